This is an optimization exercise on Yosys and OpenROAD, whose aim is small area and a short achievable clock period, not a production implementation.
The RTL was checked by simulation tests, not by an equivalence proof against the original design.
Order is by start time. A run may have started before the one above it ended, and the first run may already hold edits.
Some runs may be left out. An edit can pass the tests and still lose a function that they never use.
Power is estimated from default activity; no workload was simulated.

File: design/flow/config.mk
export PLATFORM = sky130hd
export DESIGN_NAME = cpu1
export DESIGN_NICKNAME = cpu1
export VERILOG_FILES = /design/flow/design.v
export SDC_FILE = /design/flow/constraint.sdc
export NUM_CORES = 8
export LEC_CHECK = 0
export CAP_MARGIN = 20
export CORE_MARGIN = 2
export CORE_UTILIZATION = 55
export PLACE_DENSITY = 0.7
export SLEW_MARGIN = 20
File: design/flow/constraint.sdc
create_clock -name core_clock -period 20.0 [get_ports {clk}]
set_input_delay 4.0000 -clock core_clock [delete_from_list [all_inputs] [get_ports {clk}]]
set_output_delay 4.0000 -clock core_clock [all_outputs]
set_load 0.01 [all_outputs]
File: design/flow/design.v
module cpu1 (
    input wire clk,
    input wire reset,
    output wire [7:0] mem_addr,
    output wire mem_we,
    output wire [31:0] mem_wdata,
    input wire [31:0] mem_rdata
);
    localparam [4:0] C_RST   = 5'd0,  C_ADDI  = 5'd1,  C_ADDIU = 5'd2,  C_BR    = 5'd3,
                     C_SLLM  = 5'd4,  C_LOAD  = 5'd5,  C_LUI   = 5'd6,  C_SBH   = 5'd7,
                     C_SLTI  = 5'd8,  C_SW    = 5'd9,  C_J     = 5'd10, C_JAL   = 5'd11,
                     C_ADD   = 5'd12, C_AND   = 5'd13, C_DIV   = 5'd14, C_MULT  = 5'd15,
                     C_JR    = 5'd16, C_MFHI  = 5'd17, C_MFLO  = 5'd18, C_SHIFT = 5'd19,
                     C_SLT   = 5'd20, C_SUB   = 5'd21, C_BREAK = 5'd22, C_RTE   = 5'd23,
                     C_ADDM  = 5'd24, C_UNDEF = 5'd25, C_OVF   = 5'd26;
    reg        fetch;       
    reg [5:0]  cnt;
    reg [4:0]  cls;
    reg [1:0]  ph;
    reg        rst_r;       
    reg        clr;         
    reg [31:0] IR, A, B, PC, EPC, HI, LO;
    reg        q1;
    reg [31:8] MDR;         
    reg [7:0]  addr_r;
    reg        we_r;
    wire [5:0]  op    = IR[31:26];
    wire [4:0]  rs    = IR[25:21];
    wire [4:0]  rt    = IR[20:16];
    wire [4:0]  rd    = IR[15:11];
    wire [4:0]  shamt = IR[10:6];
    wire [5:0]  funct = IR[5:0];
    wire [31:0] seimm = {{16{IR[15]}}, IR[15:0]};
    assign mem_addr  = addr_r;
    assign mem_we    = we_r;
    assign mem_wdata = B;
    reg [4:0] dec;
    always @(*) begin
        case (op)
            6'h00: case (funct)
                6'h20: dec = C_ADD;
                6'h24: dec = C_AND;
                6'h1A: dec = C_DIV;
                6'h18: dec = C_MULT;
                6'h08: dec = C_JR;
                6'h10: dec = C_MFHI;
                6'h12: dec = C_MFLO;
                6'h00, 6'h04, 6'h03, 6'h07, 6'h02: dec = C_SHIFT;
                6'h2A: dec = C_SLT;
                6'h22: dec = C_SUB;
                6'h0D: dec = C_BREAK;
                6'h13: dec = C_RTE;
                6'h05: dec = C_ADDM;
                default: dec = C_UNDEF;
            endcase
            6'h01: dec = C_SLLM;
            6'h02: dec = C_J;
            6'h03: dec = C_JAL;
            6'h04, 6'h05, 6'h06, 6'h07: dec = C_BR;
            6'h08: dec = C_ADDI;
            6'h09: dec = C_ADDIU;
            6'h0A: dec = C_SLTI;
            6'h0F: dec = C_LUI;
            6'h20, 6'h21, 6'h23: dec = C_LOAD;
            6'h28, 6'h29: dec = C_SBH;
            6'h2B: dec = C_SW;
            6'h2D: dec = C_RST;
            default: dec = C_UNDEF;
        endcase
    end
    function has_wb(input [4:0] k);
        case (k)
            C_ADDI, C_ADDIU, C_SLLM, C_LOAD, C_LUI, C_SLTI, C_JAL,
            C_ADD, C_AND, C_SHIFT, C_SLT, C_SUB, C_ADDM: has_wb = 1'b1;
            default: has_wb = 1'b0;
        endcase
    endfunction
    localparam NC = 30;
    localparam X_PC = 0, X_HI = 1, Y_B = 2, Y_IMM = 3, Y_IMM4 = 4, Y_4 = 5, INV = 6,
               MSTEP = 7, MINIT = 8, A_LD = 9, A_RD = 10, B_LD = 11, B_RD = 12, B_PC = 13,
               B_UP = 14, IR_LD = 15, MDR_LD = 16, PC_SUM = 17, PC_JT = 18, PC_A = 19,
               PC_EPC = 20, PC_RD = 21, EPC_SUM = 22, EPC_PC = 23, AD_SUM = 24, AD_A = 25,
               AD_B = 26, AD_VEC = 27, AD_HOLD = 28, OVF_CHK = 29;
    function [NC-1:0] ctrl_of(input f, input [5:0] c, input [4:0] k);
        reg [NC-1:0] v;
        begin
            v = {NC{1'b0}};
            case (k)
                C_ADDI, C_ADDIU, C_SLLM, C_LOAD, C_SBH, C_SW: v[Y_IMM] = 1'b1;
                C_SLTI: begin v[Y_IMM] = 1'b1; v[INV] = 1'b1; end
                C_ADD, C_ADDM: v[Y_B] = 1'b1;
                C_SUB, C_SLT: begin v[Y_B] = 1'b1; v[INV] = 1'b1; end
                default: ;
            endcase
            if (f) begin
                if (c == 6'd5) begin
                    v[X_PC] = 1'b1; v[Y_4] = 1'b1; v[Y_IMM] = 1'b0; v[Y_B] = 1'b0; v[INV] = 1'b0;
                    v[PC_SUM] = 1'b1;
                end
                if (c == 6'd0 && k == C_BREAK) begin
                    v[X_PC] = 1'b1; v[Y_4] = 1'b1; v[INV] = 1'b1; v[PC_SUM] = 1'b1;
                end
                if (c == 6'd0) begin
                    v[PC_JT]  = (k == C_J) || (k == C_JAL);
                    v[PC_A]   = (k == C_JR);
                    v[PC_EPC] = (k == C_RTE);
                end
                v[IR_LD] = (c == 6'd3);
                v[A_LD]  = (c[5:2] == 4'd1);
                v[B_LD]  = (c >= 6'd8);
            end else begin
                v[B_LD] = (c == 6'd0) && (k != C_OVF);
                case (k)
                    C_ADDI: v[OVF_CHK] = (c == 6'd0);
                    C_ADD, C_SUB: v[OVF_CHK] = (c == 6'd1);
                    C_BR: begin
                        v[Y_B] = ~c[2]; v[INV] = ~c[2];
                        v[X_PC] = c[2]; v[Y_IMM4] = c[2]; v[PC_SUM] = c[2];
                    end
                    C_UNDEF: begin
                        v[X_PC] = 1'b1; v[Y_IMM4] = 1'b1;
                        v[EPC_SUM] = (c == 6'd1);
                        v[PC_RD] = (c == 6'd6);
                        v[AD_VEC] = (c >= 6'd2);
                    end
                    C_OVF: begin
                        v[EPC_PC] = (c == 6'd2);
                        v[PC_RD] = (c == 6'd7);
                        v[AD_VEC] = (c >= 6'd2);
                    end
                    C_MULT: begin
                        v[X_HI] = 1'b1;
                        v[MINIT] = (c == 6'd1);
                        v[MSTEP] = (c >= 6'd2) && (c <= 6'd33);
                    end
                    C_J: v[PC_JT] = (c == 6'd1);
                    C_JAL: begin
                        v[PC_JT] = (c == 6'd1) || (c == 6'd2);
                        v[B_PC] = (c == 6'd1);
                    end
                    C_SLLM: begin
                        v[AD_SUM] = (c == 6'd1);
                        v[AD_HOLD] = (c == 6'd2) || (c == 6'd3);
                        v[AD_B] = (c == 6'd4);
                        v[MDR_LD] = (c == 6'd4);
                    end
                    C_LOAD: begin
                        v[AD_SUM] = (c == 6'd3);
                        v[AD_HOLD] = (c >= 6'd4);
                        v[B_RD] = (c == 6'd6);
                        v[MDR_LD] = (c == 6'd6);
                    end
                    C_SBH: begin
                        v[AD_SUM] = (c == 6'd3);
                        v[AD_HOLD] = (c == 6'd4) || (c == 6'd5);
                        v[B_UP] = (c == 6'd7);
                    end
                    C_SW: begin
                        v[AD_SUM] = (c == 6'd3) || (c == 6'd7);
                        v[AD_HOLD] = (c == 6'd4) || (c == 6'd5) || (c == 6'd8) || (c == 6'd9);
                        v[B_UP] = (c == 6'd7);
                    end
                    C_ADDM: begin
                        v[AD_A] = (c == 6'd1);
                        v[AD_HOLD] = ((c >= 6'd2) && (c <= 6'd4)) || ((c >= 6'd6) && (c <= 6'd8));
                        v[AD_B] = (c == 6'd5);
                        v[A_RD] = (c == 6'd4);
                        v[B_RD] = (c == 6'd8);
                        v[MDR_LD] = (c == 6'd8);
                        v[OVF_CHK] = (c == 6'd9);
                    end
                    default: ;
                endcase
            end
            ctrl_of = v;
        end
    endfunction
    reg [NC-1:0] ct;        
    reg mb_q, mi_q;         
    wire inv = ct[INV] | mi_q;
    wire [31:0] xv = ct[X_PC] ? PC : (ct[X_HI] ? HI : A);
    wire [31:0] yv0 = ({32{ct[Y_B] | mb_q}} & B)
                    | ({32{ct[Y_IMM]}} & seimm)
                    | ({32{ct[Y_IMM4]}} & {seimm[29:0], 2'b00})
                    | {29'd0, ct[Y_4], 2'b00};
    wire [31:0] yv = inv ? ~yv0 : yv0;
    wire [31:0] sum = xv + yv + {31'd0, inv};
    wire ovf = (xv[31] == yv[31]) && (sum[31] != xv[31]);
    wire lt  = sum[31] ^ ovf;            
    wire eq  = (A == B);
    wire maior = ~lt & ~eq;
    wire taken = op[1] ? (op[0] ? maior : ~maior) : (op[0] ? ~eq : eq);
    wire ex_br2 = ~fetch & (cls == C_BR) & (cnt == 6'd2);
    reg nf, p_f;
    reg [5:0] nc, p_c;
    reg [4:0] nk, p_k;
    reg done;
    always @(*) begin
        done = 1'b0;
        p_k = cls;
        p_c = cnt + 6'd1;
        p_f = fetch;
        if (fetch) begin
            if (cnt == 6'd10) begin
                p_f = 1'b0;
                p_c = 6'd0;
                p_k = dec;
            end
        end else begin
            case (cls)
                C_RST, C_JR, C_BREAK, C_RTE: done = 1'b1;
                C_LUI, C_SLTI, C_J, C_SLT, C_ADD, C_SUB: done = (cnt == 6'd1);
                C_ADDI, C_ADDIU, C_JAL, C_SHIFT: done = (cnt == 6'd2);
                C_AND: done = (cnt == 6'd3);
                C_BR: done = (cnt == 6'd4);
                C_SLLM: done = (cnt == 6'd7);
                C_LOAD: done = (cnt == 6'd8);
                C_SBH, C_SW: done = (cnt == 6'd9);
                C_MULT: done = (cnt == 6'd35);
                C_ADDM: done = (cnt == 6'd10);
                C_UNDEF: done = (cnt == 6'd6);
                C_OVF: done = (cnt == 6'd7);
                C_DIV, C_MFHI, C_MFLO: p_c = 6'd1;
                default: ;
            endcase
            if (done) begin
                p_f = 1'b1;
                p_c = 6'd0;
            end
        end
        nf = p_f; nc = p_c; nk = p_k;
        if (ovf_q) begin
            nf = 1'b0; nc = {5'd0, fetch}; nk = C_OVF;
        end
        if (ex_br2 && !taken_q) begin
            nf = 1'b1; nc = 6'd0;
        end
    end
    wire [NC-1:0] ct_n = ctrl_of(p_f, p_c, p_k);
    always @(posedge clk) begin
        if (reset) begin
            fetch <= 1'b0;
            cnt <= 6'd0;
            cls <= C_RST;
            ct <= {NC{1'b0}};
        end else begin
            fetch <= nf;
            cnt <= nc;
            cls <= nk;
            ct <= ct_n;
        end
    end
    wire nb0 = ct[MINIT] ? A[0] : LO[1];
    wire nb1 = ct[MINIT] ? 1'b0 : LO[0];
    always @(posedge clk) begin
        mb_q <= ct_n[MSTEP] & (nb0 ^ nb1);
        mi_q <= ct_n[MSTEP] & nb0 & ~nb1;
    end
    always @(posedge clk) rst_r <= reset;
    reg ovf_q, taken_q;
    always @(posedge clk) begin
        if (reset) ovf_q <= 1'b0;
        else ovf_q <= ct[OVF_CHK] & ovf;
        taken_q <= taken;
    end
    always @(posedge clk) begin
        if (reset) ph <= 2'd0;
        else ph <= ph + 2'd1;
    end
    wire [1:0]  ph1 = ph + 2'd1;
    wire [31:0] sh_src = funct[2] ? A : B;
    wire [4:0]  sh_amt = funct[2] ? B[4:0] : shamt;
    wire        sh_right = funct[1];
    wire        sh_fill = funct[0] & sh_src[31];
    wire        sh_nz = (sh_amt[2:0] != 3'd0);
    wire [3:0]  sh_m0 = sh_right ? {2'b00, ph1} + {2'b00, sh_amt[4:3]}
                                 : {2'b00, ph1} - {2'b00, sh_amt[4:3]} - {3'b000, sh_nz};
    wire [3:0]  sh_m1 = sh_m0 + 4'd1;
    wire [2:0]  sh_s = sh_right ? sh_amt[2:0] : (3'd0 - sh_amt[2:0]);
    function [7:0] sh_chunk(input [3:0] x, input [31:0] src, input fill);
        begin
            if (x[3]) sh_chunk = 8'd0;
            else if (x[2]) sh_chunk = {8{fill}};
            else case (x[1:0])
                2'd0: sh_chunk = src[7:0];
                2'd1: sh_chunk = src[15:8];
                2'd2: sh_chunk = src[23:16];
                default: sh_chunk = src[31:24];
            endcase
        end
    endfunction
    wire [15:0] sh_win = {sh_chunk(sh_m1, sh_src, sh_fill), sh_chunk(sh_m0, sh_src, sh_fill)};
    wire [15:0] sh_w1 = sh_s[2] ? {4'd0, sh_win[15:4]} : sh_win;
    wire [15:0] sh_w2 = sh_s[1] ? {2'd0, sh_w1[15:2]} : sh_w1;
    wire [7:0]  sh_out = sh_s[0] ? sh_w2[8:1] : sh_w2[7:0];
    reg [31:0] wdata;
    always @(*) begin
        case (cls)
            C_SLLM: wdata = A;
            C_LOAD: wdata = op[1] ? B : (op[0] ? {16'd0, B[15:0]} : {24'd0, B[7:0]});
            C_LUI: wdata = {IR[15:0], 16'd0};
            C_SLTI, C_SLT: wdata = {31'd0, lt};
            C_JAL: wdata = B;
            C_AND: wdata = A & B;
            C_MFHI: wdata = HI;
            C_MFLO: wdata = LO;
            default: wdata = sum;
        endcase
    end
    reg [7:0] wchunk_n;
    always @(*) begin
        if (cls == C_SHIFT) wchunk_n = sh_out;
        else case (ph1)
            2'd0: wchunk_n = wdata[7:0];
            2'd1: wchunk_n = wdata[15:8];
            2'd2: wchunk_n = wdata[23:16];
            default: wchunk_n = wdata[31:24];
        endcase
    end
    wire wen_n = ((p_f & (p_c[5:2] == 4'd0) & has_wb(p_k)) |
                  (~p_f & (p_k == C_MFHI || p_k == C_MFLO) & (p_c == 6'd1)))
                 & ~ovf_q;
    reg       wen_q;
    reg [7:0] wchunk_q;
    always @(posedge clk) begin
        if (reset) wen_q <= 1'b0;
        else wen_q <= wen_n;
        wchunk_q <= wchunk_n;
    end
    reg [4:0] wsel;
    always @(*) begin
        case (cls)
            C_ADDI, C_ADDIU, C_SLLM, C_LOAD, C_LUI, C_SLTI: wsel = rt;
            C_JAL: wsel = 5'd31;
            C_ADDM: wsel = rs;
            default: wsel = rd;
        endcase
    end
    wire [7:0] wchunk = clr ? 8'd0 : wchunk_q;
    wire wen = wen_q & ~ovf_q;       
    wire [7:0] head [0:31];
    genvar r;
    generate
        for (r = 0; r < 32; r = r + 1) begin : RF
            reg [31:0] ring;
            always @(posedge clk)
                ring <= {(clr || (wen && wsel == r)) ? wchunk : ring[7:0], ring[31:8]};
            assign head[r] = ring[7:0];
        end
    endgenerate
    wire [4:0] rsel = ct[A_LD] ? rs : rt;
    wire [7:0] rchunk = head[rsel];
    always @(posedge clk) begin
        if (reset) clr <= 1'b1;
        else if (fetch && cnt == 6'd3) clr <= 1'b0;
    end
    always @(posedge clk) begin
        if (ct[A_RD])
            A <= mem_rdata;
        else if (ct[A_LD]) begin
            case (ph)
                2'd0: A[7:0]   <= rchunk;
                2'd1: A[15:8]  <= rchunk;
                2'd2: A[23:16] <= rchunk;
                default: A[31:24] <= rchunk;
            endcase
        end
    end
    always @(posedge clk) begin
        if (ct[B_RD])
            B <= mem_rdata;
        else if (ct[B_LD]) begin
            case (ph)
                2'd0: B[7:0]   <= rchunk;
                2'd1: B[15:8]  <= rchunk;
                2'd2: B[23:16] <= rchunk;
                default: B[31:24] <= rchunk;
            endcase
        end else if (ct[B_PC])
            B <= PC;
        else if (ct[B_UP])
            B[31:8] <= (cls == C_SW) ? MDR : 24'd0;
    end
    always @(posedge clk) begin
        if (ct[IR_LD]) IR <= mem_rdata;
    end
    always @(posedge clk) begin
        if (rst_r) MDR <= 24'd0;
        else if (ct[MDR_LD]) MDR <= mem_rdata[31:8];
    end
    wire [31:0] jt = {3'b000, PC[31:28], IR[22:0], 2'b00};
    reg [31:0] pc_next;
    always @(*) begin
        if (ct[PC_RD]) pc_next = {24'd0, mem_rdata[7:0]};
        else if (rst_r) pc_next = 32'd0;
        else if (ct[PC_SUM]) pc_next = sum;
        else if (ct[PC_JT]) pc_next = jt;
        else if (ct[PC_A]) pc_next = A;
        else if (ct[PC_EPC]) pc_next = EPC;
        else pc_next = PC;
    end
    always @(posedge clk) PC <= pc_next;
    reg [7:0] pc_next_addr;
    always @(*) begin
        if (rst_r) pc_next_addr = 8'd0;
        else if (ct[PC_SUM]) pc_next_addr = sum[7:0];
        else if (ct[PC_JT]) pc_next_addr = jt[7:0];
        else if (ct[PC_A]) pc_next_addr = A[7:0];
        else if (ct[PC_EPC]) pc_next_addr = EPC[7:0];
        else pc_next_addr = PC[7:0];
    end
    always @(posedge clk) begin
        if (rst_r) EPC <= 32'd0;
        else if (ct[EPC_SUM]) EPC <= sum;
        else if (ct[EPC_PC]) EPC <= PC;
    end
    always @(posedge clk) begin
        if (rst_r) begin
            HI <= 32'd0;
            LO <= 32'd0;
            q1 <= 1'b0;
        end else if (ct[MINIT]) begin
            HI <= 32'd0;
            LO <= A;
            q1 <= 1'b0;
        end else if (ct[MSTEP]) begin
            HI <= {1'b0, sum[31:1]};
            LO <= {sum[0], LO[31:1]};
            q1 <= LO[0];
        end
    end
    reg [7:0] addr_n;
    always @(*) begin
        if (ct[AD_SUM]) addr_n = sum[7:0];
        else if (ct[AD_A]) addr_n = A[7:0];
        else if (ct[AD_B]) addr_n = B[7:0];
        else if (ct[AD_VEC]) addr_n = (cls == C_OVF) ? 8'd254 : 8'd253;
        else if (ct[AD_HOLD]) addr_n = addr_r;
        else addr_n = pc_next_addr;
    end
    wire we_n = ~fetch & (cls == C_SBH || cls == C_SW) & (cnt == 6'd7);
    always @(posedge clk or posedge reset) begin
        if (reset) begin
            addr_r <= 8'd0;
            we_r <= 1'b0;
        end else begin
            addr_r <= addr_n;
            we_r <= we_n;
        end
    end
endmodule
File: design/flow/flow/run.sh
#!/bin/bash
# The standard layout (standard.sh, the standard synthesis unchanged),
# with two changes to how the layout is made: timing repair aims at 15 ns of
# setup slack (a 5 ns cycle; the constraint stays the design's own), and the
# port buffers are buf_2 cells. The whole make output goes to standard.log;
# ORFS keeps each step's own log under orfs/logs.
set -euo pipefail
bash standard.sh SETUP_SLACK_MARGIN=15 "BUFFER_PORTS_ARGS=-buffer_cell sky130_fd_sc_hd__buf_2" finish > standard.log 2>&1
File: design/flow/standard.sh
#!/bin/bash
# synth_recipe.tcl (not shown) runs the flow's synth.tcl, then flattens the netlist and writes it again
# the make line also repeats each setting of config.mk as NAME=value (left out here)
make -C /OpenROAD-flow-scripts/flow DESIGN_CONFIG=/design/flow/config.mk WORK_HOME=/design/flow/orfs CLKGATE_MAP_FILE= SYNTH_SCRIPT=/design/flow/synth_recipe.tcl "${@:-finish}"
==> reports/qor.csv, run 1 <==
stage;metric;value;unit
timing;fin crit share;0.2762;
timing;RSZ-0062 raised after global routing;true;
global_routing;pin count of the biggest net entering global routing;191;
timing;Max Transition Viols Final;0;
yosys;top cell type by total area after synthesis;dfxtp_1;
clocking;Max clock buf depth;3;
floorplanning;die width;303.8;µm
drt;1st-iter DRT viols;4880;
clocking;Hold Buf Count CTS;0;
timing;Tmin final;5523;ps
critical_path;Worst setup SP type;flip-flop;
yosys;Post-synth EDFFs;104;
timing;Least-Margin Pin Slew;1278;ps
clocking;htree depth;4;
place;GP Congestion;1.066;
timing;Relative slew margins;0.1481;
run_status;status;no timing/DRC/antenna violations;
final_layout;share of cells above drive strength 1;0.1377;
final_layout;most frequent cells in the layout;dfxtp_1 (1211), nor2_1 (536), mux2i_1 (421), nand2_1 (357), a21oi_1 (250);
critical_path;worst-path fanout max;2;
power_and_ir_drop;Peak VDD IR;0.09851;mV
clocking;CTS buffer count;134;
clocking;Clock Root Buffer;clkbuf_16;
floorplanning;starting density of the core;0.5575;
critical_path;crit path cell chain;buf_2;
final_layout;synthesis-to-layout area growth;14.80;%
clocking;clock-pin slew on the worst setup and hold paths;60;ps
floorplanning;Ports;75;
yosys;Syn Area/Cell;10.52;µm²
global_routing;first-pass GRT wire length;260900;µm
clocking;CTS tree;yes;
yosys;#FFs+latches synth;1344;
yosys;Syn Inst Count;4697;
final_layout;NumNets Final;4908;
drt;first-pass iteration count of the detailed router;8;
yosys;Yosys cell types;110;
critical_path;Buf/Inv on CP;1;
critical_path;Worst EP arrival;1520;ps
final_layout;final cell count without fillers;6064;
global_routing;Total Routing Usage GR;0.3861;
floorplanning;Die Span Y;303.8;µm
critical_path;crit-path max cell delay;560;ps
global_routing;total gr overflow;0;
final_layout;most common cell after layout, fill and taps aside;dfxtp_1;
global_routing;initial antenna violation count;11;
drt;routed len/inst;30.26;µm
timing;Setup Skew;42.55;ps
critical_path;critical path's slowest cell;edfxtp_1;
critical_path;WS Path Type;flip-flop to output port;
power_and_ir_drop;Leakage;21.68;nW
clocking;clock latency on the worst-skew pair;750;ps
final_layout;Util after Layout;0.6400;
timing;Final setup violation count;0;
power_and_ir_drop;PwrDens;98.64;nW/µm²
timing;fmax;181.0;MHz
yosys;ys flop type;dfxtp_1;
critical_path;Top Family by Delay on Critical Path;flip-flops;
drt;DR vias;39080;
drt;Residual DRC;0;
yosys;asr flop ratio synth;0.006696;
timing;number of hold violations in the final report;0;
critical_path;CP Capture Type;output port;
timing;Setup TNS;0;ps
yosys;Net Count, Synth;4820;
place;HPWL after DPL;121100;µm
drt;DRT Wirelength;183500;µm
run;Max-cap violations;0;
yosys;top post-synthesis cells by area;dfxtp_1 (50%), mux2i_1 (8.6%), edfxtp_1 (6.3%), nor2_1 (4.1%), nand2_1 (2.7%);
yosys;Ys Warns;1;
drt;via/cell ratio;6.444;
critical_path;worst endpoint required time;16000;ps
drt;Final ANT Viol Nets;0;
place;IO Port Bufs;74;
floorplanning;die area;92270;µm²
yosys;Mapped Area;49420;µm²
floorplanning;core area;88650;µm²
floorplanning;Row Count;109;
place;placed insts;5722;
yosys;sequential share of the synthesized area;0.5664;
global_routing;vias in the first global route;36700;
yosys;Yosys top cell area share;0.4987;
hold_path;worst min-delay path category;flip-flop to flip-flop;
clocking;Sink Count;1344;
-- worst paths after layout --
kind / startpoint / cells past startpoint / slack [ps] / end
worst max-delay path: B[19] / 1 / 14480 / mem_wdata[19]
worst min-delay path: RF[31].ring[28] / 0 / 310 / RF[31].ring[20]
worst max register to register: ct[1] / 14 / 15090 / PC[28]
worst min register to register: RF[31].ring[28] / 0 / 310 / RF[31].ring[20]
max in group asynchronous: reset / 3 / 16260 / addr_r[4]
min in group asynchronous: reset / 3 / 3530 / we_r
-- layout make-up --
class                      instances  area, µm²
fill                            7017      31910
sequential                      1344      28030
multi-input combinational       2984      20260
clock buffer                     186       3904
timing repair buffer             254       1921
tap                             1165       1458
clock inverter                    59      888.4
inverter                          67      259.0
antenna                            5      12.51
-- what timing repair did --
action | 4_1_cts | 5_1_grt
gates cloned | 1 | 3
hold endpoints to repair | 0 | 0
setup buffers | 55 | 33
endpoints found under the setup margin | 60 | 55
pin swaps | 1 | 25
gates resized for setup | 33 | 37
-- synthesized netlist by cell type (all sizes together) (30+ instances only) --
library cell and instances:
xnor2 30, edfxtp 104, a21o 33, dfxtp 1231, a32oi 30, a21oi 255
buf 81, a22o 47, ha 85, a221oi 55, mux2i 426, a22oi 60
a211oi 74, xor2 42, nand2 373, a222oi 47, clkbuf 224, inv 64
nor2 555, nor2b 36, nor3 60, nand3 109, o21ai 197
-- routing by layer --
metal,wire length (µm),share of wire,vias up,track usage
li1,-,-,17060,-
met1,70790,0.39,18870,0.4973
met2,78350,0.43,2501,0.5750
met3,21100,0.11,637,0.1089
met4,13200,0.072,12,0.2395
met5,70,0.00038,-,0
-- cell families after synthesis --
kind of cell,count (synthesis),share of synthesized area
flip-flops,1344,0.5664
adder cells (fa/ha/maj),90,0.02334
buffers and inverters,372,0.02985
AND/OR/NAND/NOR,1320,0.1211
AO/OA/AOI/OAI,1025,0.1442
multiplexers,474,0.1023
XOR/XNOR,72,0.01276
-- through the flow --
stage	cell area [µm²]	hold WS (ps)	setup slack (ps)	power, mW
floorplan	49470	309.6	14950	2.881
global placement	50850	309.6	14090	2.957
detailed placement	50860	312.1	14010	2.957
CTS	56270	305.2	14470	5.596
global route	56720	309.6	14440	5.718
finish	56730	307.4	14480	5.596
-- flip-flops by register name, indices dropped and copies added (netlist names), 2 cells and up, named ones only --
signal	count
RF.ring	1024
A	32
B	32
EPC	32
IR	32
LO	32
PC	32
HI	31
ct	30
MDR	24
addr_r	8
wchunk_q	8
cnt	6
cls	5
ph	2
-- where the power goes --
part	leakage (nW)	internal, mW	switching, mW	total [mW]
Clock	2.33	1.57	1.11	2.68
Combinational	8.35	0.0575	0.111	0.169
Sequential	11.0	2.71	0.0384	2.75
==> inputs of run 2 (changes only) <==
--- a/design/flow/design.v
+++ b/design/flow/design.v
@@ -21,3 +21,3 @@
     reg        clr;         
-    reg [31:0] IR, A, B, PC, EPC, HI, LO;
+    reg [31:0] IR, A, B, PC, HI, LO;
     reg        q1;
@@ -35,43 +35,40 @@
     assign mem_we    = we_r;
-    assign mem_wdata = B;
+    reg [31:0] wd_r;        
+    assign mem_wdata = wd_r;
     reg [4:0] dec;
     always @(*) begin
-        case (op)
-            6'h00: case (funct)
-                6'h20: dec = C_ADD;
-                6'h24: dec = C_AND;
-                6'h1A: dec = C_DIV;
-                6'h18: dec = C_MULT;
-                6'h08: dec = C_JR;
-                6'h10: dec = C_MFHI;
-                6'h12: dec = C_MFLO;
-                6'h00, 6'h04, 6'h03, 6'h07, 6'h02: dec = C_SHIFT;
-                6'h2A: dec = C_SLT;
-                6'h22: dec = C_SUB;
-                6'h0D: dec = C_BREAK;
-                6'h13: dec = C_RTE;
-                6'h05: dec = C_ADDM;
-                default: dec = C_UNDEF;
-            endcase
-            6'h01: dec = C_SLLM;
-            6'h02: dec = C_J;
-            6'h03: dec = C_JAL;
-            6'h04, 6'h05, 6'h06, 6'h07: dec = C_BR;
-            6'h08: dec = C_ADDI;
-            6'h09: dec = C_ADDIU;
-            6'h0A: dec = C_SLTI;
-            6'h0F: dec = C_LUI;
-            6'h20, 6'h21, 6'h23: dec = C_LOAD;
-            6'h28, 6'h29: dec = C_SBH;
-            6'h2B: dec = C_SW;
-            6'h2D: dec = C_RST;
-            default: dec = C_UNDEF;
-        endcase
+        dec = C_UNDEF;
+        if (op == 6'h00) begin
+            if (funct == 6'h20) dec = C_ADD;
+            else if (funct == 6'h24) dec = C_AND;
+            else if (funct == 6'h1A) dec = C_DIV;
+            else if (funct == 6'h18) dec = C_MULT;
+            else if (funct == 6'h08) dec = C_JR;
+            else if (funct == 6'h10) dec = C_MFHI;
+            else if (funct == 6'h12) dec = C_MFLO;
+            else if (funct == 6'h00 || funct == 6'h04 || funct == 6'h03 || funct == 6'h07 || funct == 6'h02)
+                dec = C_SHIFT;
+            else if (funct == 6'h2A) dec = C_SLT;
+            else if (funct == 6'h22) dec = C_SUB;
+            else if (funct == 6'h0D) dec = C_BREAK;
+            else if (funct == 6'h13) dec = C_RTE;
+            else if (funct == 6'h05) dec = C_ADDM;
+        end
+        else if (op == 6'h01) dec = C_SLLM;
+        else if (op == 6'h02) dec = C_J;
+        else if (op == 6'h03) dec = C_JAL;
+        else if (op[5:2] == 4'b0001) dec = C_BR;
+        else if (op == 6'h08) dec = C_ADDI;
+        else if (op == 6'h09) dec = C_ADDIU;
+        else if (op == 6'h0A) dec = C_SLTI;
+        else if (op == 6'h0F) dec = C_LUI;
+        else if (op == 6'h20 || op == 6'h21 || op == 6'h23) dec = C_LOAD;
+        else if (op == 6'h28 || op == 6'h29) dec = C_SBH;
+        else if (op == 6'h2B) dec = C_SW;
+        else if (op == 6'h2D) dec = C_RST;
     end
     function has_wb(input [4:0] k);
-        case (k)
-            C_ADDI, C_ADDIU, C_SLLM, C_LOAD, C_LUI, C_SLTI, C_JAL,
-            C_ADD, C_AND, C_SHIFT, C_SLT, C_SUB, C_ADDM: has_wb = 1'b1;
-            default: has_wb = 1'b0;
-        endcase
+        has_wb = (k == C_ADDI) || (k == C_ADDIU) || (k == C_SLLM) || (k == C_LOAD) ||
+                 (k == C_LUI) || (k == C_SLTI) || (k == C_ADD) || (k == C_AND) ||
+                 (k == C_SHIFT) || (k == C_SLT) || (k == C_SUB) || (k == C_ADDM);
     endfunction
@@ -88,3 +85,5 @@
             case (k)
-                C_ADDI, C_ADDIU, C_SLLM, C_LOAD, C_SBH, C_SW: v[Y_IMM] = 1'b1;
+                C_ADDI, C_ADDIU, C_LOAD, C_SBH, C_SW: v[Y_IMM] = 1'b1;
+                C_SLLM: v[Y_IMM] = ~f && (c == 6'd1);   
+                C_MFHI: v[X_HI] = 1'b1;       
                 C_SLTI: begin v[Y_IMM] = 1'b1; v[INV] = 1'b1; end
@@ -121,3 +120,2 @@
                         v[X_PC] = 1'b1; v[Y_IMM4] = 1'b1;
-                        v[EPC_SUM] = (c == 6'd1);
                         v[PC_RD] = (c == 6'd6);
@@ -126,3 +124,3 @@
                     C_OVF: begin
-                        v[EPC_PC] = (c == 6'd2);
+                        v[X_PC] = 1'b1;             
                         v[PC_RD] = (c == 6'd7);
@@ -136,6 +134,3 @@
                     C_J: v[PC_JT] = (c == 6'd1);
-                    C_JAL: begin
-                        v[PC_JT] = (c == 6'd1) || (c == 6'd2);
-                        v[B_PC] = (c == 6'd1);
-                    end
+                    C_JAL: v[PC_JT] = (c == 6'd1) || (c == 6'd2);
                     C_SLLM: begin
@@ -177,3 +172,3 @@
     endfunction
-    reg [NC-1:0] ct;        
+    wire [NC-1:0] ct = ctrl_of(fetch, cnt, cls);    
     reg mb_q, mi_q;         
@@ -190,4 +185,2 @@
     wire eq  = (A == B);
-    wire maior = ~lt & ~eq;
-    wire taken = op[1] ? (op[0] ? maior : ~maior) : (op[0] ? ~eq : eq);
     wire ex_br2 = ~fetch & (cls == C_BR) & (cnt == 6'd2);
@@ -238,3 +231,3 @@
     end
-    wire [NC-1:0] ct_n = ctrl_of(p_f, p_c, p_k);
+    wire [NC-1:0] ct_n = ctrl_of(p_f, p_c, p_k);    
     always @(posedge clk) begin
@@ -244,3 +237,2 @@
             cls <= C_RST;
-            ct <= {NC{1'b0}};
         end else begin
@@ -249,3 +241,2 @@
             cls <= nk;
-            ct <= ct_n;
         end
@@ -259,8 +250,16 @@
     always @(posedge clk) rst_r <= reset;
-    reg ovf_q, taken_q;
+    reg chk_q, s31_q, x31_q, y31_q, eq_q;
     always @(posedge clk) begin
-        if (reset) ovf_q <= 1'b0;
-        else ovf_q <= ct[OVF_CHK] & ovf;
-        taken_q <= taken;
-    end
+        if (reset) chk_q <= 1'b0;
+        else chk_q <= ct[OVF_CHK];
+        s31_q <= sum[31];
+        x31_q <= xv[31];
+        y31_q <= yv[31];
+        eq_q <= eq;
+    end
+    wire ovf_r = (x31_q == y31_q) && (s31_q != x31_q);
+    wire ovf_q = chk_q & ovf_r;
+    wire lt_r = s31_q ^ ovf_r;
+    wire maior_r = ~lt_r & ~eq_q;
+    wire taken_q = op[1] ? (op[0] ? maior_r : ~maior_r) : (op[0] ? ~eq_q : eq_q);
     always @(posedge clk) begin
@@ -270,11 +269,15 @@
     wire [1:0]  ph1 = ph + 2'd1;
-    wire [31:0] sh_src = funct[2] ? A : B;
-    wire [4:0]  sh_amt = funct[2] ? B[4:0] : shamt;
-    wire        sh_right = funct[1];
-    wire        sh_fill = funct[0] & sh_src[31];
+    wire [31:0] sh_src = B;
+    wire [4:0]  sh_amt = funct[2] ? A[4:0] : shamt;
     wire        sh_nz = (sh_amt[2:0] != 3'd0);
-    wire [3:0]  sh_m0 = sh_right ? {2'b00, ph1} + {2'b00, sh_amt[4:3]}
-                                 : {2'b00, ph1} - {2'b00, sh_amt[4:3]} - {3'b000, sh_nz};
+    reg  [3:0]  sh_off;
+    reg  [2:0]  sh_s;
+    reg         sh_fill;
+    always @(posedge clk) begin
+        sh_off <= funct[1] ? {2'b00, sh_amt[4:3]} : 4'd0 - {2'b00, sh_amt[4:3]} - {3'b000, sh_nz};
+        sh_s <= funct[1] ? sh_amt[2:0] : (3'd0 - sh_amt[2:0]);
+        sh_fill <= funct[0] & B[31];
+    end
+    wire [3:0]  sh_m0 = {2'b00, ph1} + sh_off;
     wire [3:0]  sh_m1 = sh_m0 + 4'd1;
-    wire [2:0]  sh_s = sh_right ? sh_amt[2:0] : (3'd0 - sh_amt[2:0]);
     function [7:0] sh_chunk(input [3:0] x, input [31:0] src, input fill);
@@ -295,27 +298,35 @@
     wire [7:0]  sh_out = sh_s[0] ? sh_w2[8:1] : sh_w2[7:0];
-    reg [31:0] wdata;
+    wire jal_early = fetch & (cnt >= 6'd7) & (cnt <= 6'd10);
+    wire jal_w = fetch && cnt >= 6'd6 && cnt <= 6'd9;
+    reg [31:0] wdata;           
+    reg        w_sum, w_lt;
     always @(*) begin
-        case (cls)
-            C_SLLM: wdata = A;
+        w_sum = 1'b0; w_lt = 1'b0;
+        wdata = 32'd0;
+        if (jal_w) wdata = PC;
+        else case (cls)
             C_LOAD: wdata = op[1] ? B : (op[0] ? {16'd0, B[15:0]} : {24'd0, B[7:0]});
             C_LUI: wdata = {IR[15:0], 16'd0};
-            C_SLTI, C_SLT: wdata = {31'd0, lt};
-            C_JAL: wdata = B;
+            C_SLTI, C_SLT: w_lt = 1'b1;
             C_AND: wdata = A & B;
-            C_MFHI: wdata = HI;
             C_MFLO: wdata = LO;
-            default: wdata = sum;
+            C_SHIFT: ;
+            default: w_sum = 1'b1;
         endcase
     end
-    reg [7:0] wchunk_n;
-    always @(*) begin
-        if (cls == C_SHIFT) wchunk_n = sh_out;
-        else case (ph1)
-            2'd0: wchunk_n = wdata[7:0];
-            2'd1: wchunk_n = wdata[15:8];
-            2'd2: wchunk_n = wdata[23:16];
-            default: wchunk_n = wdata[31:24];
+    function [7:0] chunk_of(input [31:0] w, input [1:0] k);
+        case (k)
+            2'd0: chunk_of = w[7:0];
+            2'd1: chunk_of = w[15:8];
+            2'd2: chunk_of = w[23:16];
+            default: chunk_of = w[31:24];
         endcase
-    end
+    endfunction
+    wire [7:0] wchunk_n = (cls == C_SHIFT && !jal_w) ? sh_out :
+                          w_sum ? chunk_of(sum, ph1) :
+                          w_lt ? {7'd0, lt & (ph1 == 2'd0)} :
+                          chunk_of(wdata, ph1);
     wire wen_n = ((p_f & (p_c[5:2] == 4'd0) & has_wb(p_k)) |
+                  (p_f & (p_c >= 6'd7) & (p_c <= 6'd10) & (op == 6'h03)) |
+                  (~p_f & (p_k == C_UNDEF || p_k == C_OVF) & (p_c >= 6'd3) & (p_c <= 6'd6)) |
                   (~p_f & (p_k == C_MFHI || p_k == C_MFLO) & (p_c == 6'd1)))
@@ -329,9 +340,10 @@
     end
-    reg [4:0] wsel;
+    reg [5:0] wsel;
     always @(*) begin
-        case (cls)
-            C_ADDI, C_ADDIU, C_SLLM, C_LOAD, C_LUI, C_SLTI: wsel = rt;
-            C_JAL: wsel = 5'd31;
-            C_ADDM: wsel = rs;
-            default: wsel = rd;
+        if (jal_early) wsel = 6'd31;
+        else case (cls)
+            C_ADDI, C_ADDIU, C_SLLM, C_LOAD, C_LUI, C_SLTI: wsel = {1'b0, rt};
+            C_ADDM: wsel = {1'b0, rs};
+            C_UNDEF, C_OVF: wsel = 6'd32;
+            default: wsel = {1'b0, rd};
         endcase
@@ -340,6 +352,6 @@
     wire wen = wen_q & ~ovf_q;       
-    wire [7:0] head [0:31];
+    wire [7:0] head [0:32];
     genvar r;
     generate
-        for (r = 0; r < 32; r = r + 1) begin : RF
+        for (r = 0; r < 33; r = r + 1) begin : RF
             reg [31:0] ring;
@@ -350,3 +362,5 @@
     endgenerate
-    wire [4:0] rsel = ct[A_LD] ? rs : rt;
+    wire swap = (op == 6'h00) && (funct == 6'h04 || funct == 6'h07);
+    wire rte = (op == 6'h00) && (funct == 6'h13);
+    wire [5:0] rsel = (ct[A_LD] ^ swap) ? {1'b0, rs} : (rte ? 6'd32 : {1'b0, rt});
     wire [7:0] rchunk = head[rsel];
@@ -378,7 +392,5 @@
             endcase
-        end else if (ct[B_PC])
-            B <= PC;
-        else if (ct[B_UP])
-            B[31:8] <= (cls == C_SW) ? MDR : 24'd0;
+        end
     end
+    always @(posedge clk) wd_r <= {(cls == C_SW) ? MDR : 24'd0, B[7:0]};
     always @(posedge clk) begin
@@ -393,8 +405,8 @@
     always @(*) begin
-        if (ct[PC_RD]) pc_next = {24'd0, mem_rdata[7:0]};
+        if (ct[PC_SUM]) pc_next = sum;
+        else if (ct[PC_RD]) pc_next = {24'd0, mem_rdata[7:0]};
         else if (rst_r) pc_next = 32'd0;
-        else if (ct[PC_SUM]) pc_next = sum;
         else if (ct[PC_JT]) pc_next = jt;
         else if (ct[PC_A]) pc_next = A;
-        else if (ct[PC_EPC]) pc_next = EPC;
+        else if (ct[PC_EPC]) pc_next = B;
         else pc_next = PC;
@@ -404,7 +416,7 @@
     always @(*) begin
-        if (rst_r) pc_next_addr = 8'd0;
-        else if (ct[PC_SUM]) pc_next_addr = sum[7:0];
+        if (ct[PC_SUM]) pc_next_addr = sum[7:0];
+        else if (rst_r) pc_next_addr = 8'd0;
         else if (ct[PC_JT]) pc_next_addr = jt[7:0];
         else if (ct[PC_A]) pc_next_addr = A[7:0];
-        else if (ct[PC_EPC]) pc_next_addr = EPC[7:0];
+        else if (ct[PC_EPC]) pc_next_addr = B[7:0];
         else pc_next_addr = PC[7:0];
@@ -412,7 +424,2 @@
     always @(posedge clk) begin
-        if (rst_r) EPC <= 32'd0;
-        else if (ct[EPC_SUM]) EPC <= sum;
-        else if (ct[EPC_PC]) EPC <= PC;
-    end
-    always @(posedge clk) begin
         if (rst_r) begin
@@ -441,3 +448,3 @@
     wire we_n = ~fetch & (cls == C_SBH || cls == C_SW) & (cnt == 6'd7);
-    always @(posedge clk or posedge reset) begin
+    always @(posedge clk) begin
         if (reset) begin
==> reports/qor.csv, run 2 <==
stage;metric;value;unit;change
run_status;status;no timing/DRC/antenna violations;;unchanged
yosys;Post-synth EDFFs;128;;was 104
yosys;#FFs+latches synth;1352;;was 1344
critical_path;crit-path max cell delay;350;ps;was 560 ps
final_layout;share of cells above drive strength 1;0.1415;;was 0.1377
power_and_ir_drop;clock share of power;0.466;;was 0.478
floorplanning;Row Count;108;;was 109
clocking;htree depth;4;;unchanged
final_layout;fillers;6879;;was 7017
drt;via/cell ratio;6.414;;was 6.444
drt;routed len/inst;30.06;µm;was 30.26 µm
final_layout;most frequent cells in the layout;dfxtp_1 (1188), nor2_1 (498), mux2i_1 (359), nand2_1 (321), a21oi_1 (201);;was dfxtp_1 (1211), nor2_1 (536), mux2i_1 (421), nand2_1 (357), a21oi_1 (250)
place;HPWL after DPL;119600;µm;was 121100 µm
yosys;Yosys top cell area share;0.5080;;was 0.4987
power_and_ir_drop;Peak VDD IR;0.1003;mV;was 0.09851 mV
critical_path;Worst setup SP type;flip-flop;;unchanged
critical_path;CP Capture Type;output port;;unchanged
power_and_ir_drop;Logic pwr share;0.033;;was 0.030
clocking;CTS tree;yes;;unchanged
yosys;Ys Warns;1;;unchanged
power_and_ir_drop;Leakage;21.80;nW;was 21.68 nW
yosys;Mapped Area;48240;µm²;was 49420 µm²
power_and_ir_drop;Sw Share;0.2229;;was 0.2245
power_and_ir_drop;Int Pwr;4.289;mW;was 4.340 mW
power_and_ir_drop;PwrDens;99.09;nW/µm²;was 98.64 nW/µm²
drt;first-pass iteration count of the detailed router;10;;was 8
run;Max-cap violations;0;;unchanged
floorplanning;die width;300.2;µm;was 303.8 µm
floorplanning;Ports;75;;unchanged
final_layout;Biggest register;RF.ring;;unchanged
global_routing;initial antenna violation count;8;;was 11
yosys;sequential share of the synthesized area;0.5876;;was 0.5664
timing;Max Transition Viols Final;0;;unchanged
clocking;Max clock buf depth;3;;unchanged
yosys;Yosys cell types;109;;was 110
drt;DRT Wirelength;175200;µm;was 183500 µm
clocking;clock latency on the worst-skew pair;750;ps;about the same
final_layout;register area;28400;µm²;was 28030 µm²
floorplanning;core area;86890;µm²;was 88650 µm²
yosys;Synth top cells by count;dfxtp_1 (1224), nor2_1 (510), mux2i_1 (359);;was dfxtp_1 (1231), nor2_1 (539), mux2i_1 (425)
global_routing;Total Routing Usage GR;0.3805;;was 0.3861
timing;fin crit share;0.2600;;was 0.2762
floorplanning;Die Span Y;300.2;µm;was 303.8 µm
timing;Least-Margin Pin Slew;1281;ps;was 1278 ps
drt;Residual DRC;0;;unchanged
drt;Final ANT Viol Nets;0;;unchanged
timing;number of hold violations in the final report;0;;unchanged
yosys;asr flop ratio synth;0;;was 0.006696
place;DP Worst Slack;13960;ps;was 14010 ps
timing;Setup TNS;0;ps;unchanged
timing;RSZ-0062 raised after global routing;true;;unchanged
place;GP Congestion;1.050;;was 1.066
power_and_ir_drop;NetSw;1.230;mW;was 1.257 mW
clocking;CTS buffer count;132;;was 134
power_and_ir_drop;Flop pwr share;0.501;;was 0.492
final_layout;Util after Layout;0.6409;;was 0.6400
timing;Final setup violation count;0;;unchanged
critical_path;Worst EP arrival;1200;ps;was 1520 ps
critical_path;worst-path fanout max;2;;unchanged
yosys;Syn Area/Cell;10.74;µm²;was 10.52 µm²
global_routing;total gr overflow;0;;unchanged
yosys;top cell type by total area after synthesis;dfxtp_1;;unchanged
yosys;dominant cell by count in the synthesized netlist;dfxtp_1;;unchanged
hold_path;worst min-delay path category;flip-flop to flip-flop;;unchanged
drt;DR vias;37390;;was 39080
timing;final worst slack;14800;ps;was 14480 ps
final_layout;NumNets Final;4685;;was 4908
timing;Setup Skew;25.48;ps;was 42.55 ps
timing;Final Hold Slack;315.1;ps;was 307.4 ps
final_layout;most common cell after layout, fill and taps aside;dfxtp_1;;unchanged
global_routing;vias in the first global route;35580;;was 36700
yosys;Syn Inst Count;4491;;was 4697
timing;Relative slew margins;0.1393;;was 0.1481
timing;fmax;192.3;MHz;was 181.0 MHz
floorplanning;die area;90090;µm²;was 92270 µm²
critical_path;Top Family by Delay on Critical Path;flip-flops;;unchanged
final_layout;synthesis-to-layout area growth;15.45;%;was 14.80%
place;IO Port Bufs;74;;unchanged
final_layout;footprint of the multi-input gates;19240;µm²;was 20260 µm²
global_routing;pin count of the biggest net entering global routing;81;;was 191
critical_path;worst endpoint required time;16000;ps;about the same
critical_path;Buf/Inv on CP;1;;unchanged
yosys;top post-synthesis cells by area;dfxtp_1 (51%), edfxtp_1 (8.0%), mux2i_1 (7.4%), nor2_1 (4.0%), nand2_1 (2.5%);;was dfxtp_1 (50%), mux2i_1 (8.6%), edfxtp_1 (6.3%), nor2_1 (4.1%), nand2_1 (2.7%)
critical_path;critical path's slowest cell;dfxtp_2;;was edfxtp_1
clocking;Sink Count;1352;;was 1344
global_routing;first-pass GRT wire length;249000;µm;was 260900 µm
final_layout;max reg flops;1056;;was 1024
timing;Tmin final;5200;ps;was 5523 ps
yosys;ys flop type;dfxtp_1;;unchanged
floorplanning;starting density of the core;0.5552;;was 0.5575
clocking;Clock Root Buffer;clkbuf_16;;unchanged
yosys;Net Count, Synth;4607;;was 4820
critical_path;crit path cell chain;buf_6;;was buf_2
clocking;clock-pin slew on the worst setup and hold paths;70;ps;was 60 ps
critical_path;WS Path Type;flip-flop to output port;;unchanged
drt;1st-iter DRT viols;5018;;was 4880
-- run 2: cell types whose count changed after synthesis, sizes merged, moves of 33 or more --
| cell | before | now |
|---|---|---|
| mux2i | 426 | 359 |
| o21ai | 197 | 159 |
| a21oi | 255 | 213 |
| a221oi | 55 | 21 |
| nand2 | 373 | 323 |
| nor2 | 555 | 522 |
| a211oi | 74 | 37 |
-- run 2: power by group through the flow --
stage          combinational, mW  clock (mW)  sequential (mW)
2_1_floorplan             0.0956           0             2.81
5_1_grt                    0.182        2.70             2.77
4_1_cts                    0.171        2.58             2.77
3_5_place_dp               0.167           0             2.83
6_report                   0.180        2.57             2.77
3_3_place_gp               0.168           0             2.83
-- run 2: final timing paths --
check                                      from             end  slack [ps]  depth (start not counted)
worst max-delay path                  addr_r[7]     mem_addr[7]       14800                          1
worst min-delay path            RF[22].ring[13]  RF[22].ring[5]         320                          0
worst max register to register           cls[3]  RF[3].ring[30]       15030                         12
worst min register to register  RF[22].ring[13]  RF[22].ring[5]         320                          0
-- run 2: what timing repair did --
action / 4_1_cts / 5_1_grt
setup endpoints to repair: 177 / 176
gates cloned: 3 / 2
setup buffers: 20 / 25
hold buffers: 0 / 0
pin swaps: 16 / 40
gates resized for setup: 96 / 106
hold endpoints to repair: 0 / 0
-- run 2: kinds of logic (layout without fill, tap and decap cells) --
logic type	after synthesis	after routing	share of synthesized area
DFF	1352	1352	0.5876
xor gates and xnor gates	77	77	0.01398
muxes	382	382	0.08150
AOI/OAI and AO/OA	934	934	0.1372
adders and majority gates	84	84	0.02200
other	0	3	0
and+or+nand+nor	1315	1316	0.1288
buffers and inverters	347	526	0.02892
-- run 2: through the flow --
step | instances | total power [mW] | cell area, µm²
after floorplan | 4491 | 2.905 | 48250
after detailed placement | 5539 | 2.993 | 49840
after CTS | 5798 | 5.518 | 54960
after global routing | 5826 | 5.644 | 55680
final | 5829 | 5.519 | 55690
after global placement | 5539 | 2.993 | 49840
-- run 2: final cells by class --
type / instances / share of cell area
Clock inverter: 50 / 0.01049
Clock buffer: 186 / 0.07037
Tap cell: 1155 / 0.02595
Sequential cell: 1352 / 0.5100
Timing Repair Buffer: 227 / 0.03318
Multi-Input combinational cell: 2793 / 0.3455
Antenna cell: 3 / 0.0001348
Inverter: 63 / 0.004336
-- run 2: routing by layer --
metal | wire [µm] | part of all wire | vias to the layer above | GRT usage
met2 | 77880 | 0.44 | 2352 | 0.5929
met5 | 31 | 0.00018 | - | 0
li1 | - | - | 16330 | -
met4 | 15960 | 0.091 | 6 | 0.2942
met3 | 16530 | 0.094 | 699 | 0.08505
met1 | 64840 | 0.37 | 18000 | 0.4592
==> inputs of run 3 (changes only) <==
--- a/design/flow/design.v
+++ b/design/flow/design.v
@@ -362,5 +362,12 @@
     endgenerate
-    wire swap = (op == 6'h00) && (funct == 6'h04 || funct == 6'h07);
-    wire rte = (op == 6'h00) && (funct == 6'h13);
-    wire [5:0] rsel = (ct[A_LD] ^ swap) ? {1'b0, rs} : (rte ? 6'd32 : {1'b0, rt});
+    wire [31:0] irn = ct[IR_LD] ? mem_rdata : IR;
+    wire swap_n = (irn[31:26] == 6'h00) && (irn[5:2] == 4'b0001) && (irn[1] == irn[0]);
+    wire rte_n = (irn[31:26] == 6'h00) && (irn[5:0] == 6'h13);
+    wire a_ld_n = p_f & (p_c[5:2] == 4'd1);
+    reg  sel_rs, sel_epc;
+    always @(posedge clk) begin
+        sel_rs <= a_ld_n ^ swap_n;
+        sel_epc <= rte_n;
+    end
+    wire [5:0] rsel = sel_rs ? {1'b0, rs} : (sel_epc ? 6'd32 : {1'b0, rt});
     wire [7:0] rchunk = head[rsel];
--- a/design/flow/config.mk
+++ b/design/flow/config.mk
@@ -10,2 +10,4 @@
 export CORE_UTILIZATION = 55
+export CTS_CLUSTER_DIAMETER = 60
+export CTS_CLUSTER_SIZE = 30
 export PLACE_DENSITY = 0.7
==> reports/qor.csv, run 3 <==
stage;metric;value;unit;change
timing;final worst slack;14840;ps;was 14800 ps
yosys;Syn Inst Count;4479;;was 4491
critical_path;r2r setup slk;15060;ps;was 15030 ps
final_layout;NumNets Final;4602;;was 4685
final_layout;Biggest register;RF.ring;;unchanged
run;Max-cap violations;0;;unchanged
floorplanning;Ports;75;;unchanged
timing;Final Hold Slack;299.2;ps;was 315.1 ps
timing;Max Transition Viols Final;0;;unchanged
timing;Setup TNS;0;ps;unchanged
yosys;Synth top cells by count;dfxtp_1 (1238), nand2_1 (435), nor2_1 (411);;was dfxtp_1 (1224), nor2_1 (510), mux2i_1 (359)
place;placed insts;5490;;was 5539
global_routing;vias in the first global route;33620;;was 35580
critical_path;Worst EP arrival;1160;ps;was 1200 ps
critical_path;crit path cell chain;buf_2;;was buf_6
place;IO Port Bufs;74;;unchanged
place;DP Worst Slack;13370;ps;was 13960 ps
drt;routed len/inst;27.75;µm;was 30.06 µm
global_routing;first-pass GRT wire length;227900;µm;was 249000 µm
critical_path;cell depth of the worst flop-to-flop path;21;;was 12
drt;DRT Wirelength;157800;µm;was 175200 µm
critical_path;worst-path fanout max;1;;was 2
global_routing;total gr overflow;0;;unchanged
drt;Final ANT Viol Nets;0;;unchanged
floorplanning;Row Count;107;;was 108
yosys;Yosys top cell area share;0.5256;;was 0.5080
timing;Least-Margin Pin Slew;1232;ps;was 1281 ps
floorplanning;die width;296.8;µm;was 300.2 µm
place;HPWL after DPL;105800;µm;was 119600 µm
place;GP Congestion;1.032;;was 1.050
clocking;Clock Root Buffer;clkbuf_16;;unchanged
run_status;status;no timing/DRC/antenna violations;;unchanged
critical_path;Buf/Inv on CP;1;;unchanged
critical_path;Worst setup SP type;flip-flop;;unchanged
timing;RSZ-0062 raised after global routing;true;;unchanged
floorplanning;starting density of the core;0.5546;;was 0.5552
yosys;#FFs+latches synth;1354;;was 1352
yosys;Ys Warns;1;;unchanged
yosys;Mapped Area;47150;µm²;was 48240 µm²
yosys;Syn Area/Cell;10.53;µm²;was 10.74 µm²
global_routing;Total Routing Usage GR;0.3471;;was 0.3805
timing;Relative slew margins;0.1785;;was 0.1393
timing;fmax;193.9;MHz;was 192.3 MHz
hold_path;hold depth;0;;unchanged
hold_path;worst min-delay path category;flip-flop to flip-flop;;unchanged
drt;first-pass iteration count of the detailed router;12;;was 10
yosys;dominant cell by count in the synthesized netlist;dfxtp_1;;unchanged
timing;fin crit share;0.2579;;was 0.2600
timing;Final setup violation count;0;;unchanged
global_routing;initial antenna violation count;3;;was 8
drt;Residual DRC;0;;unchanged
critical_path;WS Path Type;flip-flop to output port;;unchanged
floorplanning;core area;85010;µm²;was 86890 µm²
floorplanning;Die Span Y;296.8;µm;was 300.2 µm
power_and_ir_drop;PwrDens;94.33;nW/µm²;was 99.09 nW/µm²
power_and_ir_drop;Peak VDD IR;0.09217;mV;was 0.1003 mV
timing;Setup Skew;49.50;ps;was 25.48 ps
critical_path;worst endpoint required time;16000;ps;about the same
hold_path;Min-Delay Endpoint;RF[6].ring[11];;was RF[22].ring[5]
final_layout;final cell count without fillers;5686;;was 5829
clocking;clock latency on the worst-skew pair;720;ps;was 750 ps
clocking;Sink Count;1354;;was 1352
clocking;CTS buffer count;81;;was 132
drt;DR vias;35710;;was 37390
clocking;CTS tree;yes;;unchanged
floorplanning;die area;88080;µm²;was 90090 µm²
clocking;clock-pin slew on the worst setup and hold paths;110;ps;was 70 ps
yosys;ys flop type;dfxtp_1;;unchanged
drt;1st-iter DRT viols;4744;;was 5018
final_layout;synthesis-to-layout area growth;12.16;%;was 15.45%
yosys;asr flop ratio synth;0;;unchanged
yosys;Post-synth EDFFs;116;;was 128
global_routing;pin count of the biggest net entering global routing;197;;was 81
critical_path;critical path's slowest cell;dfxtp_1;;was dfxtp_2
timing;number of hold violations in the final report;0;;unchanged
drt;via/cell ratio;6.280;;was 6.414
final_layout;n_diodes;0;;was 3
yosys;top post-synthesis cells by area;dfxtp_1 (53%), edfxtp_1 (7.4%), mux2i_1 (5.7%), nand2_1 (3.5%), nor2_1 (3.3%);;was dfxtp_1 (51%), edfxtp_1 (8.0%), mux2i_1 (7.4%), nor2_1 (4.0%), nand2_1 (2.5%)
critical_path;reg-to-reg startpoint;cnt[1];;was cls[3]
clocking;Max clock buf depth;3;;unchanged
yosys;sequential share of the synthesized area;0.5995;;was 0.5876
critical_path;CP Capture Type;output port;;unchanged
yosys;top cell type by total area after synthesis;dfxtp_1;;unchanged
power_and_ir_drop;Leakage;20.59;nW;was 21.80 nW
critical_path;Worst R2R End;wchunk_q[6];;was RF[3].ring[30]
critical_path;crit-path max cell delay;330;ps;was 350 ps
hold_path;HP Start;RF[6].ring[19];;was RF[22].ring[13]
final_layout;max reg flops;1056;;unchanged
final_layout;share of cells above drive strength 1;0.1182;;was 0.1415
final_layout;most common cell after layout, fill and taps aside;dfxtp_1;;unchanged
yosys;Net Count, Synth;4596;;was 4607
place;cell area after placement;48670;µm²;was 49840 µm²
critical_path;Top Family by Delay on Critical Path;flip-flops;;unchanged
final_layout;most frequent cells in the layout;dfxtp_1 (1194), nand2_1 (433), nor2_1 (400), a21oi_1 (296), mux2i_1 (270);;was dfxtp_1 (1188), nor2_1 (498), mux2i_1 (359), nand2_1 (321), a21oi_1 (201)
clocking;htree depth;3;;was 4
timing;Tmin final;5157;ps;was 5200 ps
yosys;Yosys cell types;83;;was 109
final_layout;cell area after layout;52880;µm²;was 55690 µm²
-- run 3: cell type report --
type | count | area [µm²]
Sequential cell | 1354 | 28330
Multi-Input combinational cell | 2779 | 18150
Tap cell | 1144 | 1431
Clock buffer | 85 | 2095
Fill cell | 6825 | 32130
Timing Repair Buffer | 217 | 1833
Inverter | 52 | 197.7
Clock inverter | 55 | 840.8
-- run 3: where the power goes --
part / switching [mW] / internal, mW / total [mW] / leakage [nW]
combinational: 0.186 / 0.103 / 0.289 / 8.13
clock: 1.05 / 0.853 / 1.90 / 1.42
sequential: 0.0488 / 2.75 / 2.80 / 11.0
-- run 3: how the worst max path moves through the flow --
stage	cells after the start	end	slack (ps)	from
after floorplan	5	sel_rs	14980	mem_rdata[29]
after global placement	18	wchunk_q[6]	13570	cnt[1]
after detailed placement	18	wchunk_q[6]	13370	cnt[1]
after CTS	1	mem_wdata[17]	14830	wd_r[17]
after global routing	1	mem_wdata[11]	14820	wd_r[11]
final	1	mem_wdata[17]	14840	wd_r[17]
-- run 3: layer usage --
metal | wire, µm | vias up | track usage
li1 | - | 15960 | -
met1 | 60020 | 17130 | 0.4389
met2 | 69300 | 2048 | 0.5359
met3 | 15550 | 570 | 0.07344
met4 | 12900 | 2 | 0.2340
met5 | 13 | - | 0
-- run 3: kinds of logic (layout without fill, tap and decap cells) --
logic type	after synthesis	in the layout	share of synthesized area
DFF	1354	1354	0.5995
adders and majority gates	85	85	0.02277
AOI/OAI and AO/OA	1052	1052	0.1478
xor gates and xnor gates	77	77	0.01430
and+or+nand+nor	1272	1273	0.1234
buffers and inverters	347	409	0.02776
muxes	292	292	0.06448
-- run 3: what timing repair did --
action | 4_1_cts | 5_1_grt
hold buffers | 0 | 0
endpoints found under the setup margin | 137 | 94
cloned | 2 | 3
buffers inserted | 14 | 36
pin swaps | 11 | 39
resized for setup | 95 | 90
hold endpoints to repair | 0 | 0
-- run 3: metrics by stage --
stage | total power [mW] | util
CTS | 4.984 | 0.6134
detailed placement | 3.128 | 0.5725
finish | 4.989 | 0.6221
global placement | 3.128 | 0.5725
global route | 5.114 | 0.6221
floorplan | 3.020 | -
==> inputs of run 4 (changes only) <==
--- a/design/flow/config.mk
+++ b/design/flow/config.mk
@@ -11,3 +11,3 @@
 export CTS_CLUSTER_DIAMETER = 60
-export CTS_CLUSTER_SIZE = 30
+export CTS_CLUSTER_SIZE = 25
 export PLACE_DENSITY = 0.7
==> reports/qor.csv, run 4 <==
stage;metric;value;unit;change
yosys;top post-synthesis cells by area;dfxtp_1 (53%), edfxtp_1 (7.4%), mux2i_1 (5.7%), nand2_1 (3.5%), nor2_1 (3.3%);;unchanged
critical_path;CP Capture Type;output port;;unchanged
yosys;sequential share of the synthesized area;0.5995;;unchanged
drt;first-pass iteration count of the detailed router;10;;was 12
global_routing;initial antenna violation count;2;;was 3
timing;Relative slew margins;0.1665;;was 0.1785
yosys;asr flop ratio synth;0;;unchanged
timing;Setup Skew;35.36;ps;was 49.50 ps
yosys;dominant cell by count in the synthesized netlist;dfxtp_1;;unchanged
yosys;Mapped Area;47150;µm²;unchanged
yosys;Yosys top cell area share;0.5256;;unchanged
drt;DRT Wirelength;157000;µm;was 157800 µm
clocking;CTS tree;yes;;unchanged
floorplanning;die area;88080;µm²;unchanged
timing;Tmin final;5154;ps;was 5157 ps
yosys;Ys Warns;1;;unchanged
clocking;Clock Root Buffer;clkbuf_16;;unchanged
floorplanning;die width;296.8;µm;unchanged
critical_path;critical path's slowest cell;dfxtp_2;;was dfxtp_1
floorplanning;Ports;75;;unchanged
floorplanning;Die Span Y;296.8;µm;unchanged
place;HPWL after DPL;105800;µm;unchanged
clocking;Max clock buf depth;3;;unchanged
yosys;Post-synth EDFFs;116;;unchanged
global_routing;total gr overflow;0;;unchanged
run;Max-cap violations;0;;unchanged
timing;RSZ-0062 raised after global routing;true;;unchanged
clocking;Hold Buf Count CTS;0;;unchanged
clocking;clock-pin slew on the worst setup and hold paths;90;ps;was 110 ps
drt;routed len/inst;27.73;µm;was 27.75 µm
final_layout;footprint of the multi-input gates;18110;µm²;was 18150 µm²
timing;fin crit share;0.2577;;was 0.2579
clocking;htree depth;3;;unchanged
final_layout;fillers;6853;;was 6825
yosys;top cell type by total area after synthesis;dfxtp_1;;unchanged
timing;number of hold violations in the final report;0;;unchanged
critical_path;crit-path max cell delay;360;ps;was 330 ps
yosys;ys flop type;dfxtp_1;;unchanged
global_routing;vias in the first global route;33550;;was 33620
hold_path;worst min-delay path category;flip-flop to flip-flop;;unchanged
drt;DR vias;35530;;was 35710
yosys;Yosys cell types;83;;unchanged
critical_path;Worst EP arrival;1150;ps;was 1160 ps
critical_path;Top Family by Delay on Critical Path;flip-flops;;unchanged
final_layout;Util after Layout;0.6167;;was 0.6221
final_layout;Biggest register;RF.ring;;unchanged
timing;Final setup violation count;0;;unchanged
floorplanning;Row Count;107;;unchanged
critical_path;Buf/Inv on CP;1;;unchanged
drt;via/cell ratio;6.277;;was 6.280
final_layout;most frequent cells in the layout;dfxtp_1 (1196), nand2_1 (434), nor2_1 (399), a21oi_1 (297), mux2i_1 (270);;was dfxtp_1 (1194), nand2_1 (433), nor2_1 (400), a21oi_1 (296), mux2i_1 (270)
place;IO Port Bufs;74;;unchanged
yosys;#FFs+latches synth;1354;;unchanged
global_routing;pin count of the biggest net entering global routing;197;;unchanged
drt;Residual DRC;0;;unchanged
yosys;Net Count, Synth;4596;;unchanged
critical_path;worst-path fanout max;2;;was 1
drt;Final ANT Viol Nets;0;;unchanged
global_routing;first-pass GRT wire length;227200;µm;was 227900 µm
power_and_ir_drop;Peak VDD IR;0.09434;mV;was 0.09217 mV
final_layout;max reg flops;1056;;unchanged
timing;Least-Margin Pin Slew;1250;ps;was 1232 ps
final_layout;register area;28330;µm²;about the same
yosys;Synth top cells by count;dfxtp_1 (1238), nand2_1 (435), nor2_1 (411);;unchanged
power_and_ir_drop;PwrDens;93.81;nW/µm²;was 94.33 nW/µm²
drt;1st-iter DRT viols;4337;;was 4744
critical_path;crit path cell chain;buf_6;;was buf_2
run_status;status;no timing/DRC/antenna violations;;unchanged
clocking;CTS buffer count;82;;was 81
timing;fmax;194.0;MHz;was 193.9 MHz
clocking;clock latency on the worst-skew pair;700;ps;was 720 ps
clocking;Sink Count;1354;;unchanged
final_layout;NumNets Final;4584;;was 4602
yosys;Syn Inst Count;4479;;unchanged
place;cell area after placement;48670;µm²;unchanged
place;GP Congestion;1.032;;unchanged
critical_path;Worst setup SP type;flip-flop;;unchanged
final_layout;share of cells above drive strength 1;0.1112;;was 0.1182
timing;Max Transition Viols Final;0;;unchanged
timing;Setup TNS;0;ps;unchanged
final_layout;most common cell after layout, fill and taps aside;dfxtp_1;;unchanged
critical_path;worst endpoint required time;16000;ps;about the same
final_layout;cell area after layout;52430;µm²;was 52880 µm²
power_and_ir_drop;Leakage;20.37;nW;was 20.59 nW
floorplanning;starting density of the core;0.5546;;unchanged
critical_path;WS Path Type;flip-flop to output port;;unchanged
yosys;Syn Area/Cell;10.53;µm²;unchanged
final_layout;synthesis-to-layout area growth;11.20;%;was 12.16%
global_routing;Total Routing Usage GR;0.3457;;was 0.3471
floorplanning;core area;85010;µm²;unchanged
[run 4: cell counts after synthesis]
No cell type changed its count.
[run 4: worst paths after layout]
kind | from | cells after the start | slack, ps | to
max | addr_r[6] | 1 | 14850 | mem_addr[6]
min | RF[6].ring[19] | 0 | 310 | RF[6].ring[11]
max reg2reg | cnt[1] | 18 | 15070 | wchunk_q[6]
min reg2reg | RF[6].ring[19] | 0 | 310 | RF[6].ring[11]
[run 4: metrics by stage]
step / hold WS, ps / power (mW) / setup WS [ps] / cells
floorplan: 309.6 / 3.020 / 14980 / 4479
global placement: 309.5 / 3.128 / 13570 / 5490
detailed placement: 312.1 / 3.128 / 13370 / 5490
CTS: 312.9 / 4.916 / 14830 / 5639
global route: 319.5 / 5.050 / 14830 / 5660
finish: 314.6 / 4.919 / 14850 / 5661
[run 4: power by group]
part / internal [mW] / switching, mW / total, mW
Combinational: 0.103 / 0.186 / 0.290
Clock: 0.856 / 0.978 / 1.83
Sequential: 2.75 / 0.0486 / 2.80
[run 4: timing repair]
item,in CTS,in global routing
setup buffers,14,20
setup endpoints to repair,137,91
cloned,2,1
resized for setup,92,81
pin swaps,11,31
[run 4: cell type report]
cell class / count / area share
flip-flops and latches: 1354 / 0.5403
clock inverters: 41 / 0.01119
diodes: 1 / 0.00004773
multi-input cells: 2779 / 0.3454
clock buffers: 92 / 0.04105
repair buffers: 198 / 0.03095
well taps: 1144 / 0.02730
inverters: 52 / 0.003770
[run 4: cell families after synthesis]
family	count (synthesis)	synth area share
adders and majority gates	85	0.02277
muxes	292	0.06448
DFF	1354	0.5995
buffers and inverters	347	0.02776
and+or+nand+nor	1272	0.1234
AOI/OAI and AO/OA	1052	0.1478
xor gates and xnor gates	77	0.01430
[run 4: routing by layer]
metal	routed length [µm]	track usage
met1	60300	0.4374
met2	69180	0.5324
met3	15040	0.07585
met4	12440	0.2311
met5	12	0
==> inputs of run 5 (changes only) <==
--- a/design/flow/config.mk
+++ b/design/flow/config.mk
@@ -9,6 +9,6 @@
 export CORE_MARGIN = 2
-export CORE_UTILIZATION = 55
+export CORE_UTILIZATION = 60
 export CTS_CLUSTER_DIAMETER = 60
 export CTS_CLUSTER_SIZE = 25
-export PLACE_DENSITY = 0.7
+export PLACE_DENSITY = 0.72
 export SLEW_MARGIN = 20
==> reports/qor.csv, run 5 <==
stage;metric;value;unit;change
clocking;clock latency on the worst-skew pair;690;ps;was 700 ps
floorplanning;Die Span Y;284.3;µm;was 296.8 µm
floorplanning;Row Count;102;;was 107
clocking;clock-pin slew on the worst setup and hold paths;90;ps;about the same
drt;routed length on met2;69540;µm;was 69180 µm
global_routing;vias in the first global route;33860;;was 33550
floorplanning;starting density of the core;0.6076;;was 0.5546
run_status;status;no timing/DRC/antenna violations;;unchanged
timing;fin crit share;0.2574;;was 0.2577
yosys;Syn Area/Cell;10.53;µm²;unchanged
timing;Least-Margin Pin Slew;1275;ps;was 1250 ps
place;GP Congestion;1.029;;was 1.032
place;IO Port Bufs;74;;unchanged
clocking;CTS tree;yes;;unchanged
critical_path;Buf/Inv on CP;1;;unchanged
global_routing;total gr overflow;0;;unchanged
final_layout;most common cell after layout, fill and taps aside;dfxtp_1;;unchanged
global_routing;initial antenna violation count;3;;was 2
drt;Met3 Routed Length;15810;µm;was 15040 µm
yosys;Ys Warns;1;;unchanged
power_and_ir_drop;Peak VDD IR;0.1092;mV;was 0.09434 mV
yosys;dominant cell by count in the synthesized netlist;dfxtp_1;;unchanged
timing;RSZ-0062 raised after global routing;true;;unchanged
critical_path;worst-path fanout max;1;;was 2
floorplanning;Ports;75;;unchanged
timing;Relative slew margins;0.1499;;was 0.1665
critical_path;critical path's slowest cell;dfxtp_2;;unchanged
clocking;Max clock buf depth;3;;unchanged
yosys;ys flop type;dfxtp_1;;unchanged
final_layout;share of cells above drive strength 1;0.1088;;was 0.1112
place;DP Worst Slack;13470;ps;was 13370 ps
drt;Post-Route M1 WL;59650;µm;was 60300 µm
timing;Setup Skew;61.71;ps;was 35.36 ps
timing;final worst slack;14850;ps;about the same
drt;DR vias;35810;;was 35530
run;Max-cap violations;0;;unchanged
final_layout;fillers;6098;;was 6853
global_routing;Total Routing Usage GR;0.3810;;was 0.3457
yosys;Syn Inst Count;4479;;unchanged
critical_path;Worst setup SP type;flip-flop;;unchanged
hold_path;worst min-delay path category;flip-flop to flip-flop;;unchanged
clocking;CTS buffer count;82;;unchanged
global_routing;pin count of the biggest net entering global routing;85;;was 197
drt;via/cell ratio;6.459;;was 6.277
yosys;sequential share of the synthesized area;0.5995;;unchanged
final_layout;Util after Layout;0.6731;;was 0.6167
final_layout;most frequent cells in the layout;dfxtp_1 (1196), nand2_1 (434), nor2_1 (400), a21oi_1 (298), mux2i_1 (270);;was dfxtp_1 (1196), nand2_1 (434), nor2_1 (399), a21oi_1 (297), mux2i_1 (270)
power_and_ir_drop;Pwr Total;4.907;mW;was 4.919 mW
critical_path;worst endpoint required time;16000;ps;about the same
final_layout;Biggest register;RF.ring;;unchanged
power_and_ir_drop;PwrDens;93.96;nW/µm²;was 93.81 nW/µm²
yosys;Mapped Area;47150;µm²;unchanged
clocking;Clock Root Buffer;clkbuf_16;;unchanged
timing;Final setup violation count;0;;unchanged
yosys;Synth top cells by count;dfxtp_1 (1238), nand2_1 (435), nor2_1 (411);;unchanged
floorplanning;die area;80840;µm²;was 88080 µm²
yosys;top cell type by total area after synthesis;dfxtp_1;;unchanged
timing;Max Transition Viols Final;0;;unchanged
drt;DRT Wirelength;158000;µm;was 157000 µm
drt;1st-iter DRT viols;4692;;was 4337
final_layout;cell area after layout;52230;µm²;was 52430 µm²
yosys;#FFs+latches synth;1354;;unchanged
timing;fmax;194.3;MHz;was 194.0 MHz
final_layout;n_diodes;0;;was 1
timing;Setup TNS;0;ps;unchanged
clocking;htree depth;3;;unchanged
drt;Final ANT Viol Nets;0;;unchanged
final_layout;synthesis-to-layout area growth;10.76;%;was 11.20%
final_layout;NumNets Final;4572;;was 4584
yosys;top post-synthesis cells by area;dfxtp_1 (53%), edfxtp_1 (7.4%), mux2i_1 (5.7%), nand2_1 (3.5%), nor2_1 (3.3%);;unchanged
clocking;Sink Count;1354;;unchanged
critical_path;CP Capture Type;output port;;unchanged
timing;Tmin final;5147;ps;was 5154 ps
global_routing;first-pass GRT wire length;228100;µm;was 227200 µm
place;cell area after placement;48510;µm²;was 48670 µm²
yosys;asr flop ratio synth;0;;unchanged
drt;Top Layer Used;met5;;unchanged
final_layout;max reg flops;1056;;unchanged
critical_path;Worst EP arrival;1150;ps;about the same
drt;Residual DRC;0;;unchanged
yosys;Net Count, Synth;4596;;unchanged
floorplanning;core area;77590;µm²;was 85010 µm²
critical_path;Top Family by Delay on Critical Path;flip-flops;;unchanged
critical_path;WS Path Type;flip-flop to output port;;unchanged
yosys;Post-synth EDFFs;116;;unchanged
floorplanning;die width;284.3;µm;was 296.8 µm
critical_path;crit-path max cell delay;360;ps;about the same
yosys;Yosys cell types;83;;unchanged
drt;routed len/inst;28.49;µm;was 27.73 µm
yosys;Yosys top cell area share;0.5256;;unchanged
timing;number of hold violations in the final report;0;;unchanged
power_and_ir_drop;Leakage;20.35;nW;was 20.37 nW
drt;first-pass iteration count of the detailed router;19;;was 10
place;HPWL after DPL;106800;µm;was 105800 µm
clocking;Hold Buf Count CTS;0;;unchanged
critical_path;crit path cell chain;buf_6;;unchanged
[run 5: changes by cell type in the layout (fill, tap and decap cells not counted), sizes merged]
cell and change:
buf -14, clkinv +8, inv -4, clkbuf -3
bufbuf +1, diode -1
[run 5: power by group]
group / switching [mW] / internal [mW]
clock: 0.984 / 0.847
sequential: 0.0589 / 2.75
combinational: 0.169 / 0.101
total: 1.21 / 3.69
[run 5: timing repair]
item | in CTS | in global routing
buffers inserted | 15 | 14
setup endpoints to repair | 114 | 116
resized for setup | 100 | 62
gates cloned | 3 | 1
pin swaps | 14 | 19
[run 5: kinds of logic (layout without fill, tap and decap cells)]
| family | count (synthesis) | in the layout | share of synthesized area |
|---|---|---|---|
| mux | 292 | 292 | 0.06448 |
| buf+inv | 347 | 371 | 0.02776 |
| compound gates | 1052 | 1052 | 0.1478 |
| fa+ha+maj | 85 | 85 | 0.02277 |
| flops | 1354 | 1354 | 0.5995 |
| xor+xnor | 77 | 77 | 0.01430 |
| simple gates | 1272 | 1273 | 0.1234 |
[run 5: path summary, 6_finish.rpt]
check | start | end | slack, ps | cells after the start
max | wd_r[23] | mem_wdata[23] | 14850 | 1
min | RF[21].ring[16] | RF[21].ring[8] | 320 | 0
max reg2reg | cnt[5] | wchunk_q[4] | 15090 | 18
min reg2reg | RF[21].ring[16] | RF[21].ring[8] | 320 | 0
[run 5: layout make-up]
type                            count  area, µm²  share of cell area
Multi-Input combinational cell   2779      18120              0.3470
Clock buffer                       88       2116             0.04051
Sequential cell                  1354      28330              0.5425
Clock inverter                     45      620.6             0.01188
Tap cell                         1040       1301             0.02492
Inverter                           52      197.7            0.003785
Timing Repair Buffer              186       1536             0.02942
[run 5: stage by stage]
step,std cells,hold slack [ps]
6_report,5544,317.0
5_1_grt,5544,320.3
4_1_cts,5528,319.7
3_5_place_dp,5377,312.1
3_3_place_gp,5376,309.5
2_1_floorplan,4479,309.6
[run 5: metal layers]
| layer | global-route usage | up-vias |
|---|---|---|
| met5 | 0 | - |
| met4 | 0.2575 | 2 |
| met3 | 0.07368 | 605 |
| met2 | 0.5896 | 2230 |
| met1 | 0.4858 | 17120 |
| li1 | - | 15860 |
==> inputs of run 6 (changes only) <==
--- a/design/flow/config.mk
+++ b/design/flow/config.mk
@@ -7,2 +7,3 @@
 export LEC_CHECK = 0
+export ABC_AREA = 1
 export CAP_MARGIN = 20
==> reports/qor.csv, run 6 <==
stage;metric;value;unit;change
yosys;post-synthesis simple-gate area fraction;0.1433;;was 0.1234
timing;final worst slack;14860;ps;was 14850 ps
global_routing;pin count of the biggest net entering global routing;57;;was 85
floorplanning;die area;79010;µm²;was 80840 µm²
drt;routed len/inst;25.46;µm;was 28.49 µm
floorplanning;Die Span Y;281.1;µm;was 284.3 µm
yosys;Yosys top cell area share;0.5380;;was 0.5256
yosys;#FFs+latches synth;1354;;unchanged
yosys;Yosys cell types;64;;was 83
critical_path;Top Family by Delay on Critical Path;flip-flops;;unchanged
power_and_ir_drop;clock share of power;0.376;;was 0.373
hold_path;Min-Delay Endpoint;RF[10].ring[13];;was RF[21].ring[8]
critical_path;Worst setup SP type;flip-flop;;unchanged
hold_path;worst min-delay path category;flip-flop to flip-flop;;unchanged
place;GP Congestion;1.044;;was 1.029
timing;Relative slew margins;0.2151;;was 0.1499
global_routing;vias in the first global route;33860;;about the same
timing;Tmin final;5145;ps;was 5147 ps
final_layout;share of cells above drive strength 1;0.07825;;was 0.1088
final_layout;max reg flops;1056;;unchanged
yosys;Net Count, Synth;5075;;was 4596
critical_path;worst endpoint required time;16000;ps;about the same
yosys;largest family of logic cells by synthesized area;compound AO/OA/AOI/OAI gates;;unchanged
clocking;clock-pin slew on the worst setup and hold paths;90;ps;about the same
drt;1st-iter DRT viols;5094;;was 4692
yosys;sequential share of the synthesized area;0.6136;;was 0.5995
drt;Final ANT Viol Nets;0;;unchanged
critical_path;cell depth of the worst flop-to-flop path;22;;was 18
place;HPWL after DPL;111000;µm;was 106800 µm
global_routing;total gr overflow;0;;unchanged
critical_path;crit-path max cell delay;340;ps;was 360 ps
yosys;top post-synthesis cells by area;dfxtp_1 (54%), edfxtp_1 (7.6%), nand2_1 (7.5%), o21ai_0 (5.9%), inv_1 (4.2%);;was dfxtp_1 (53%), edfxtp_1 (7.4%), mux2i_1 (5.7%), nand2_1 (3.5%), nor2_1 (3.3%)
final_layout;cell area after layout;50680;µm²;was 52230 µm²
clocking;Sink Count;1354;;unchanged
final_layout;most frequent cells in the layout;dfxtp_1 (1209), nand2_1 (916), o21ai_0 (536), inv_1 (509), nor2_1 (287);;was dfxtp_1 (1196), nand2_1 (434), nor2_1 (400), a21oi_1 (298), mux2i_1 (270)
power_and_ir_drop;Flop pwr share;0.565;;was 0.572
yosys;asr flop ratio synth;0;;unchanged
final_layout;Util after Layout;0.6673;;was 0.6731
final_layout;Biggest register;RF.ring;;unchanged
drt;via/cell ratio;6.031;;was 6.459
critical_path;Worst R2R End;wchunk_q[4];;unchanged
power_and_ir_drop;Leakage;20.55;nW;was 20.35 nW
global_routing;Total Routing Usage GR;0.3862;;was 0.3810
clocking;CTS buffer count;81;;was 82
critical_path;critical path's slowest cell;dfxtp_1;;was dfxtp_2
place;DP Worst Slack;14030;ps;was 13470 ps
power_and_ir_drop;NetSw;1.250;mW;was 1.212 mW
floorplanning;Row Count;101;;was 102
floorplanning;die width;281.1;µm;was 284.3 µm
drt;DR vias;36670;;was 35810
timing;number of hold violations in the final report;0;;unchanged
floorplanning;Ports;75;;unchanged
power_and_ir_drop;Logic pwr share;0.060;;was 0.055
timing;Setup Skew;46.57;ps;was 61.71 ps
power_and_ir_drop;Pwr Total;4.936;mW;was 4.907 mW
yosys;Mapped Area;46060;µm²;was 47150 µm²
yosys;Ys Warns;1;;unchanged
yosys;ys flop type;dfxtp_1;;unchanged
drt;DRT Wirelength;154800;µm;was 158000 µm
final_layout;NumNets Final;5121;;was 4572
clocking;clock latency on the worst-skew pair;690;ps;about the same
final_layout;synthesis-to-layout area growth;10.02;%;was 10.76%
drt;Residual DRC;0;;unchanged
final_layout;most common cell after layout, fill and taps aside;dfxtp_1;;unchanged
yosys;Syn Inst Count;4958;;was 4479
yosys;top cell type by total area after synthesis;dfxtp_1;;unchanged
critical_path;crit path cell chain;buf_2;;was buf_6
clocking;Clock Root Buffer;clkbuf_16;;unchanged
critical_path;r2r setup slk;15240;ps;was 15090 ps
timing;Setup TNS;0;ps;unchanged
global_routing;first-pass GRT wire length;223100;µm;was 228100 µm
power_and_ir_drop;Peak VDD IR;0.1113;mV;was 0.1092 mV
global_routing;initial antenna violation count;5;;was 3
hold_path;hold depth;0;;unchanged
hold_path;HP Start;RF[10].ring[21];;was RF[21].ring[16]
yosys;mux cell area share after synthesis;0.001304;;was 0.06448
critical_path;reg-to-reg startpoint;cnt[1];;was cnt[5]
yosys;Post-synth EDFFs;116;;unchanged
run;Max-cap violations;0;;unchanged
critical_path;Worst EP arrival;1140;ps;was 1150 ps
clocking;CTS tree;yes;;unchanged
run_status;status;no timing/DRC/antenna violations;;unchanged
timing;fmax;194.4;MHz;was 194.3 MHz
power_and_ir_drop;Int Pwr;3.687;mW;was 3.695 mW
timing;Final setup violation count;0;;unchanged
critical_path;worst-path fanout max;1;;unchanged
yosys;Compound-Gate Fraction of Synth Area;0.1478;;about the same
floorplanning;starting density of the core;0.6065;;was 0.6076
drt;first-pass iteration count of the detailed router;7;;was 19
yosys;Syn Area/Cell;9.291;µm²;was 10.53 µm²
yosys;post-synthesis adder-cell area fraction;0.02287;;was 0.02277
yosys;Post-Synth XOR/XNOR Area;0.01046;;was 0.01430
timing;Max Transition Viols Final;0;;unchanged
timing;RSZ-0062 raised after global routing;true;;unchanged
place;cell area after placement;47350;µm²;was 48510 µm²
yosys;dominant cell by count in the synthesized netlist;dfxtp_1;;unchanged
critical_path;WS Path Type;flip-flop to output port;;unchanged
yosys;Synth top cells by count;dfxtp_1 (1238), nand2_1 (918), o21ai_0 (543);;was dfxtp_1 (1238), nand2_1 (435), nor2_1 (411)
clocking;Max clock buf depth;3;;unchanged
clocking;htree depth;3;;unchanged
timing;fin crit share;0.2572;;was 0.2574
power_and_ir_drop;PwrDens;97.40;nW/µm²;was 93.96 nW/µm²
power_and_ir_drop;Sw Share;0.2532;;was 0.2470
critical_path;Buf/Inv on CP;1;;unchanged
place;IO Port Bufs;74;;unchanged
clocking;Hold Buf Count CTS;0;;unchanged
timing;Least-Margin Pin Slew;1176;ps;was 1275 ps
critical_path;CP Capture Type;output port;;unchanged
floorplanning;core area;75950;µm²;was 77590 µm²
==> run 6: cell count changes in the layout (fill, tap and decap cells not counted), sizes merged, moves of 90 or more <==
cell,before,now
nand3,99,222
o21ai,205,621
a21oi,303,181
a21o,97,7
mux2i,270,6
inv,70,557
nand2,435,938
nor2,412,303
==> run 6: worst max path at each step <==
stage	startpoint	to	slack, ps	depth (start not counted)
5_1_grt	wd_r[21]	mem_wdata[21]	14820	1
6_report	wd_r[21]	mem_wdata[21]	14860	1
3_5_place_dp	fetch	wchunk_q[4]	14030	23
3_3_place_gp	fetch	wchunk_q[4]	14130	23
4_1_cts	wd_r[25]	mem_wdata[25]	14840	1
2_1_floorplan	mem_rdata[0]	sel_rs	15010	5
==> run 6: cells by family after synthesis <==
family / Yosys count
DFF: 1354
xor gates and xnor gates: 55
muxes: 6
buffers and inverters: 721
AOI/OAI and AO/OA: 1166
adders and majority gates: 83
and+or+nand+nor: 1573
==> run 6: through the flow <==
step                      hold slack [ps]  cells
after floorplan                     309.6   4958
after global placement              309.5   5934
after detailed placement            312.1   5934
after CTS                           301.5   6069
after global routing                312.2   6078
final                               311.1   6080
==> run 6: power by group through the flow <==
stage               clock network [mW]  registers, mW  logic [mW]
finish                            1.85           2.79       0.294
CTS                               1.86           2.78       0.278
global route                      1.95           2.79       0.307
detailed placement                   0           2.85       0.275
global placement                     0           2.85       0.275
floorplan                            0           2.83       0.171
==> run 6: worst register-to-register path, stage by stage (launching register included) <==
cell and delay, ps:
dfxtp_1 370, inv_1 170, ha_2 260, nand3_2 190
nor2_2 220, nand2_1 160, a31oi_4 290, clkinv_2 230
o21ai_0 330, xor2_1 250, ha_1 310, a21o_1 180
a21oi_2 190, inv_1 110, nand3_1 80, nand3_1 170
nand2_1 100, o211ai_1 170, a31oi_1 220, xor2_1 320
nand2_1 100, nand3_1 110, nand3_1 80
==> run 6: per-layer routing <==
metal  up-vias  track usage  share of wire
li1      16630            -              -
met1     17510       0.5803           0.44
met2      2189       0.5441           0.41
met3       334      0.09818           0.12
met4         2       0.1144          0.034
met5         -            0       0.000078
==> run 6: timing repair <==
| action | in CTS | in global routing |
|---|---|---|
| buffers inserted | 5 | 6 |
| gates resized for setup | 60 | 43 |
| endpoints found under the setup margin | 97 | 89 |
| pin swaps | 2 | 6 |
| cloned | 3 | 1 |
==> run 6: layout make-up <==
type / count / area, µm²
multi-input cells: 2885 / 15200
diodes: 2 / 5.005
well taps: 1030 / 1289
clock buffers: 84 / 2081
flip-flops and latches: 1354 / 28310
clock inverters: 43 / 710.7
repair buffers: 131 / 997.2
inverters: 549 / 2079
fillers: 5976 / 25270
repair inverters: 2 / 12.51
==> inputs of run 7 (changes only) <==
--- a/design/flow/config.mk
+++ b/design/flow/config.mk
@@ -10,6 +10,6 @@
 export CORE_MARGIN = 2
-export CORE_UTILIZATION = 60
+export CORE_UTILIZATION = 65
 export CTS_CLUSTER_DIAMETER = 60
 export CTS_CLUSTER_SIZE = 25
-export PLACE_DENSITY = 0.72
+export PLACE_DENSITY = 0.75
 export SLEW_MARGIN = 20
==> reports/qor.csv, run 7 <==
stage;metric;value;unit;change
run_status;status;no timing/DRC/antenna violations;;unchanged
final_layout;Biggest register;RF.ring;;unchanged
place;GP Congestion;1.078;;was 1.044
global_routing;pin count of the biggest net entering global routing;57;;unchanged
power_and_ir_drop;Leakage;20.43;nW;was 20.55 nW
clocking;htree depth;3;;unchanged
floorplanning;die width;270.2;µm;was 281.1 µm
critical_path;CP Launch Point;wd_r[19];;was wd_r[21]
critical_path;crit path cell chain;buf_6;;was buf_2
drt;first-pass iteration count of the detailed router;14;;was 7
final_layout;share of cells above drive strength 1;0.07588;;was 0.07825
yosys;Yosys top cell area share;0.5380;;unchanged
global_routing;Total Routing Usage GR;0.4188;;was 0.3862
hold_path;worst min-delay path category;flip-flop to flip-flop;;unchanged
final_layout;fillers;5074;;was 5976
global_routing;total gr overflow;0;;unchanged
global_routing;vias in the first global route;35300;;was 33860
timing;Final setup violation count;0;;unchanged
yosys;top cell type by total area after synthesis;dfxtp_1;;unchanged
floorplanning;core area;70150;µm²;was 75950 µm²
final_layout;NumNets Final;5114;;was 5121
drt;DR vias;37790;;was 36670
drt;Final ANT Viol Nets;0;;unchanged
power_and_ir_drop;PwrDens;96.41;nW/µm²;was 97.40 nW/µm²
yosys;top post-synthesis cells by area;dfxtp_1 (54%), edfxtp_1 (7.6%), nand2_1 (7.5%), o21ai_0 (5.9%), inv_1 (4.2%);;unchanged
timing;Setup TNS;0;ps;unchanged
floorplanning;Ports;75;;unchanged
timing;number of hold violations in the final report;0;;unchanged
run;Max-cap violations;0;;unchanged
critical_path;Top Family by Delay on Critical Path;flip-flops;;unchanged
global_routing;initial antenna violation count;8;;was 5
critical_path;crit-path max cell delay;330;ps;was 340 ps
yosys;Ys Warns;1;;unchanged
final_layout;synthesis-to-layout area growth;9.303;%;was 10.02%
place;IO Port Bufs;74;;unchanged
clocking;Max clock buf depth;3;;unchanged
critical_path;critical path depth;1;;unchanged
yosys;#FFs+latches synth;1354;;unchanged
yosys;Syn Area/Cell;9.291;µm²;unchanged
timing;fin crit share;0.2562;;was 0.2572
final_layout;max reg flops;1056;;unchanged
critical_path;worst-path fanout max;1;;unchanged
yosys;asr flop ratio synth;0;;unchanged
timing;Relative slew margins;0.2149;;was 0.2151
critical_path;r2r setup slk;15190;ps;was 15240 ps
drt;routed len/inst;26.17;µm;was 25.46 µm
floorplanning;die area;73010;µm²;was 79010 µm²
clocking;Hold Buf Count CTS;0;;unchanged
yosys;Synth top cells by count;dfxtp_1 (1238), nand2_1 (918), o21ai_0 (543);;unchanged
timing;Tmin final;5123;ps;was 5145 ps
drt;1st-iter DRT viols;5285;;was 5094
critical_path;cell depth of the worst flop-to-flop path;23;;was 22
yosys;dominant cell by count in the synthesized netlist;dfxtp_1;;unchanged
critical_path;crit path capture;mem_wdata[19];;was mem_wdata[21]
critical_path;Worst setup SP type;flip-flop;;unchanged
critical_path;Worst EP arrival;1120;ps;was 1140 ps
critical_path;Buf/Inv on CP;1;;unchanged
clocking;CTS tree;yes;;unchanged
clocking;clock latency on the worst-skew pair;700;ps;was 690 ps
clocking;CTS buffer count;77;;was 81
timing;Setup Skew;63.62;ps;was 46.57 ps
timing;Max Transition Viols Final;0;;unchanged
floorplanning;Die Span Y;270.2;µm;was 281.1 µm
critical_path;WS Path Type;flip-flop to output port;;unchanged
critical_path;Worst R2R End;wchunk_q[4];;unchanged
critical_path;CP Capture Type;output port;;unchanged
yosys;sequential share of the synthesized area;0.6136;;unchanged
clocking;Clock Root Buffer;clkbuf_16;;unchanged
yosys;Mapped Area;46060;µm²;unchanged
clocking;Sink Count;1354;;unchanged
timing;Least-Margin Pin Slew;1176;ps;about the same
global_routing;first-pass GRT wire length;227400;µm;was 223100 µm
critical_path;reg-to-reg startpoint;cnt[1];;unchanged
yosys;Yosys cell types;64;;unchanged
place;placed insts;5843;;was 5934
drt;DRT Wirelength;156400;µm;was 154800 µm
clocking;clock-pin slew on the worst setup and hold paths;100;ps;was 90 ps
place;HPWL after DPL;110600;µm;was 111000 µm
drt;via/cell ratio;6.321;;was 6.031
floorplanning;Row Count;97;;was 101
yosys;ys flop type;dfxtp_1;;unchanged
yosys;Syn Inst Count;4958;;unchanged
yosys;Post-synth EDFFs;116;;unchanged
power_and_ir_drop;Peak VDD IR;0.1015;mV;was 0.1113 mV
yosys;Net Count, Synth;5075;;unchanged
critical_path;worst endpoint required time;16000;ps;about the same
drt;Residual DRC;0;;unchanged
floorplanning;starting density of the core;0.6567;;was 0.6065
final_layout;final cell count without fillers;5978;;was 6080
timing;RSZ-0062 raised after global routing;true;;unchanged
final_layout;most common cell after layout, fill and taps aside;dfxtp_1;;unchanged
timing;fmax;195.2;MHz;was 194.4 MHz
final_layout;most frequent cells in the layout;dfxtp_1 (1208), nand2_1 (917), o21ai_0 (536), inv_1 (508), nor2_1 (287);;was dfxtp_1 (1209), nand2_1 (916), o21ai_0 (536), inv_1 (509), nor2_1 (287)
critical_path;critical path's slowest cell;dfxtp_2;;was dfxtp_1
run 7: what timing repair did:
action | in CTS | in global routing
endpoints found under the hold margin | 0 | 0
pin swaps | 2 | 4
setup endpoints to repair | 92 | 81
resized for setup | 54 | 49
cloned | 2 | 0
buffers inserted | 2 | 9
run 7: how the worst min path moves through the flow:
stage	startpoint	end	slack (ps)	depth (start not counted)
4_1_cts	RF[10].ring[13]	RF[10].ring[5]	280	0
3_5_place_dp	RF[11].ring[22]	RF[11].ring[14]	310	0
2_1_floorplan	RF[0].ring[8]	RF[0].ring[0]	310	0
5_1_grt	RF[10].ring[13]	RF[10].ring[5]	290	0
3_3_place_gp	RF[10].ring[28]	RF[10].ring[20]	310	0
6_report	RF[10].ring[13]	RF[10].ring[5]	280	0
run 7: kinds of logic (layout without fill, tap and decap cells):
logic type	after synthesis	count (layout)	synth area share
simple gates	1573	1574	0.1433
fa+ha+maj	83	83	0.02287
flops	1354	1354	0.6136
buf+inv	721	796	0.06068
other cells	0	4	0
mux	6	6	0.001304
xor+xnor	55	55	0.01046
compound gates	1166	1166	0.1478
run 7: power by group:
group / leakage [nW] / switching, mW / internal, mW
combinational: 8.10 / 0.208 / 0.0763
clock: 1.24 / 0.969 / 0.813
sequential: 11.1 / 0.0321 / 2.76
run 7: through the flow:
step	util	hold slack, ps	worst slack, ps	power [mW]	instance area (µm²)
finish	0.7177	282.0	14880	4.854	50350
global route	0.7176	285.3	14850	4.953	50340
floorplan	-	309.6	15010	3.002	46070
CTS	0.7133	279.8	14860	4.830	50040
detailed placement	0.6732	312.1	14230	3.113	47220
global placement	0.6732	309.5	14460	3.113	47220
run 7: cell type report:
class                   instances  area [µm²]  share of cell area
inverters                     549        2083             0.04138
flip-flops and latches       1354       28300              0.5622
clock buffers                  85        1987             0.03946
multi-input cells            2884       15190              0.3017
repair inverters                1       7.507           0.0001491
diodes                          4       10.01           0.0001988
clock inverters                31       600.6             0.01193
well taps                     940        1176             0.02336
repair buffers                130       989.7             0.01966
run 7: layer usage:
layer / GRT usage / routed length (µm) / part of all wire / vias up
met2: 0.5980 / 63810 / 0.41 / 2798
met1: 0.6010 / 64160 / 0.41 / 17870
met3: 0.1176 / 20870 / 0.13 / 496
met5: 0 / 20 / 0.00013 / -
met4: 0.1681 / 7571 / 0.048 / 2
li1: - / - / - / 16620
==> inputs of run 8 (changes only) <==
--- a/design/flow/config.mk
+++ b/design/flow/config.mk
@@ -13,3 +13,3 @@
 export CTS_CLUSTER_SIZE = 25
-export PLACE_DENSITY = 0.75
+export PLACE_DENSITY = 0.82
 export SLEW_MARGIN = 20
==> reports/qor.csv, run 8 <==
stage;metric;value;unit;change
yosys;mux cell area share after synthesis;0.001304;;unchanged
critical_path;worst endpoint required time;16000;ps;about the same
final_layout;most frequent cells in the layout;dfxtp_1 (1200), nand2_1 (917), o21ai_0 (538), inv_1 (510), nor2_1 (288);;was dfxtp_1 (1208), nand2_1 (917), o21ai_0 (536), inv_1 (508), nor2_1 (287)
yosys;Yosys top cell area share;0.5380;;unchanged
drt;Final ANT Viol Nets;0;;unchanged
drt;routed len/inst;25.77;µm;was 26.17 µm
yosys;Post-Synth XOR/XNOR Area;0.01046;;unchanged
timing;Setup TNS;0;ps;unchanged
timing;Least-Margin Pin Slew;1358;ps;was 1176 ps
yosys;Compound-Gate Fraction of Synth Area;0.1478;;unchanged
yosys;post-synthesis adder-cell area fraction;0.02287;;unchanged
clocking;CTS tree;yes;;unchanged
yosys;post-synthesis simple-gate area fraction;0.1433;;unchanged
power_and_ir_drop;Leakage;20.50;nW;was 20.43 nW
critical_path;reg-to-reg startpoint;sel_rs;;was cnt[1]
final_layout;Util after Layout;0.7195;;was 0.7177
yosys;Post-synth EDFFs;116;;unchanged
yosys;Yosys cell types;64;;unchanged
final_layout;Biggest register;RF.ring;;unchanged
global_routing;vias in the first global route;35060;;was 35300
critical_path;r2r setup slk;14940;ps;was 15190 ps
yosys;#FFs+latches synth;1354;;unchanged
yosys;dominant cell by count in the synthesized netlist;dfxtp_1;;unchanged
clocking;Clock Root Buffer;clkbuf_16;;unchanged
clocking;clock-pin slew on the worst setup and hold paths;90;ps;was 100 ps
yosys;Syn Inst Count;4958;;unchanged
timing;fmax;194.9;MHz;was 195.2 MHz
run_status;status;no timing/DRC/antenna violations;;unchanged
yosys;sequential share of the synthesized area;0.6136;;unchanged
clocking;Max clock buf depth;3;;unchanged
power_and_ir_drop;PwrDens;96.31;nW/µm²;was 96.41 nW/µm²
yosys;Mapped Area;46060;µm²;unchanged
critical_path;Worst EP arrival;1130;ps;was 1120 ps
drt;first-pass iteration count of the detailed router;8;;was 14
drt;via/cell ratio;6.278;;was 6.321
timing;Tmin final;5132;ps;was 5123 ps
yosys;largest family of logic cells by synthesized area;compound AO/OA/AOI/OAI gates;;unchanged
floorplanning;Ports;75;;unchanged
final_layout;most common cell after layout, fill and taps aside;dfxtp_1;;unchanged
critical_path;crit path cell chain;buf_6;;unchanged
place;DP Worst Slack;14310;ps;was 14230 ps
place;HPWL after DPL;109600;µm;was 110600 µm
final_layout;max reg flops;1056;;unchanged
yosys;Ys Warns;1;;unchanged
yosys;Net Count, Synth;5075;;unchanged
critical_path;critical path depth;1;;unchanged
critical_path;crit-path max cell delay;330;ps;about the same
timing;Setup Skew;46.15;ps;was 63.62 ps
final_layout;share of cells above drive strength 1;0.07773;;was 0.07588
run;Max-cap violations;0;;unchanged
floorplanning;core area;70150;µm²;unchanged
floorplanning;die area;73010;µm²;unchanged
yosys;Syn Area/Cell;9.291;µm²;unchanged
clocking;Sink Count;1354;;unchanged
global_routing;first-pass GRT wire length;225500;µm;was 227400 µm
drt;DRT Wirelength;154300;µm;was 156400 µm
clocking;Hold Buf Count CTS;0;;unchanged
yosys;ys flop type;dfxtp_1;;unchanged
drt;DR vias;37580;;was 37790
power_and_ir_drop;Peak VDD IR;0.1113;mV;was 0.1015 mV
critical_path;critical path's slowest cell;dfxtp_2;;unchanged
critical_path;Top Family by Delay on Critical Path;flip-flops;;unchanged
global_routing;Total Routing Usage GR;0.4139;;was 0.4188
timing;final worst slack;14870;ps;was 14880 ps
timing;RSZ-0062 raised after global routing;true;;unchanged
final_layout;NumNets Final;5124;;was 5114
critical_path;CP Launch Point;wd_r[13];;was wd_r[19]
critical_path;cell depth of the worst flop-to-flop path;13;;was 23
hold_path;worst min-delay path category;flip-flop to flip-flop;;unchanged
timing;Relative slew margins;0.08309;;was 0.2149
floorplanning;Row Count;97;;unchanged
global_routing;initial antenna violation count;7;;was 8
timing;fin crit share;0.2566;;was 0.2562
critical_path;worst-path fanout max;1;;unchanged
clocking;CTS buffer count;78;;was 77
critical_path;CP Capture Type;output port;;unchanged
place;GP Congestion;1.075;;was 1.078
place;IO Port Bufs;74;;unchanged
timing;Max Transition Viols Final;0;;unchanged
clocking;htree depth;3;;unchanged
drt;Residual DRC;0;;unchanged
critical_path;WS Path Type;flip-flop to output port;;unchanged
final_layout;synthesis-to-layout area growth;9.569;%;was 9.303%
power_and_ir_drop;Pwr Total;4.861;mW;was 4.854 mW
floorplanning;starting density of the core;0.6567;;unchanged
global_routing;total gr overflow;0;;unchanged
yosys;Synth top cells by count;dfxtp_1 (1238), nand2_1 (918), o21ai_0 (543);;unchanged
critical_path;crit path capture;mem_wdata[13];;was mem_wdata[19]
timing;Final setup violation count;0;;unchanged
floorplanning;die width;270.2;µm;unchanged
yosys;top post-synthesis cells by area;dfxtp_1 (54%), edfxtp_1 (7.6%), nand2_1 (7.5%), o21ai_0 (5.9%), inv_1 (4.2%);;unchanged
timing;number of hold violations in the final report;0;;unchanged
critical_path;Worst R2R End;B[28];;was wchunk_q[4]
final_layout;fillers;5182;;was 5074
clocking;clock latency on the worst-skew pair;700;ps;about the same
yosys;asr flop ratio synth;0;;unchanged
floorplanning;Die Span Y;270.2;µm;unchanged
timing;Final Hold Slack;308.0;ps;was 282.0 ps
global_routing;pin count of the biggest net entering global routing;59;;was 57
critical_path;Worst setup SP type;flip-flop;;unchanged
critical_path;Buf/Inv on CP;1;;unchanged
drt;1st-iter DRT viols;5898;;was 5285
yosys;top cell type by total area after synthesis;dfxtp_1;;unchanged
[run 8: area by class of cell]
class	count	area, µm²	area share
Sequential cell	1354	28320	0.5610
Tap cell	940	1176	0.02330
Inverter	549	2100	0.04160
Clock inverter	29	531.8	0.01054
Multi-Input combinational cell	2884	15180	0.3009
Antenna cell	4	10.01	0.0001983
Timing Repair Buffer	138	1092	0.02164
Timing Repair inverter	2	12.51	0.0002479
Clock buffer	87	2048	0.04058
[run 8: per-layer routing]
layer,GRT usage,up-vias,share of wire
li1,-,16630,-
met1,0.5914,17720,0.41
met2,0.5752,2716,0.40
met3,0.1270,503,0.14
met4,0.1892,8,0.054
met5,0,-,0.00032
[run 8: worst min path at each step]
| stage | start | slack, ps | end | depth (start not counted) |
|---|---|---|---|---|
| floorplan | RF[0].ring[8] | 310 | RF[0].ring[0] | 0 |
| finish | RF[15].ring[21] | 310 | RF[15].ring[13] | 0 |
| detailed placement | RF[0].ring[29] | 310 | RF[0].ring[21] | 0 |
| global route | RF[16].ring[25] | 300 | RF[16].ring[17] | 0 |
| global placement | RF[0].ring[11] | 310 | RF[0].ring[3] | 0 |
| CTS | RF[16].ring[25] | 290 | RF[16].ring[17] | 0 |
[run 8: power breakdown]
part	total (mW)	leakage (nW)	switching, mW	internal (mW)
sequential	2.78	11.1	0.0283	2.76
combinational	0.291	8.16	0.213	0.0778
clock	1.79	1.24	0.951	0.835
total	4.86	20.5	1.19	3.67
[run 8: metrics by stage]
| step | std cells | instance area (µm²) |
|---|---|---|
| final | 5987 | 50470 |
| after global placement | 5851 | 47280 |
| after detailed placement | 5851 | 47280 |
| after floorplan | 4958 | 46070 |
| after global routing | 5983 | 50460 |
| after CTS | 5973 | 50130 |
[run 8: kinds of logic (layout without fill, tap and decap cells)]
kind of cell | Yosys count | after routing
compound gates | 1166 | 1166
xor+xnor | 55 | 55
fa+ha+maj | 83 | 83
buf+inv | 721 | 805
flops | 1354 | 1354
mux | 6 | 6
other cells | 0 | 4
simple gates | 1573 | 1574
[run 8: what timing repair did]
item	4_1_cts	5_1_grt
setup buffers	4	9
endpoints found under the setup margin	94	73
gates cloned	2	1
pin swaps	2	3
gates resized for setup	61	62

## port drivers added, routing unchanged
The flow's constraints put no driver on any port. The routed layouts listed below were extracted and timed again, unchanged, in two steps. Step 1, drivers: a clkbuf_16 drives clk and a buf_2 each remaining input, both assumed. Step 2 also shifts input and output timing later by t, the mid clock arrival at the registers, as if the neighbouring blocks saw the same clock. Slacks: ideal ports / drivers / drivers and shift; pairs: ideal ports / drivers.
run | shift t [ns] | slack for setup (ns) | clock arrival spread, ns | slew at the worst register clock pin (ns) | pins driven straight from the clock port
run 1 | 0.801 | 14.477 / 14.404 / 14.321 | 0.042 / 0.043 | 0.07 / 0.07 | 1
run 2 | 0.802 | 14.800 / 14.730 / 14.749 | 0.027 / 0.027 | 0.07 / 0.07 | 1
run 3 | 0.749 | 14.843 / 14.780 / 14.529 | 0.060 / 0.060 | 0.11 / 0.11 | 1
run 4 | 0.747 | 14.846 / 14.782 / 14.530 | 0.046 / 0.046 | 0.10 / 0.10 | 1
run 5 | 0.732 | 14.853 / 14.787 / 14.460 | 0.067 / 0.067 | 0.10 / 0.10 | 1
run 6 | 0.738 | 14.855 / 14.783 / 14.649 | 0.052 / 0.053 | 0.10 / 0.10 | 1
run 7 | 0.730 | 14.877 / 14.809 / 14.682 | 0.068 / 0.068 | 0.10 / 0.10 | 1
run 8 | 0.739 | 14.868 / 14.797 / 14.699 | 0.058 / 0.058 | 0.10 / 0.10 | 1
After both steps every run listed still meets setup and hold. The setup slack of run 5, which loses most, moves by -0.066 ns with the drivers and by -0.393 ns with both steps.
